This is an optimization exercise on Yosys and OpenROAD, whose aim is small area, not a production implementation.
Only simulation tests tie the RTL to the original design; equivalence was not proved.
The runs stand in the order in which they began. Some may have run side by side, so a run need not build on the results above it, and the first need not be the original design.
Not every run is shown, and edits may drop behaviour that the tests do not exercise.

`flow/config.mk`:
```
export PLATFORM = sky130hd
export DESIGN_NAME = ee354_2048
export DESIGN_NICKNAME = ee354_2048
export VERILOG_FILES = /design/flow/design.v
export SDC_FILE = /design/flow/constraint.sdc
export NUM_CORES = 4
export LEC_CHECK = 0
export CAP_MARGIN = 20
export CORE_MARGIN = 2
export CORE_UTILIZATION = 40
export SLEW_MARGIN = 20
```
`flow/constraint.sdc`:
```
create_clock -name core_clock -period 15.0 [get_ports {Clk}]
set_input_delay 3.0000 -clock core_clock [delete_from_list [all_inputs] [get_ports {Clk}]]
set_output_delay 3.0000 -clock core_clock [all_outputs]
set_load 0.01 [all_outputs]
```
`flow/design.v`:
```
`timescale 1ns / 1ps
module ee354_2048(Clk, Reset, q_I, q_Wait, q_Up, q_Down, q_Right, q_Left, q_Win, q_Lose, up, down, left, right, hCount, vCount, rgb, background, bright);
input Clk, Reset;
input up, down, left, right;
input [9:0] hCount, vCount;
input bright;
output q_I, q_Wait, q_Up, q_Down, q_Right, q_Left, q_Win, q_Lose;
output reg [11:0] rgb;
output reg [11:0] background;
reg[7:0] state;
assign {q_Lose, q_Win, q_Left, q_Right, q_Down, q_Up, q_Wait, q_I} = state;
localparam
I = 8'b00000001, WAIT = 8'b00000010, UP = 8'b00000100, DOWN = 8'b00001000, 
RIGHT = 8'b00010000, LEFT = 8'b00100000, WIN = 8'b01000000, LOSE = 8'b10000000;
reg[10:0] board [3:0][3:0];
integer i, j;
integer m, n;
reg placeable, found_11;
reg place;
reg enter_loop;
task BLOCK_COLOR;
    input[1:0] k, l;
    begin
    rgb = 12'b0000_0000_0000;  
    if (board[k][l] == 11'b00000000000)  
        rgb = 12'b0110_0110_0110;
    if (board[k][l] == 11'b00000000001)  
        rgb = 12'b1110_1101_1100;
    if (board[k][l] == 11'b00000000010)  
        rgb = 12'b1100_1001_1000;
    if (board[k][l] == 11'b00000000100)  
        rgb = 12'b1101_1001_0101;
    if (board[k][l] == 11'b00000001000)  
        rgb = 12'b1111_1000_0100;
    if (board[k][l] == 11'b00000010000)  
        rgb = 12'b1111_0110_0101;
    if (board[k][l] == 11'b00000100000)  
        rgb = 12'b1111_0011_0011;
    if (board[k][l] == 11'b00001000000)  
        rgb = 12'b1110_1011_0100;
    if (board[k][l] == 11'b00010000000)  
        rgb = 12'b1111_1011_0000;
    if (board[k][l] == 11'b00100000000)  
        rgb = 12'b1000_1011_0101;
    if (board[k][l] == 11'b01000000000)  
        rgb = 12'b0100_1010_1101;
    if (board[k][l] == 11'b10000000000)  
        rgb = 12'b0001_0101_1101;
    end
endtask
always @ (*) begin
    if (~bright)
        rgb = 12'b0000_0000_0000;
    else if ( (vCount >= 40) && (vCount <= 80) && (hCount >= 180) && (hCount <= 220) )
        rgb = 12'b1110_1101_1100;    
    else if ( (vCount >= 40) && (vCount <= 80) && (hCount >= 230) && (hCount <= 270) )
        rgb = 12'b1100_1001_1000;    
    else if ( (vCount >= 40) && (vCount <= 80) && (hCount >= 280) && (hCount <= 320) )
        rgb = 12'b1101_1001_0101;    
    else if ( (vCount >= 40) && (vCount <= 80) && (hCount >= 330) && (hCount <= 370) )
        rgb = 12'b1111_1000_0100;    
    else if ( (vCount >= 40) && (vCount <= 80) && (hCount >= 380) && (hCount <= 420) )
        rgb = 12'b1111_0110_0101;    
    else if ( (vCount >= 40) && (vCount <= 80) && (hCount >= 430) && (hCount <= 470) )
        rgb = 12'b1111_0011_0011;    
    else if ( (vCount >= 40) && (vCount <= 80) && (hCount >= 480) && (hCount <= 520) )
        rgb = 12'b1110_1011_0100;    
    else if ( (vCount >= 40) && (vCount <= 80) && (hCount >= 530) && (hCount <= 570) )
        rgb = 12'b1111_1011_0000;    
    else if ( (vCount >= 40) && (vCount <= 80) && (hCount >= 580) && (hCount <= 620) )
        rgb = 12'b1000_1011_0101;    
    else if ( (vCount >= 40) && (vCount <= 80) && (hCount >= 630) && (hCount <= 670) )
        rgb = 12'b0100_1010_1101;    
    else if ( (vCount >= 40) && (vCount <= 80) && (hCount >= 680) && (hCount <= 720) )
        rgb = 12'b0001_0101_1101;    
    else if ( (vCount >= 180) && (vCount <= 220) && (hCount >= 380) && (hCount <= 420) )
        BLOCK_COLOR(0,0);
    else if ( (vCount >= 180) && (vCount <= 220) && (hCount >= 425) && (hCount <= 465) )
        BLOCK_COLOR(0,1);
    else if ( (vCount >= 180) && (vCount <= 220) && (hCount >= 470) && (hCount <= 510) )
        BLOCK_COLOR(0,2);
    else if ( (vCount >= 180) && (vCount <= 220) && (hCount >= 515) && (hCount <= 555) )
        BLOCK_COLOR(0,3);
    else if ( (vCount >= 225) && (vCount <= 265) && (hCount >= 380) && (hCount <= 420) )
        BLOCK_COLOR(1,0);
    else if ( (vCount >= 225) && (vCount <= 265) && (hCount >= 425) && (hCount <= 465) )
        BLOCK_COLOR(1,1);
    else if ( (vCount >= 225) && (vCount <= 265) && (hCount >= 470) && (hCount <= 510) )
        BLOCK_COLOR(1,2);
    else if ( (vCount >= 225) && (vCount <= 265) && (hCount >= 515) && (hCount <= 555) )
        BLOCK_COLOR(1,3);
    else if ( (vCount >= 270) && (vCount <= 310) && (hCount >= 380) && (hCount <= 420) )
        BLOCK_COLOR(2,0);
    else if ( (vCount >= 270) && (vCount <= 310) && (hCount >= 425) && (hCount <= 465) )
        BLOCK_COLOR(2,1);
    else if ( (vCount >= 270) && (vCount <= 310) && (hCount >= 470) && (hCount <= 510) )
        BLOCK_COLOR(2,2);
    else if ( (vCount >= 270) && (vCount <= 310) && (hCount >= 515) && (hCount <= 555) )
        BLOCK_COLOR(2,3);
    else if ( (vCount >= 315) && (vCount <= 355) && (hCount >= 380) && (hCount <= 420) )
        BLOCK_COLOR(3,0);
    else if ( (vCount >= 315) && (vCount <= 355) && (hCount >= 425) && (hCount <= 465) )
        BLOCK_COLOR(3,1);
    else if ( (vCount >= 315) && (vCount <= 355) && (hCount >= 470) && (hCount <= 510) )
        BLOCK_COLOR(3,2);
    else if ( (vCount >= 315) && (vCount <= 355) && (hCount >= 515) && (hCount <= 555) )
        BLOCK_COLOR(3,3);
    else
        rgb=background;
end
always @ (*) begin
    placeable = 0;
    found_11 = 0;
    for (m = 0; m < 4; m = m+1) begin
        for (n = 0; n < 4; n = n+1) begin
            if (board[m][n] == 0)
                placeable = 1;
            else if (board[m][n] == 11'b10000000000)
                found_11 = 1;
        end
    end
end
always @ (posedge Clk, posedge Reset)
begin
    if(Reset)
    begin
        state <= I;
        background <= 12'b1111_1111_1111;
    end
    else
        case(state)
            I:
                state <= WAIT;
            WAIT:
            begin
                if (up)
                    state <= UP;
                else if (down)
                    state <= DOWN;
                else if (left)
                    state <= LEFT;
                else if (right)
                    state <= RIGHT;
                if (found_11)
                    state <= WIN;
                else if (!placeable)
                    state <= LOSE;
            end
            UP, DOWN, RIGHT, LEFT:
                state <= WAIT;
            WIN:
            begin
                background <= 12'b0000_1000_0000;
            end
            LOSE:
            begin
                background <= 12'b1000_0000_0000;
            end
            default: ;
        endcase
end
always @ (posedge Clk)
begin
    if(!Reset)
        case(state)
            I:
            begin
            enter_loop <= 1;
                for (i = 0; i < 4; i = i+1) begin
                    for (j = 0; j < 4; j = j+1) begin
                        board[i][j] = 11'b00000000000;
                    end
                end
                board[0][0] = 11'b00000000001;
            end
            WAIT:
            begin
                place = enter_loop;
                for (i = 0; i < 4; i = i+1) begin
                    for (j = 0; j < 4; j = j+1) begin
                        if (board[i][j] == 0) begin
                            if (place) begin
                                board[i][j] = 11'b00000000001;
                                place = 0;
                            end
                        end
                        else if (board[i][j] == 11'b10000000000)
                            place = 0;
                    end
                end
                enter_loop <= place;
            end
            UP:
            begin
                enter_loop <= 1;
            for (j = 0; j<4; j=j+1) begin
                if(board[0][j] == 11'b00000000000) begin
                    board[0][j] = board[1][j];
                    board[1][j] = 11'b00000000000;
                end
                else if (board[0][j] == board[1][j]) begin
                    board[0][j] = board[0][j] << 1;
                    board[1][j] = 11'b00000000000;
                end
            end
            for (j = 0; j<4; j=j+1) begin
                if(board[1][j] == 11'b00000000000) begin
                    board[1][j] = board[2][j];
                    board[2][j] = 11'b00000000000;
                end
                else if (board[1][j] == board[2][j]) begin
                    board[1][j] = board[1][j] << 1;
                    board[2][j] = 11'b00000000000;
                end
                if(board[0][j] == 11'b00000000000) begin
                    board[0][j] = board[1][j];
                    board[1][j] = 11'b00000000000;
                end
                else if (board[0][j] == board[1][j]) begin
                    board[0][j] = board[0][j] << 1;
                    board[1][j] = 11'b00000000000;
                end
            end
            for (j = 0; j<4; j=j+1) begin
                if(board[2][j] == 11'b00000000000) begin
                    board[2][j] = board[3][j];
                    board[3][j] = 11'b00000000000;
                end
                else if (board[2][j] == board[3][j]) begin
                    board[2][j] = board[2][j] << 1;
                    board[3][j] = 11'b00000000000;
                end
                if(board[1][j] == 11'b00000000000) begin
                    board[1][j] = board[2][j];
                    board[2][j] = 11'b00000000000;
                end
                else if (board[1][j] == board[2][j]) begin
                    board[1][j] = board[1][j] << 1;
                    board[2][j] = 11'b00000000000;
                end
                if(board[0][j] == 11'b00000000000) begin
                    board[0][j] = board[1][j];
                    board[1][j] = 11'b00000000000;
                end
                else if (board[0][j] == board[1][j]) begin
                    board[0][j] = board[0][j] << 1;
                    board[1][j] = 11'b00000000000;
                end
            end
            end
            DOWN:
            begin
            enter_loop <= 1;
            for (j = 0; j<4; j=j+1) begin
                if(board[3][j] == 11'b00000000000) begin
                    board[3][j] = board[2][j];
                    board[2][j] = 11'b00000000000;
                end
                else if (board[3][j] == board[2][j]) begin
                    board[3][j] = board[3][j] << 1;
                    board[2][j] = 11'b00000000000;
                end
            end
            for (j = 0; j<4; j=j+1) begin
                if(board[2][j] == 11'b00000000000) begin
                    board[2][j] = board[1][j];
                    board[1][j] = 11'b00000000000;
                end
                else if (board[2][j] == board[1][j]) begin
                    board[2][j] = board[2][j] << 1;
                    board[1][j] = 11'b00000000000;
                end
                if(board[3][j] == 11'b00000000000) begin
                    board[3][j] = board[2][j];
                    board[2][j] = 11'b00000000000;
                end
                else if (board[3][j] == board[2][j]) begin
                    board[3][j] = board[3][j] << 1;
                    board[2][j] = 11'b00000000000;
                end
            end
            for (j = 0; j<4; j=j+1) begin
                if(board[1][j] == 11'b00000000000) begin
                    board[1][j] = board[0][j];
                    board[0][j] = 11'b00000000000;
                end
                else if (board[1][j] == board[0][j]) begin
                    board[1][j] = board[1][j] << 1;
                    board[0][j] = 11'b00000000000;
                end
                if(board[2][j] == 11'b00000000000) begin
                    board[2][j] = board[1][j];
                    board[1][j] = 11'b00000000000;
                end
                else if (board[2][j] == board[1][j]) begin
                    board[2][j] = board[2][j] << 1;
                    board[1][j] = 11'b00000000000;
                end
                if(board[3][j] == 11'b00000000000) begin
                    board[3][j] = board[2][j];
                    board[2][j] = 11'b00000000000;
                end
                else if (board[3][j] == board[2][j]) begin
                    board[3][j] = board[3][j] << 1;
                    board[2][j] = 11'b00000000000;
                end
            end
            end
            LEFT:
            begin
            enter_loop <= 1;
            for (i = 0; i<4; i=i+1) begin
                if(board[i][0] == 11'b00000000000) begin
                    board[i][0] = board[i][1];
                    board[i][1] = 11'b00000000000;
                end
                else if (board[i][0] == board[i][1]) begin
                    board[i][0] = board[i][0] << 1;
                    board[i][1] = 11'b00000000000;
                end
            end
            for (i = 0; i<4; i=i+1) begin
                if(board[i][1] == 11'b00000000000) begin
                    board[i][1] = board[i][2];
                    board[i][2] = 11'b00000000000;
                end
                else if (board[i][1] == board[i][2]) begin
                    board[i][1] = board[i][1] << 1;
                    board[i][2] = 11'b00000000000;
                end
                if(board[i][0] == 11'b00000000000) begin
                    board[i][0] = board[i][1];
                    board[i][1] = 11'b00000000000;
                end
                else if (board[i][0] == board[i][1]) begin
                    board[i][0] = board[i][0] << 1;
                    board[i][1] = 11'b00000000000;
                end
            end
            for (i = 0; i<4; i=i+1) begin
                if(board[i][2] == 11'b00000000000) begin
                    board[i][2] = board[i][3];
                    board[i][3] = 11'b00000000000;
                end
                else if (board[i][2] == board[i][3]) begin
                    board[i][2] = board[i][2] << 1;
                    board[i][3] = 11'b00000000000;
                end
                if(board[i][1] == 11'b00000000000) begin
                    board[i][1] = board[i][2];
                    board[i][2] = 11'b00000000000;
                end
                else if (board[i][1] == board[i][2]) begin
                    board[i][1] = board[i][1] << 1;
                    board[i][2] = 11'b00000000000;
                end
                if(board[i][0] == 11'b00000000000) begin
                    board[i][0] = board[i][1];
                    board[i][1] = 11'b00000000000;
                end
                else if (board[i][0] == board[i][1]) begin
                    board[i][0] = board[i][0] << 1;
                    board[i][1] = 11'b00000000000;
                end
            end
            end
            RIGHT:
            begin
            enter_loop <= 1;
            for (i = 0; i<4; i=i+1) begin
                if(board[i][3] == 11'b00000000000) begin
                    board[i][3] = board[i][2];
                    board[i][2] = 11'b00000000000;
                end
                else if (board[i][3] == board[i][2]) begin
                    board[i][3] = board[i][3] << 1;
                    board[i][2] = 11'b00000000000;
                end
            end
            for (i = 0; i<4; i=i+1) begin
                if(board[i][2] == 11'b00000000000) begin
                    board[i][2] = board[i][1];
                    board[i][1] = 11'b00000000000;
                end
                else if (board[i][2] == board[i][1]) begin
                    board[i][2] = board[i][2] << 1;
                    board[i][1] = 11'b00000000000;
                end
                if(board[i][3] == 11'b00000000000) begin
                    board[i][3] = board[i][2];
                    board[i][2] = 11'b00000000000;
                end
                else if (board[i][3] == board[i][2]) begin
                    board[i][3] = board[i][3] << 1;
                    board[i][2] = 11'b00000000000;
                end
            end
            for (i = 0; i<4; i=i+1) begin
                if(board[i][1] == 11'b00000000000) begin
                    board[i][1] = board[i][0];
                    board[i][0] = 11'b00000000000;
                end
                else if (board[i][1] == board[i][0]) begin
                    board[i][1] = board[i][1] << 1;
                    board[i][0] = 11'b00000000000;
                end
                if(board[i][2] == 11'b00000000000) begin
                    board[i][2] = board[i][1];
                    board[i][1] = 11'b00000000000;
                end
                else if (board[i][2] == board[i][1]) begin
                    board[i][2] = board[i][2] << 1;
                    board[i][1] = 11'b00000000000;
                end
                if(board[i][3] == 11'b00000000000) begin
                    board[i][3] = board[i][2];
                    board[i][2] = 11'b00000000000;
                end
                else if (board[i][3] == board[i][2]) begin
                    board[i][3] = board[i][3] << 1;
                    board[i][2] = 11'b00000000000;
                end
            end
            end
            default: ;
        endcase
end
endmodule
```
`flow/run.sh`:
```
#!/bin/bash
# synth_recipe.tcl (not shown) runs the flow's synth.tcl, then flattens the netlist and writes it again
# the make line also repeats each setting of config.mk as NAME=value (left out here)
make -C /OpenROAD-flow-scripts/flow DESIGN_CONFIG=/design/flow/config.mk WORK_HOME=/design/flow/orfs CLKGATE_MAP_FILE= SYNTH_SCRIPT=/design/flow/synth_recipe.tcl finish
```
==> results.toml, run 1 <==
[outcome]
outcome = "complete, no violations"

[logic_synthesis]
avgSynthCellArea_um2 = 6.532
synth_cells = 10434
synth-seq-cells = 188
async_reset_ff_share_pct = 5.851
ys_warn_count = 2
syn_area_um2 = 68160
syn_nets = 10461
yosysSeqAreaShare_pct = 8.209
synth_edf_count = 177
synth_cell_type_count = 127
ys.flop_type = "edfxtp_1"

[timing]
whs_ns = 0.5301
final-max-slew-violation-count = 0
rsz0062_at_grt = "false"
finClkSkew_ns = 0.02202
worst_slew_pin_slew_ns = 1.338
slew_headroom_pct = 10.83
tns_ns = 0
timing.fmax_ghz = 0.07635
setup_viol = 0
post-route-min-period_ns = 13.10
hold_violations = 0
finalCritPeriodShare_pct = 87.32

[routing]
vias = 94127
wirelength_um = 453600
drtIter0Drc = 16266
first_pass_iters = 13
routed_via_density = 7.684
post_drt_wl_per_cell_um = 37.03
ant_nets = 0
drc_errors = 0

[cts]
cts_setup_buffers = 0
htreeDepth = 4
clk_path_buf_depth = 2
cts_root_buf = "clkbuf_16"
clk_pin_slew_ns = 0.08
numCtsBuffers = 17
cts.repair.resized = 0
ctsHoldBuffers = 0
clock_latency_ns = 0.59
tritoncts = "built"
clock-sinks = 188

[placed_design]
dp_hpwl_um = 343000
gp_congestion = 1.129
portBuffers = 58

[job]
drv_cap = 0

[worst_hold_path]
holdCritPathClass = "flip-flop to flip-flop"
hold_path.startpoint = "state[0]"
hold_end = "state[0]"
hold_depth = 1

[critical_path]
critPathCaptureType = "primary output"
cpLargestDelayFamily = "compound AO/OA/AOI/OAI gates"
start_kind = "input port"
worst_path_max_delay_cell = "clkdlybuf4s50_1"
cpMostUsedCell = "o21ai_0"
r2r_start = "board[3][10]"
cp.buffers_inverters = 3
rrSetupSlack_ns = 4.12
critPathMaxStageDelay_ns = 0.86
arrival_ns = 10.10
crit_fanout = 14
timing.rr.end = "board[2][1]"
required_ns = 12.00
path_cells = "clkdlybuf4s50_1, or4b_2, a221oi_1, buf_4, o2111a_1, and2_1, o21ai_0, a21oi_1, o21ai_0, a21oi_1, a31oi_1, a211oi_1, a311o_1, nand3_1, o21ai_0, a21oi_1, o21ai_0, o21ai_0, o21ai_0, nand2_1, a311oi_1, a2111oi_0, nor3_1, clkdlybuf4s50_1"
reg2reg_depth = 21
critPathKind = "input port to primary output"

[floorplanning]
die_y_um = 416.8
num_rows = 151
core-area_um2 = 169300
die-area_um2 = 173700
start_util_pct = 40.26
io_pins = 59
die_w_um = 416.8

[layout]
fin_nets = 10027
regArea_um2 = 5595
fillers = 17973
multiInputGateArea_um2 = 58050
areaGrowthSynthToFinish_pct = 5.423
drive_above_1_share_pct = 9.338

[global_route]
antenna_found_initial = 25
first_global_vias = 82690
grt_max_degree = 40
grtUsageTotal_pct = 49.27
grt.overflow.total = 0
grt_pass1_wl_um = 629500
## Yosys cell counts, types with 74 or more instances
| cell type | number | area [µm²] |
|---|---|---|
| a211oi_1 | 106 | 795.8 |
| o22ai_1 | 219 | 1370 |
| xor2_1 | 228 | 1997 |
| or2_2 | 97 | 606.8 |
| nand2b_1 | 75 | 469.2 |
| nand3_1 | 385 | 1927 |
| nand2_1 | 1102 | 4136 |
| nor3_1 | 390 | 1952 |
| a221oi_1 | 74 | 648.1 |
| nor2_1 | 1045 | 3923 |
| a31oi_1 | 346 | 2165 |
| buf_1 | 135 | 506.7 |
| inv_1 | 194 | 728.2 |
| a21oi_1 | 531 | 2658 |
| or3_1 | 122 | 763.2 |
| a221o_1 | 90 | 900.9 |
| edfxtp_1 | 177 | 5315 |
| a31o_2 | 75 | 656.9 |
| mux2_2 | 79 | 889.6 |
| nand4_1 | 276 | 1727 |
| and3_1 | 141 | 882.1 |
| buf_2 | 186 | 930.9 |
| nor4_1 | 223 | 1395 |
| and4_1 | 75 | 656.9 |
| xnor2_1 | 475 | 4160 |
| clkbuf_1 | 606 | 2275 |
| o31ai_1 | 157 | 1179 |
| a22oi_1 | 107 | 803.3 |
| o21ai_0 | 594 | 2973 |
| o211ai_1 | 118 | 885.9 |
| mux2i_1 | 363 | 3633 |
| and2_1 | 95 | 594.3 |
| o221ai_1 | 91 | 797.0 |
## through the flow
stage          instances  utilization (%)  cell area [µm²]  setup slack, ns
2_1_floorplan      10434                -            68160            4.931
3_3_place_gp       12186            41.94            71000            1.777
3_5_place_dp       12187            41.95            71010            1.965
4_1_cts            12219            42.31            71620            1.942
5_1_grt            12233            42.42            71820            1.689
6_report           12249            42.45            71860            1.902
## per-layer routing
layer  track usage [%]  routed length, µm  vias up
li1                  -                  -    39393
met1             63.44             173900    44912
met2             67.02             173700     8055
met3             18.65              66760     1751
met4             33.90              38960       16
met5                 0                337        -
## cells by family (layout without fill, tap and decap cells)
group,after synthesis,after routing,share of synthesized area [%]
DFF,188,188,8.209
buffers and inverters,1175,754,7.084
xor gates and xnor gates,703,703,9.034
and+or+nand+nor,4418,4418,32.72
AOI/OAI and AO/OA,3503,3503,36.23
muxes,447,447,6.724
other,0,18,0
## cell usage in the layout (no fill, tap or decap), drive strengths merged, types with 90 or more instances in the layout
master     n
xor2     228
nor3     406
nand4    279
xnor2    475
a211oi   112
or2      101
inv      202
mux2i    363
or3      122
o211ai   119
nand2   1104
o21ai    655
and3     142
nor2    1049
nand3    388
o22ai    223
a22oi    115
nor4     238
o221ai    91
a221o     90
buf      453
o31ai    164
a21oi    533
a31oi    352
edfxtp   177
and2     105
## cell type report
type                    count  area share, %
diodes                     18        0.06269
clock buffers              17         0.5920
clock inverters            15         0.2473
inverters                 208          1.087
multi-input cells        9071          80.79
flip-flops and latches    188          7.787
well taps                2218          3.862
repair buffers            514          5.572
## flip-flops by register name (all words and copies together), names as in the netlist
name / count
board: 176
state: 8
background: 3
enter_loop: 1
## how the worst max path moves through the flow
| stage | cells after the start | endpoint | slack [ns] | start |
|---|---|---|---|---|
| 2_1_floorplan | 22 | rgb[8] | 4.93 | hCount[8] |
| 3_5_place_dp | 24 | rgb[1] | 1.97 | hCount[9] |
| 5_1_grt | 24 | rgb[1] | 1.69 | hCount[9] |
| 6_report | 24 | rgb[1] | 1.90 | hCount[9] |
| 3_3_place_gp | 24 | rgb[1] | 1.78 | hCount[9] |
| 4_1_cts | 24 | rgb[1] | 1.94 | hCount[9] |
Power of run 1 is not shown: the default activity estimate is doubtful for this run.
==> run 2, diff against run 1 <==
==> flow/design.v (replaced) <==
`timescale 1ns / 1ps
module step2048(input [3:0] a, input [3:0] b, output [3:0] ao, output [3:0] bo);
    wire z  = (a == 4'd0);
    wire eq = (a == b);
    wire [3:0] inc = (a == 4'd11) ? 4'd0 : a + 4'd1;
    assign ao = z ? b : (eq ? inc : a);
    assign bo = (z | eq) ? 4'd0 : b;
endmodule
module line2048(input [15:0] i, output [15:0] o);
    wire [3:0] a0 = i[3:0], a1 = i[7:4], a2 = i[11:8], a3 = i[15:12];
    wire [3:0] b0, b1, c1, c2, d1, e1, e2, e3, f1, f2, g0, g1;
    step2048 s1(a0, a1, b0, b1);    
    step2048 s2(b1, a2, c1, c2);    
    step2048 s3(b0, c1, d1, e1);    
    step2048 s4(c2, a3, e2, e3);    
    step2048 s5(e1, e2, f1, f2);    
    step2048 s6(d1, f1, g0, g1);    
    assign o = {e3, f2, g1, g0};
endmodule
module move_in(input [63:0] bd, input A, input B, input dU, input dD, input dL, input dR,
               output [31:0] uin);
    function [3:0] cellv(input [63:0] b, input integer r, input integer c);
        cellv = b[(4*r+c)*4 +: 4];
    endfunction
    genvar gu, gp;
    generate for (gu = 0; gu < 2; gu = gu + 1) begin : u
        for (gp = 0; gp < 4; gp = gp + 1) begin : ip
            assign uin[gu*16 + gp*4 +: 4] =
                ({4{A & dL}} & cellv(bd, gu, gp))     | ({4{B & dL}} & cellv(bd, gu+2, gp))   |
                ({4{A & dR}} & cellv(bd, gu, 3-gp))   | ({4{B & dR}} & cellv(bd, gu+2, 3-gp)) |
                ({4{A & dU}} & cellv(bd, gp, gu))     | ({4{B & dU}} & cellv(bd, gp, gu+2))   |
                ({4{A & dD}} & cellv(bd, 3-gp, gu))   | ({4{B & dD}} & cellv(bd, 3-gp, gu+2));
        end
    end endgenerate
endmodule
module move_out(input [63:0] bd, input [31:0] uout, input A, input B, input clr, input pl,
                input dU, input dD, input dL, input dR, input [15:0] place,
                output [63:0] cur, output [63:0] bd_next);
    genvar gi, gj;
    generate for (gi = 0; gi < 4; gi = gi + 1) begin : ni
        for (gj = 0; gj < 4; gj = gj + 1) begin : nj
            wire [3:0] cL = uout[(gi%2)*16 + gj*4 +: 4];
            wire [3:0] cR = uout[(gi%2)*16 + (3-gj)*4 +: 4];
            wire [3:0] cU = uout[(gj%2)*16 + gi*4 +: 4];
            wire [3:0] cD = uout[(gj%2)*16 + (3-gi)*4 +: 4];
            wire bL = ((gi >= 2) & B & dL) | clr;
            wire bR = (gi >= 2) & B & dR;
            wire bU = (gj >= 2) & B & dU;
            wire bD = (gj >= 2) & B & dD;
            wire bany = bL | bR | bU | bD;
            wire [3:0] cv = ({4{bL}} & cL) | ({4{bR}} & cR) | ({4{bU}} & cU) | ({4{bD}} & cD) |
                            ({4{~bany}} & bd[(4*gi+gj)*4 +: 4]);
            assign cur[(4*gi+gj)*4 +: 4] = cv;
            wire aL = (gi < 2) & A & dL;
            wire aR = (gi < 2) & A & dR;
            wire aU = (gj < 2) & A & dU;
            wire aD = (gj < 2) & A & dD;
            wire aany = aL | aR | aU | aD;
            wire [3:0] pv = (pl & place[4*gi+gj]) ? 4'd1 : cv;
            wire [3:0] nv = ({4{aL}} & cL) | ({4{aR}} & cR) | ({4{aU}} & cU) | ({4{aD}} & cD) |
                            ({4{~aany}} & pv);
            assign bd_next[(4*gi+gj)*4 +: 4] = (gi == 0 && gj == 0) ? (nv | {3'b000, clr}) : nv;
        end
    end endgenerate
endmodule
module placer(input [63:0] cur, output [15:0] place, output placeable, output found_11);
    wire [15:0] blank, is11;
    genvar gk;
    generate for (gk = 0; gk < 16; gk = gk + 1) begin : t
        assign blank[gk] = (cur[gk*4 +: 4] == 4'd0);
        assign is11[gk]  = (cur[gk*4 +: 4] == 4'd11);
    end endgenerate
    assign placeable = |blank;
    assign found_11  = |is11;
    wire [15:0] stop = blank | is11;
    generate for (gk = 0; gk < 16; gk = gk + 1) begin : p
        if (gk == 0) assign place[gk] = blank[gk];
        else assign place[gk] = blank[gk] & ~|stop[gk-1:0];
    end endgenerate
endmodule
module display(input [9:0] hCount, input [9:0] vCount, input bright, input [63:0] cur,
               input bgset, input win, output [11:0] rgb);
    wire [10:0] t, u;
    genvar i;
    generate for (i = 0; i < 11; i = i + 1) begin : k
        assign t[i] = hCount >= 180 + 50*i;
        assign u[i] = hCount >= 221 + 50*i;
    end endgenerate
    wire keyh = |(t & ~u);
    wire keyv = (vCount >= 40) && (vCount < 81);
    wire inkey = keyh & keyv;
    wire [3:0] kexp;
    assign kexp[0] = ~t[1] | (t[2] & ~t[3]) | (t[4] & ~t[5]) | (t[6] & ~t[7]) | (t[8] & ~t[9]) | t[10];
    assign kexp[1] = (t[1] & ~t[3]) | (t[5] & ~t[7]) | t[9];
    assign kexp[2] = t[3] & ~t[7];
    assign kexp[3] = t[7];
    wire [3:0] rt, ru, ct, cu;
    generate for (i = 0; i < 4; i = i + 1) begin : b
        assign rt[i] = vCount >= 180 + 45*i;
        assign ru[i] = vCount >= 221 + 45*i;
        assign ct[i] = hCount >= 380 + 45*i;
        assign cu[i] = hCount >= 421 + 45*i;
    end endgenerate
    wire inboard = |(rt & ~ru) & |(ct & ~cu);
    wire [1:0] br = {rt[2], (rt[1] & ~rt[2]) | rt[3]};
    wire [1:0] bc = {ct[2], (ct[1] & ~ct[2]) | ct[3]};
    wire [3:0] bexp = cur[{br, bc, 2'b00} +: 4];
    wire [3:0] e = inkey ? kexp : bexp;
    reg [11:0] color;
    always @(*)
        case (e)
            4'd0:  color = 12'h666;
            4'd1:  color = 12'hEDC;
            4'd2:  color = 12'hC98;
            4'd3:  color = 12'hD95;
            4'd4:  color = 12'hF84;
            4'd5:  color = 12'hF65;
            4'd6:  color = 12'hF33;
            4'd7:  color = 12'hEB4;
            4'd8:  color = 12'hFB0;
            4'd9:  color = 12'h8B5;
            4'd10: color = 12'h4AD;
            4'd11: color = 12'h15D;
            default: color = 12'h000;
        endcase
    wire [11:0] background = ~bgset ? 12'hFFF : (win ? 12'h080 : 12'h800);
    assign rgb = ~bright ? 12'h000 : (inkey | inboard) ? color : background;
endmodule
module ee354_2048(Clk, Reset, q_I, q_Wait, q_Up, q_Down, q_Right, q_Left, q_Win, q_Lose, up, down, left, right, hCount, vCount, rgb, background, bright);
input Clk, Reset;
input up, down, left, right;
input [9:0] hCount, vCount;
input bright;
output q_I, q_Wait, q_Up, q_Down, q_Right, q_Left, q_Win, q_Lose;
output [11:0] rgb;
output [11:0] background;
reg sI, sW, sM, sWin, sLose;
reg [1:0] dir;    
reg bgset;        
reg first;        
reg pend;         
wire dU = (dir == 2'd0), dD = (dir == 2'd1), dL = (dir == 2'd2), dR = (dir == 2'd3);
assign q_I = sI;
assign q_Wait = sW;
assign q_Up = sM & dU;
assign q_Down = sM & dD;
assign q_Left = sM & dL;
assign q_Right = sM & dR;
assign q_Win = sWin;
assign q_Lose = sLose;
assign background = ~bgset ? 12'hFFF : (sWin ? 12'h080 : 12'h800);
reg [63:0] bd;    
wire A = sM;            
wire B = sW & pend;     
wire [31:0] uin, uout;
wire [63:0] cur, bd_next;
wire [15:0] place;
wire placeable, found_11;
move_in mi(.bd(bd), .A(A), .B(B), .dU(dU), .dD(dD), .dL(dL), .dR(dR), .uin(uin));
line2048 ln0(uin[15:0], uout[15:0]);
line2048 ln1(uin[31:16], uout[31:16]);
move_out mo(.bd(bd), .uout(uout), .A(A), .B(B), .clr(sI), .pl(sW & first),
            .dU(dU), .dD(dD), .dL(dL), .dR(dR), .place(place), .cur(cur), .bd_next(bd_next));
placer pc(.cur(cur), .place(place), .placeable(placeable), .found_11(found_11));
display dp(.hCount(hCount), .vCount(vCount), .bright(bright), .cur(cur), .bgset(bgset),
           .win(sWin), .rgb(rgb));
always @(posedge Clk)
    bd <= bd_next;
wire go = ~found_11 & placeable & (up | down | left | right);
always @(posedge Clk) begin
    first <= ~sW;
    pend <= sM;
    if (sW)
        dir <= up ? 2'd0 : down ? 2'd1 : left ? 2'd2 : 2'd3;
end
always @(posedge Clk, posedge Reset)
begin
    if (Reset) begin
        sI <= 1'b1;
        sW <= 1'b0;
        sM <= 1'b0;
        sWin <= 1'b0;
        sLose <= 1'b0;
        bgset <= 1'b0;
    end else begin
        sI <= 1'b0;
        sW <= sI | sM | (sW & ~found_11 & placeable & ~go);
        sM <= sW & go;
        sWin <= sWin | (sW & found_11);
        sLose <= sLose | (sW & ~found_11 & ~placeable);
        bgset <= sWin | sLose;
    end
end
endmodule
--- a/flow/config.mk
+++ b/flow/config.mk
@@ -11 +11,2 @@
 export SLEW_MARGIN = 20
+export SYNTH_HIERARCHICAL = 1
==> run 2 against run 1 <==
  * Still clean on timing, DRC and antenna
  * Final cell count is 84% lower
  * Setup slack worse by 0.97 ns
  * Global-route usage is 20 points lower
  * Highest routed layer unchanged
==> results.toml, run 2 <==
[outcome]
outcome = "complete, no violations"

[floorplanning]
die-area_um2 = 32890
die_y_um = 181.4
core-area_um2 = 30750
num_rows = 64
start_util_pct = 40.92
io_pins = 59
die_w_um = 181.4

[logic_synthesis]
synth_cells = 1675
synthTopCellsByCount = "186 x nand2_1, 104 x a22o_1, 80 x inv_1"
synth_area_leaders = "dfxtp_1 11%, a22o_1 7.2%, nand2_1 5.5%"
syn_nets = 1733
synth_top_cell_by_area = "dfxtp_1"
synth_cell_type_count = 99
syn_area_um2 = 12580
avgSynthCellArea_um2 = 7.512
ys.flop_type = "dfxtp_1"
yosys.area.top_type_share_pct = 10.50
async_reset_ff_share_pct = 8.108
ys_warn_count = 9
synth-seq-cells = 74
yosysMostFrequentCell = "nand2_1"
yosysSeqAreaShare_pct = 12.18
synth_edf_count = 2

[routing]
wirelength_met1_um = 20020
wirelength_um = 50110
vias = 14333
wl_met2_um = 21260
ant_nets = 0
highest_layer = "met5"
post_drt_wl_per_cell_um = 24.99
drc_errors = 0
drtIter0Drc = 1990
first_pass_iters = 10
route.met3.wl_um = 5972
routed_via_density = 7.149

[layout]
drive_above_1_share_pct = 11.50
fillers = 3146
final_cell_mix = "186 x nand2_1, 104 x a22o_1, 80 x inv_1, 78 x a22oi_1, 76 x o21ai_0"
layout_commonest_cell = "nand2_1"
largest_reg_flops = 64
areaGrowthSynthToFinish_pct = 5.150
fin_nets = 1661

[worst_hold_path]
holdCritPathClass = "flip-flop to flip-flop"
hold_path.startpoint = "sLose"

[global_route]
grt.overflow.total = 0
grt_max_degree = 86
first_global_vias = 13100
antenna_found_initial = 2
grt_pass1_wl_um = 76960
grtUsageTotal_pct = 29.38

[critical_path]
cpMostUsedCell = "nand4_2"
crit_fanout = 33
r2r_start = "dir[0]"
critPathCaptureType = "primary output"
critPathKind = "flip-flop to primary output"
start_kind = "flip-flop"
arrival_ns = 11.07
critPathMaxStageDelay_ns = 0.70
required_ns = 12.00
cp-startpoint = "dir[0]"
worst_path_max_delay_cell = "and2_2"

[timing]
post-route-min-period_ns = 14.07
worst_slew_pin_slew_ns = 1.102
hold_violations = 0
finClkSkew_ns = 0.01033
timing.fmax_ghz = 0.07109
finalCritPeriodShare_pct = 93.77
rsz0062_at_grt = "false"
tns_ns = 0
slew_headroom_pct = 26.28
final-max-slew-violation-count = 0
setup_viol = 0

[cts]
clk_pin_slew_ns = 0.07
ctsHoldBuffers = 0
tritoncts = "built"
clock-sinks = 74
clk_path_buf_depth = 2
cts_setup_buffers = 0
numCtsBuffers = 9
clock_latency_ns = 0.35
cts_root_buf = "clkbuf_16"
htreeDepth = 3
cts.repair.resized = 0

[placed_design]
gp_congestion = 1.026
portBuffers = 58
dp_hpwl_um = 37110

[job]
drv_cap = 0
-- run 2: modules after synthesis, one instance, submodules excluded, excerpt --
module	cells	times used	flops+latches
move_out	507	1	0
display	330	1	0
ee354_2048	112	1	74
move_in	204	1	0
placer	78	1	0
step2048	37	12	0
-- run 2: layout make-up --
type | instances | area [µm²] | area share (%)
clock buffer | 9 | 225.2 | 1.702
tap | 396 | 495.5 | 3.745
clock inverter | 7 | 101.3 | 0.7660
inverter | 80 | 300.3 | 2.270
sequential | 74 | 1536 | 11.61
antenna | 1 | 2.502 | 0.01891
timing repair buffer | 78 | 747.0 | 5.645
multi-input combinational | 1360 | 9823 | 74.24
-- run 2: critical path: cells and delay by family (launching register included) --
kind	cells	cell delay [ns]
xor gates and xnor gates	5	0.93
DFF	1	0.58
and+or+nand+nor	13	4.17
buffers and inverters	1	0.57
AOI/OAI and AO/OA	13	3.93
adders and majority gates	1	0.28
muxes	1	0.18
-- run 2: stage by stage --
stage                     hold slack (ns)  utilization (%)  worst slack (ns)  area [µm²]  std cells
after floorplan                    0.4782                -             3.665       12580       1675
after global placement             0.4927            41.92             1.863       12890       1987
after detailed placement           0.4947            41.92             1.577       12890       1987
after CTS                          0.5205            42.99             1.148       13220       2003
after global routing               0.5340            43.02            0.2756       13230       2004
final                              0.5097            43.03            0.9340       13230       2005
-- run 2: final timing paths --
path	endpoint	slack (ns)	depth (start not counted)
min in group asynchronous	sLose	2.85	2
max in group asynchronous	sI	11.89	2
hold reg to reg	bgset	0.51	1
hold / removal	bgset	0.51	1
setup reg to reg	bd[37]	4.76	31
setup / recovery	rgb[7]	0.93	34
-- run 2: logic make-up after synthesis --
family | Yosys count | share of synthesized area, %
AO/OA/AOI/OAI | 633 | 39.22
AND/OR/NAND/NOR | 602 | 27.16
buffers and inverters | 241 | 9.983
flip-flops | 74 | 12.18
XOR/XNOR | 48 | 4.057
multiplexers | 45 | 4.295
adder cells (fa/ha/maj) | 31 | 3.082
other | 1 | 0.02980
-- run 2: routing by layer --
metal | vias to the layer above | track usage, %
li1 | 6439 | -
met1 | 6681 | 39.28
met2 | 1003 | 44.17
met3 | 208 | 6.511
met4 | 2 | 15.12
met5 | - | 0
Power of run 2 is left out: the tool's default activity adds up to more than one toggle a clock period on the data nets, which glitch-free logic cannot reach.
==> run 3, diff against run 2 <==
==> flow/design.v (replaced) <==
`timescale 1ns / 1ps
module step2048(input [3:0] a, input [3:0] b, output [3:0] ao, output [3:0] bo);
    wire z  = ~|a;
    wire eq = ~|(a ^ b);
    wire f = (~a[3] & ~(a[2] & a[1])) | (a[3] & a[1] & ~a[0]);
    wire m = z | eq;
    assign ao = m ? (z ? b : {a[2:0], f}) : a;
    assign bo = m ? 4'd0 : b;
endmodule
module line2048(input [15:0] i, output [15:0] o);
    wire [3:0] a0 = i[3:0], a1 = i[7:4], a2 = i[11:8], a3 = i[15:12];
    wire [3:0] b0, b1, c1, c2, d1, e1, e2, e3, f1, f2, g0, g1;
    step2048 s1(a0, a1, b0, b1);    
    step2048 s2(b1, a2, c1, c2);    
    step2048 s3(b0, c1, d1, e1);    
    step2048 s4(c2, a3, e2, e3);    
    step2048 s5(e1, e2, f1, f2);    
    step2048 s6(d1, f1, g0, g1);    
    assign o = {e3, f2, g1, g0};
endmodule
module move_in(input [63:0] bd, input A, input B, input ax, input fr, output [31:0] uin);
    function [3:0] cellv(input [63:0] b, input integer r, input integer c);
        cellv = b[(4*r+c)*4 +: 4];
    endfunction
    wire rn = ~ax & ~fr, rf = ~ax & fr, cn = ax & ~fr, cf = ax & fr;
    genvar gu, gp;
    generate for (gu = 0; gu < 2; gu = gu + 1) begin : u
        for (gp = 0; gp < 4; gp = gp + 1) begin : ip
            assign uin[gu*16 + gp*4 +: 4] =
                ({4{A & rn}} & cellv(bd, gu, gp))     | ({4{B & rn}} & cellv(bd, gu+2, gp))   |
                ({4{A & rf}} & cellv(bd, gu, 3-gp))   | ({4{B & rf}} & cellv(bd, gu+2, 3-gp)) |
                ({4{A & cn}} & cellv(bd, gp, gu))     | ({4{B & cn}} & cellv(bd, gp, gu+2))   |
                ({4{A & cf}} & cellv(bd, 3-gp, gu))   | ({4{B & cf}} & cellv(bd, 3-gp, gu+2));
        end
    end endgenerate
endmodule
module move_out(input [63:0] bd, input [31:0] uout, input A, input B, input clr, input pl,
                input ax, input [15:0] place, output [63:0] cur, output [63:0] bd_next);
    genvar gi, gj;
    generate for (gi = 0; gi < 4; gi = gi + 1) begin : ni
        for (gj = 0; gj < 4; gj = gj + 1) begin : nj
            wire [3:0] cR = uout[(gi%2)*16 + gj*4 +: 4];    
            wire [3:0] cC = uout[(gj%2)*16 + gi*4 +: 4];    
            wire bR = ((gi >= 2) & B & ~ax) | clr;
            wire bC = (gj >= 2) & B & ax;
            wire [3:0] cv = ({4{bR}} & cR) | ({4{bC}} & cC) | ({4{~(bR | bC)}} & bd[(4*gi+gj)*4 +: 4]);
            assign cur[(4*gi+gj)*4 +: 4] = cv;
            wire aR = (gi < 2) & A & ~ax;
            wire aC = (gj < 2) & A & ax;
            wire [3:0] pv = (pl & place[4*gi+gj]) ? 4'd1 : cv;
            wire [3:0] nv = ({4{aR}} & cR) | ({4{aC}} & cC) | ({4{~(aR | aC)}} & pv);
            assign bd_next[(4*gi+gj)*4 +: 4] = (gi == 0 && gj == 0) ? (nv | {3'b000, clr}) : nv;
        end
    end endgenerate
endmodule
module placer(input [63:0] cur, input hf, input vf, output [15:0] place, output placeable,
              output found_11);
    wire [15:0] blank, is11;
    genvar gi, gj;
    generate for (gi = 0; gi < 16; gi = gi + 1) begin : t
        assign blank[gi] = (cur[gi*4 +: 4] == 4'd0);
        assign is11[gi]  = (cur[gi*4 +: 4] == 4'b1000);
    end endgenerate
    assign placeable = |blank;
    assign found_11  = |is11;
    wire [15:0] stop = blank | is11;
    wire [3:0] rs = {|stop[15:12], |stop[11:8], |stop[7:4], |stop[3:0]};
    generate for (gi = 0; gi < 4; gi = gi + 1) begin : pr
        wire rb = vf ? |(rs >> (gi + 1)) : |(rs << (4 - gi));
        for (gj = 0; gj < 4; gj = gj + 1) begin : pc
            wire [3:0] rw = stop[4*gi +: 4];
            wire cb = hf ? |(rw >> (gj + 1)) : |(rw << (4 - gj));
            assign place[4*gi+gj] = blank[4*gi+gj] & ~rb & ~cb;
        end
    end endgenerate
endmodule
module display(input [9:0] hCount, input [9:0] vCount, input bright, input [63:0] cur,
               input hf, input vf, input bgset, input win, output [11:0] rgb);
    wire [10:0] t, u;
    genvar i;
    generate for (i = 0; i < 11; i = i + 1) begin : k
        assign t[i] = hCount >= 180 + 50*i;
        assign u[i] = hCount >= 221 + 50*i;
    end endgenerate
    wire keyh = |(t & ~u);
    wire keyv = (vCount >= 40) && (vCount < 81);
    wire inkey = keyh & keyv;
    wire [3:0] kexp;
    assign kexp[0] = ~t[3] | (t[4] & ~t[5]) | (t[6] & ~t[8]);
    assign kexp[1] = (t[1] & ~t[4]) | (t[5] & ~t[6]) | (t[7] & ~t[9]);
    assign kexp[2] = (t[2] & ~t[5]) | (t[6] & ~t[7]) | (t[8] & ~t[10]);
    assign kexp[3] = (t[3] & ~t[6]) | (t[7] & ~t[8]) | t[9];
    wire [3:0] rt, ru, ct, cu;
    generate for (i = 0; i < 4; i = i + 1) begin : b
        assign rt[i] = vCount >= 180 + 45*i;
        assign ru[i] = vCount >= 221 + 45*i;
        assign ct[i] = hCount >= 380 + 45*i;
        assign cu[i] = hCount >= 421 + 45*i;
    end endgenerate
    wire inboard = |(rt & ~ru) & |(ct & ~cu);
    wire [1:0] br = {rt[2], (rt[1] & ~rt[2]) | rt[3]};
    wire [1:0] bc = {ct[2], (ct[1] & ~ct[2]) | ct[3]};
    wire [3:0] bexp = cur[{br ^ {vf, vf}, bc ^ {hf, hf}, 2'b00} +: 4];
    wire [3:0] e = inkey ? kexp : bexp;
    reg [11:0] color;
    always @(*)
        case (e)
            4'b0000: color = 12'h666;    
            4'b0001: color = 12'hEDC;    
            4'b0010: color = 12'hC23;    
            4'b0011: color = 12'hC98;    
            4'b0100: color = 12'h2B4;    
            4'b0101: color = 12'hEB4;    
            4'b0110: color = 12'h8B5;    
            4'b0111: color = 12'hD95;    
            4'b1000: color = 12'h15D;    
            4'b1001: color = 12'hBD4;    
            4'b1010: color = 12'hF33;    
            4'b1011: color = 12'hFB0;    
            4'b1100: color = 12'h4AD;    
            4'b1101: color = 12'hF65;    
            4'b1110: color = 12'hF84;    
            4'b1111: color = 12'hF44;    
        endcase
    wire [11:0] background = ~bgset ? 12'hFFF : (win ? 12'h080 : 12'h800);
    assign rgb = ~bright ? 12'h000 : (inkey | inboard) ? color : background;
endmodule
module ee354_2048(Clk, Reset, q_I, q_Wait, q_Up, q_Down, q_Right, q_Left, q_Win, q_Lose, up, down, left, right, hCount, vCount, rgb, background, bright);
input Clk, Reset;
input up, down, left, right;
input [9:0] hCount, vCount;
input bright;
output q_I, q_Wait, q_Up, q_Down, q_Right, q_Left, q_Win, q_Lose;
output [11:0] rgb;
output [11:0] background;
reg sI, sW, sM, sWin, sLose;
reg ax;           
reg fr;           
reg hf, vf;       
reg bgset;        
reg first;        
reg pend;         
wire far = fr ^ (ax ? vf : hf);
assign q_I = sI;
assign q_Wait = sW;
assign q_Up = sM & ax & ~far;
assign q_Down = sM & ax & far;
assign q_Left = sM & ~ax & ~far;
assign q_Right = sM & ~ax & far;
assign q_Win = sWin;
assign q_Lose = sLose;
assign background = ~bgset ? 12'hFFF : (sWin ? 12'h080 : 12'h800);
reg [63:0] bd;    
wire A = sM;            
wire B = sW & pend;     
wire [31:0] uin, uout;
wire [63:0] cur, bd_next;
wire [15:0] place;
wire placeable, found_11;
move_in mi(.bd(bd), .A(A), .B(B), .ax(ax), .fr(fr), .uin(uin));
line2048 ln0(uin[15:0], uout[15:0]);
line2048 ln1(uin[31:16], uout[31:16]);
move_out mo(.bd(bd), .uout(uout), .A(A), .B(B), .clr(sI), .pl(sW & first), .ax(ax),
            .place(place), .cur(cur), .bd_next(bd_next));
placer pc(.cur(cur), .hf(hf), .vf(vf), .place(place), .placeable(placeable), .found_11(found_11));
display dp(.hCount(hCount), .vCount(vCount), .bright(bright), .cur(cur), .hf(hf), .vf(vf),
           .bgset(bgset), .win(sWin), .rgb(rgb));
always @(posedge Clk)
    bd <= bd_next;
wire go = ~found_11 & placeable & (up | down | left | right);
always @(posedge Clk) begin
    first <= ~sW;
    pend <= sM;
    if (sW) begin
        ax <= up | down;
        fr <= (up | down) ? (~up ^ vf) : (~left ^ hf);
    end
    if (sI) begin
        hf <= 1'b0;
        vf <= 1'b0;
    end else if (sM & fr) begin
        hf <= hf ^ ~ax;
        vf <= vf ^ ax;
    end
end
always @(posedge Clk, posedge Reset)
begin
    if (Reset) begin
        sI <= 1'b1;
        sW <= 1'b0;
        sM <= 1'b0;
        sWin <= 1'b0;
        sLose <= 1'b0;
        bgset <= 1'b0;
    end else begin
        sI <= 1'b0;
        sW <= sI | sM | (sW & ~found_11 & placeable & ~go);
        sM <= sW & go;
        sWin <= sWin | (sW & found_11);
        sLose <= sLose | (sW & ~found_11 & ~placeable);
        bgset <= sWin | sLose;
    end
end
endmodule
==> flow/flow/run.sh (new file) <==
#!/bin/bash
# Layout flow: the standard layout, with the synthesis step run by the standard flow's own
# synthesis script but an area-oriented ABC mapping script (area.abc) in place of
# ORFS's speed script. Everything before and after ABC (flip-flop mapping, flattening,
# renaming) is the standard flow's synthesis unchanged, so the registers keep their names and cells.
set -euo pipefail
W=$(pwd)
export AREA_ABC_SCRIPT="$W/flow/area.abc"
export FLOW_SYNTH_TCL="$W/synth_recipe.tcl"
make -C "$FLOW_HOME" DESIGN_CONFIG="$W/config.mk" WORK_HOME="$W/orfs" CLKGATE_MAP_FILE= \
    SYNTH_SCRIPT="$W/flow/synth_area.tcl" synth > "$W/synth.log" 2>&1
bash "$W/standard.sh" > "$W/layout.log" 2>&1
==> flow/flow/area.abc (new file) <==
strash
&get -n
&fraig -x
&put
scorr
dc2
dretime
strash
dc2
balance
rewrite
refactor
balance
rewrite
rewrite -z
balance
refactor -z
rewrite -z
balance
dc2
balance
rewrite
refactor
balance
rewrite
rewrite -z
balance
refactor -z
rewrite -z
balance
&get -n
&dch -f
&nf -R 1000
&put
==> flow/flow/synth_area.tcl (new file) <==
# synth_recipe.tcl with ORFS's ABC call redirected to the area script in AREA_ABC_SCRIPT
proc abc {args} {
  set i [lsearch -exact $args -script]
  if { $i >= 0 } {
    set args [lreplace $args [expr { $i + 1 }] [expr { $i + 1 }] $::env(AREA_ABC_SCRIPT)]
  }
  puts "area abc: $args"
  yosys abc {*}$args
}
source $::env(FLOW_SYNTH_TCL)
==> flow/standard.sh (new file) <==
#!/bin/bash
# synth_recipe.tcl (not shown) runs the flow's synth.tcl, then flattens the netlist and writes it again
# the make line also repeats each setting of config.mk as NAME=value (left out here)
make -C /OpenROAD-flow-scripts/flow DESIGN_CONFIG=/design/flow/config.mk WORK_HOME=/design/flow/orfs CLKGATE_MAP_FILE= SYNTH_SCRIPT=/design/flow/synth_recipe.tcl "${@:-finish}"
--- a/flow/config.mk
+++ b/flow/config.mk
@@ -11,2 +11 @@
 export SLEW_MARGIN = 20
-export SYNTH_HIERARCHICAL = 1
removed: flow/run.sh
==> run 3 against run 2 <==
  * Still clean
  * Critical path depth up 11
  * Clock skew is 0.0031 ns lower
  * Flip-flop and latch count grew 2
  * Final cell count down 18%
  * Utilization increased by 5.6 points
  * Count of clock-buffer cells in the layout up 5
  * Global-route usage rose by 3.1 points
  * Final area down 25%
  * Die area is 33% lower
  * Non-clock buffer count increased by 26
  * Largest cell class unchanged
==> results.toml, run 3 <==
[outcome]
outcome = "complete, no violations"

[routing]
wl_met2_um = 15730
route.met3.wl_um = 4230
drtIter0Drc = 1710
highest_layer = "met4"
vias = 11055
post_drt_wl_per_cell_um = 22.34
routed_via_density = 6.761
first_pass_iters = 13
ant_nets = 0
drc_errors = 0
wirelength_met1_um = 14940
wirelength_um = 36530

[logic_synthesis]
yosysMostFrequentCell = "nand2_1"
syn_nets = 1285
synth_area_leaders = "dfxtp_1 16%, nand2_1 9.6%, o21ai_0 7.7%"
synthTopCellsByCount = "214 x nand2_1, 138 x nor2_1, 128 x o21ai_0"
yosys.area.top_type_share_pct = 16.29
avgSynthCellArea_um2 = 6.663
synth_top_cell_by_area = "dfxtp_1"
ys_warn_count = 3
ys.flop_type = "dfxtp_1"
synth_edf_count = 2
syn_area_um2 = 8356
synth_cells = 1254
synth-seq-cells = 76
synth_cell_type_count = 72
yosysSeqAreaShare_pct = 18.82
async_reset_ff_share_pct = 7.895

[layout]
fillers = 2109
final_cell_mix = "214 x nand2_1, 136 x nor2_1, 127 x o21ai_0, 125 x a21oi_1, 68 x dfxtp_1"
layout_commonest_cell = "nand2_1"
final_design_area_no_fill_um2 = 9911
antenna_cells = 0
drive_above_1_share_pct = 5.495
areaGrowthSynthToFinish_pct = 18.61
fin_nets = 1391
largest_reg_flops = 64

[worst_hold_path]
holdCritPathClass = "flip-flop to flip-flop"
hold_end = "sLose"
hold_path.startpoint = "sLose"
hold_depth = 1

[floorplanning]
io_pins = 59
core-area_um2 = 20360
die-area_um2 = 22060
num_rows = 52
start_util_pct = 41.03
die_y_um = 148.5
die_w_um = 148.5

[critical_path]
rrSetupSlack_ns = 4.84
critPathCaptureType = "primary output"
critPathKind = "flip-flop to primary output"
timing.rr.end = "bd[24]"
arrival_ns = 11.08
worst_path_max_delay_cell = "clkdlybuf4s50_1"
start_kind = "flip-flop"
required_ns = 12.00
crit_fanout = 24
reg2reg_depth = 39
critPathMaxStageDelay_ns = 0.56
r2r_start = "ax"
cpMostUsedCell = "nor2_1"

[global_route]
grt_pass1_wl_um = 56410
first_global_vias = 9936
grt.overflow.total = 0
grt_max_degree = 45
antenna_found_initial = 0
grtUsageTotal_pct = 32.45

[timing]
final-max-slew-violation-count = 0
timing.fmax_ghz = 0.07103
post-route-min-period_ns = 14.08
setup_viol = 0
worst_slew_pin_slew_ns = 1.054
finClkSkew_ns = 0.007263
hold_violations = 0
slew_headroom_pct = 29.71
finalCritPeriodShare_pct = 93.86
rsz0062_at_grt = "false"
tns_ns = 0

[cts]
clock-sinks = 76
clk_pin_slew_ns = 0.06
htreeDepth = 3
numCtsBuffers = 9
ctsHoldBuffers = 0
cts_root_buf = "clkbuf_16"
clk_path_buf_depth = 2
clock_latency_ns = 0.35
tritoncts = "built"

[placed_design]
portBuffers = 58
gp_congestion = 1.036
dp_hpwl_um = 27690
place_area_um2 = 9573

[job]
drv_cap = 0
## run 3: worst max-delay path: cells and delay by family, from the launching register on
family,cells,cell delay [ns]
buffers and inverters,8,1.76
and+or+nand+nor,21,4.19
AOI/OAI and AO/OA,12,3.23
DFF,1,0.55
muxes,1,0.40
xor gates and xnor gates,3,0.55
## run 3: worst max path at each step
stage	from	end	depth (start not counted)
final	sW	rgb[1]	45
after CTS	sM	rgb[3]	38
after global placement	sM	rgb[3]	38
after global routing	sW	rgb[1]	40
after floorplan	sW	rgb[1]	39
after detailed placement	sM	rgb[3]	38
## run 3: logic make-up (layout without fill, tap and decap cells)
family / Yosys count / in the layout / share of synthesized area (%)
multiplexers: 20 / 20 / 2.576
adder cells (fa/ha/maj): 4 / 4 / 0.5990
buffers and inverters: 53 / 164 / 2.785
flip-flops: 76 / 76 / 18.82
AO/OA/AOI/OAI: 510 / 510 / 40.30
XOR/XNOR: 48 / 48 / 5.031
other: 1 / 1 / 0.04488
AND/OR/NAND/NOR: 542 / 542 / 29.84
## run 3: per-stage QoR
step	worst slack, ns	utilization [%]	hold WS, ns	cells
floorplan	0.7451	-	0.4864	1254
global placement	0.6139	47.01	0.4908	1616
detailed placement	0.6233	47.01	0.4954	1616
CTS	0.1994	48.35	0.5123	1632
global route	0.01178	48.67	0.5244	1635
finish	0.9207	48.67	0.5119	1635
## run 3: repair_timing
item,in CTS,in global routing
resized for setup,0,12
setup endpoints to repair,0,12
setup buffers,0,3
## run 3: metal layers
metal,track usage (%),vias to the layer above
met2,50.58,809
li1,-,5048
met1,44.12,5064
met3,6.902,134
met4,12.10,0
met5,0,-
## run 3: cell type report
cell class	instances	area, µm²	area share [%]
clock inverters	2	10.01	0.1010
well taps	270	337.8	3.409
multi-input cells	1125	6610	66.70
clock buffers	14	264.0	2.664
flip-flops and latches	76	1573	15.87
inverters	44	165.2	1.666
repair buffers	104	950.9	9.595
Power of run 3 is left out for the same reason.
==> run 4, diff against run 3 <==
--- a/flow/design.v
+++ b/flow/design.v
@@ -43,5 +43,5 @@
             wire [3:0] cC = uout[(gj%2)*16 + gi*4 +: 4];    
-            wire bR = ((gi >= 2) & B & ~ax) | clr;
+            wire bR = (gi >= 2) & B & ~ax;
             wire bC = (gj >= 2) & B & ax;
-            wire [3:0] cv = ({4{bR}} & cR) | ({4{bC}} & cC) | ({4{~(bR | bC)}} & bd[(4*gi+gj)*4 +: 4]);
+            wire [3:0] cv = ({4{bR}} & cR) | ({4{bC}} & cC) | ({4{~(bR | bC | clr)}} & bd[(4*gi+gj)*4 +: 4]);
             assign cur[(4*gi+gj)*4 +: 4] = cv;
@@ -99,6 +99,18 @@
     end endgenerate
-    wire inboard = |(rt & ~ru) & |(ct & ~cu);
-    wire [1:0] br = {rt[2], (rt[1] & ~rt[2]) | rt[3]};
-    wire [1:0] bc = {ct[2], (ct[1] & ~ct[2]) | ct[3]};
-    wire [3:0] bexp = cur[{br ^ {vf, vf}, bc ^ {hf, hf}, 2'b00} +: 4];
+    wire [3:0] ir = rt & ~ru, ic = ct & ~cu;    
+    wire inboard = |ir & |ic;
+    wire [3:0] pr = vf ? {ir[0], ir[1], ir[2], ir[3]} : ir;
+    wire [3:0] pc = hf ? {ic[0], ic[1], ic[2], ic[3]} : ic;
+    reg [3:0] bexp;
+    reg [3:0] colv;
+    integer r, c;
+    always @(*) begin
+        bexp = 4'd0;
+        for (c = 0; c < 4; c = c + 1) begin
+            colv = 4'd0;
+            for (r = 0; r < 4; r = r + 1)
+                colv = colv | ({4{pr[r]}} & cur[(4*r+c)*4 +: 4]);
+            bexp = bexp | ({4{pc[c]}} & colv);
+        end
+    end
     wire [3:0] e = inkey ? kexp : bexp;
@@ -140,4 +152,3 @@
 reg bgset;        
-reg first;        
-reg pend;         
+reg pend;
 wire far = fr ^ (ax ? vf : hf);
@@ -162,3 +173,3 @@
 line2048 ln1(uin[31:16], uout[31:16]);
-move_out mo(.bd(bd), .uout(uout), .A(A), .B(B), .clr(sI), .pl(sW & first), .ax(ax),
+move_out mo(.bd(bd), .uout(uout), .A(A), .B(B), .clr(sI), .pl(B), .ax(ax),
             .place(place), .cur(cur), .bd_next(bd_next));
@@ -171,4 +182,3 @@
 always @(posedge Clk) begin
-    first <= ~sW;
-    pend <= sM;
+    pend <= ~sW;
     if (sW) begin
--- a/flow/flow/run.sh
+++ b/flow/flow/run.sh
@@ -5,2 +5,4 @@
 # renaming) is the standard flow's synthesis unchanged, so the registers keep their names and cells.
+# The later steps are standard.sh with smaller port buffers, no timing-driven
+# global placement and smaller clock-tree buffers (clkbuf_8).
 set -euo pipefail
@@ -11,2 +13,7 @@
     SYNTH_SCRIPT="$W/flow/synth_area.tcl" synth > "$W/synth.log" 2>&1
-bash "$W/standard.sh" > "$W/layout.log" 2>&1
+bash "$W/standard.sh" \
+    "BUFFER_PORTS_ARGS=-buffer_cell sky130_fd_sc_hd__buf_1" \
+    GPL_TIMING_DRIVEN=0 \
+    "CTS_ARGS=-sink_clustering_enable -repair_clock_nets -dont_use_dummy_load -buf_list sky130_fd_sc_hd__clkbuf_8" \
+    CAP_MARGIN=10 SLEW_MARGIN=10 \
+    finish > "$W/layout.log" 2>&1
--- a/flow/flow/area.abc
+++ b/flow/flow/area.abc
@@ -31,4 +31,5 @@
 &get -n
-&dch -f
-&nf -R 1000
+&deepsyn -T 300
+&dch -f -C 32
+&nf -R 1000 -p -C 32
 &put
==> run 4 against run 3 <==
  * Clock skew increased by 0.023 ns
  * Final cell count down 15%
  * Critical path type unchanged
  * Setup slack gained 0.11 ns
  * Die area fell by 11%
  * Still clean
==> results.toml, run 4 <==
[outcome]
outcome = "complete, no violations"

[global_route]
grt_use_met2_pct = 44.29
antenna_found_initial = 0
grt_pass1_wl_um = 44350
grt_max_degree = 43
grtUsageTotal_pct = 27.69
grt.overflow.total = 0
first_global_vias = 8252
grtUsageMet3_pct = 4.889
gr-max-usage-layer = "met2"
use_met1_pct = 37.54

[layout]
areaGrowthSynthToFinish_pct = 11.62
antenna_cells = 0
utilization_pct = 45.80
largest_reg_flops = 64
final_design_area_no_fill_um2 = 8255
final_cell_mix = "159 x nor2_1, 151 x nand2_1, 96 x a21oi_1, 84 x o21ai_0, 67 x dfxtp_1"
layout_commonest_cell = "nor2_1"
fin_nets = 1202
drive_above_1_share_pct = 4.296

[floorplanning]
start_util_pct = 41.03
die-area_um2 = 19590
die_y_um = 140.0
io_pins = 59
core-area_um2 = 18020
num_rows = 49
die_w_um = 140.0

[worst_hold_path]
hold_end = "sLose"
holdCritPathClass = "flip-flop to flip-flop"
hold_depth = 1
hold_path.startpoint = "sLose"

[logic_synthesis]
synthMuxAreaShare_pct = 2.115
synth_area_leaders = "dfxtp_1 18%, nor2_1 8.3%, nand2_1 7.7%"
synth_edf_count = 2
ys.flop_type = "dfxtp_1"
synth_top_cell_by_area = "dfxtp_1"
yosys.area.top_type_share_pct = 18.14
yosysSeqAreaShare_pct = 20.99
async_reset_ff_share_pct = 8.000
synth_top_family_by_area = "compound AO/OA/AOI/OAI gates"
synth_xor_area_share_pct = 3.316
synthTopCellsByCount = "164 x nor2_1, 152 x nand2_1, 98 x a21oi_1"
synth_cells = 1086
syn_nets = 1122
synth_compound_area_share_pct = 38.83
yosysMostFrequentCell = "nor2_1"
avgSynthCellArea_um2 = 6.810
ys_warn_count = 3
synth-seq-cells = 75
synthSimpleGateAreaFrac_pct = 30.43
synth_cell_type_count = 61
syn_area_um2 = 7396
synth_fa_ha_area_share_pct = 1.523

[critical_path]
reg2reg_depth = 39
critPathMaxStageDelay_ns = 0.71
worst_path_max_delay_cell = "a222oi_1"
crit_fanout = 38
critPathKind = "flip-flop to primary output"
r2r_start = "sM"
required_ns = 12.00
start_kind = "flip-flop"
timing.rr.end = "bd[12]"
rrSetupSlack_ns = 4.04
cp-startpoint = "sM"
critPathCaptureType = "primary output"
arrival_ns = 10.97

[placed_design]
portBuffers = 58
preCtsSetupSlack_ns = -0.3175
place_area_um2 = 8028
gp_congestion = 0.9814
dp_hpwl_um = 21530

[routing]
post_drt_wl_per_cell_um = 20.04
ant_nets = 0
first_pass_iters = 10
routed_via_density = 6.467
drc_errors = 0
drtIter0Drc = 1266
vias = 9009
wirelength_um = 27910

[cts]
clock_latency_ns = 0.38
clk_path_buf_depth = 2
clk_pin_slew_ns = 0.09
tritoncts = "built"
clock-sinks = 75
ctsHoldBuffers = 0
htreeDepth = 3
cts_root_buf = "clkbuf_8"
numCtsBuffers = 9

[timing]
setup_viol = 0
timing.fmax_ghz = 0.07159
slew_headroom_pct = 24.89
finalCritPeriodShare_pct = 93.13
finClkSkew_ns = 0.03013
hold_violations = 0
post-route-min-period_ns = 13.97
worst_slew_pin_slew_ns = 1.115
setup_ws_ns = 1.031
final-max-slew-violation-count = 0
whs_ns = 0.5198

[job]
drv_cap = 0
[run 4: cell types whose count changed after synthesis, moves of 9 or more]
cell      delta
nand2_1     -62
o21ai_0     -43
a21oi_1     -28
nor2_1      +26
nor3_1      +23
a22o_1      +15
a31oi_1     -15
nand2b_1    +15
xnor2_1     -15
a22oi_1     -14
and3_1      -12
nor2b_1     -11
nand4_1      -9
[run 4: worst max path at each step]
| stage | depth (start not counted) | slack (ns) | end |
|---|---|---|---|
| global route | 44 | -0.07 | rgb[8] |
| detailed placement | 38 | -0.32 | rgb[10] |
| finish | 41 | 1.03 | rgb[8] |
| CTS | 38 | 0.14 | rgb[10] |
| floorplan | 37 | 1.05 | rgb[10] |
| global placement | 38 | -2.52 | rgb[10] |
[run 4: layout make-up]
type	instances	area (µm²)
Buffer	9	67.56
Clock buffer	9	123.9
Fill cell	1941	9769
Inverter	36	135.1
Multi-Input combinational cell	966	5733
Sequential cell	75	1554
Tap cell	229	286.5
Timing Repair Buffer	69	355.3
[run 4: logic make-up after synthesis]
logic type,count (synthesis)
mux,15
compound gates,419
xor+xnor,28
fa+ha+maj,9
flops,75
simple gates,494
other cells,1
buf+inv,45
[run 4: metal layers]
layer | share of wire (%) | wire length (µm)
met5 | 0 | 0
met4 | 3.3 | 923
met3 | 7.6 | 2132
met2 | 45 | 12660
met1 | 44 | 12190
[run 4: timing repair]
action                                  4_1_cts  5_1_grt
resized for setup                             4       16
pin swaps                                     1        2
setup buffers                                 1        4
endpoints found under the setup margin       11       12
[run 4: critical path: cells and delay by family (launching register included)]
| family | cells | cell delay (ns) |
|---|---|---|
| and+or+nand+nor | 20 | 4.48 |
| AOI/OAI and AO/OA | 17 | 4.83 |
| xor gates and xnor gates | 2 | 0.26 |
| DFF | 1 | 0.60 |
| buffers and inverters | 2 | 0.41 |
[run 4: metrics by stage]
| step | setup TNS (ns) | std cells |
|---|---|---|
| 2_1_floorplan | 0 | 1086 |
| 3_3_place_gp | -25.57 | 1373 |
| 3_5_place_dp | -0.9406 | 1379 |
| 4_1_cts | 0 | 1389 |
| 5_1_grt | -0.1263 | 1393 |
| 6_report | 0 | 1393 |
Power of run 4 is left out for the same reason.
==> run 5, diff against run 4 <==
--- a/flow/design.v
+++ b/flow/design.v
@@ -4,5 +4,5 @@
     wire eq = ~|(a ^ b);
-    wire f = (~a[3] & ~(a[2] & a[1])) | (a[3] & a[1] & ~a[0]);
+    wire f = (~b[3] & ~(b[2] & b[1])) | (b[3] & b[1] & ~b[0]);
     wire m = z | eq;
-    assign ao = m ? (z ? b : {a[2:0], f}) : a;
+    assign ao = m ? (z ? b : {b[2:0], f}) : a;
     assign bo = m ? 4'd0 : b;
@@ -147,3 +147,10 @@
 output [11:0] background;
-reg sI, sW, sM, sWin, sLose;
+reg [2:0] st;
+wire sI = (st == 3'b000);
+wire sW = ~st[2] & st[0];
+wire sM = ~st[2] & st[1] & ~st[0];
+wire sWin = st[2] & ~st[1];
+wire sLose = st[2] & st[1];
+wire bgset = st[2] & st[0];
+wire pend = ~st[2] & ~st[1] & st[0];
 reg ax;           
@@ -151,4 +158,2 @@
 reg hf, vf;       
-reg bgset;        
-reg pend;
 wire far = fr ^ (ax ? vf : hf);
@@ -165,3 +170,3 @@
 wire A = sM;            
-wire B = sW & pend;     
+wire B = pend;          
 wire [31:0] uin, uout;
@@ -180,5 +185,3 @@
     bd <= bd_next;
-wire go = ~found_11 & placeable & (up | down | left | right);
 always @(posedge Clk) begin
-    pend <= ~sW;
     if (sW) begin
@@ -197,16 +200,8 @@
 begin
-    if (Reset) begin
-        sI <= 1'b1;
-        sW <= 1'b0;
-        sM <= 1'b0;
-        sWin <= 1'b0;
-        sLose <= 1'b0;
-        bgset <= 1'b0;
-    end else begin
-        sI <= 1'b0;
-        sW <= sI | sM | (sW & ~found_11 & placeable & ~go);
-        sM <= sW & go;
-        sWin <= sWin | (sW & found_11);
-        sLose <= sLose | (sW & ~found_11 & ~placeable);
-        bgset <= sWin | sLose;
+    if (Reset)
+        st <= 3'b000;
+    else begin
+        st[2] <= st[2] | (sW & (found_11 | ~placeable));
+        st[1] <= st[2] ? st[1] : (sW & ~found_11);
+        st[0] <= st[2] | ~st[0] | (~found_11 & placeable & ~(up | down | left | right));
     end
--- a/flow/flow/synth_area.tcl
+++ b/flow/flow/synth_area.tcl
@@ -1,2 +1,3 @@
-# synth_recipe.tcl with ORFS's ABC call redirected to the area script in AREA_ABC_SCRIPT
+# synth_recipe.tcl with ORFS's ABC call redirected to the area script in AREA_ABC_SCRIPT,
+# and no extraction of half and full adders (ABC maps that logic with the rest)
 proc abc {args} {
@@ -9,2 +10,4 @@
 }
+# leave half and full adders to ABC
+proc extract_fa {args} { puts "extract_fa skipped" }
 source $::env(FLOW_SYNTH_TCL)
==> run 5 against run 4 <==
  * Global-route usage grew 1.6 points
  * Critical path type unchanged
  * Setup slack worse by 0.33 ns
  * Final area rose by 0.14%
  * Final cell count grew 2.3%
  * Utilization grew 0.54 points
  * Highest routed layer unchanged
  * Sequential share of layout area is 1.2 points lower
==> results.toml, run 5 <==
[outcome]
outcome = "complete, no violations"

[routing]
drc_errors = 0
ant_nets = 0
first_pass_iters = 13
vias = 9338
post_drt_wl_per_cell_um = 21.00
wirelength_um = 29930
routed_via_density = 6.553
drtIter0Drc = 1506

[logic_synthesis]
ys_warn_count = 3
yosysSeqAreaShare_pct = 20.10
async_reset_ff_share_pct = 4.225
synth-seq-cells = 71
synth_cells = 1108
synth_edf_count = 2
ys.flop_type = "dfxtp_1"
avgSynthCellArea_um2 = 6.539
yosys.area.top_type_share_pct = 18.24
yosysMostFrequentCell = "nand2_1"
syn_area_um2 = 7246
synth_area_leaders = "dfxtp_1 18%, nand2_1 10%, o21ai_0 7.9%"
syn_nets = 1135
synth_cell_type_count = 63
synth_top_cell_by_area = "dfxtp_1"
synthTopCellsByCount = "202 x nand2_1, 141 x nor2_1, 115 x o21ai_0"

[global_route]
grt_pass1_wl_um = 44930
grt_max_degree = 36
grtUsageTotal_pct = 29.27
grt_use_met2_pct = 46.53
first_global_vias = 8214
use_met1_pct = 38.72
grtUsageMet3_pct = 6.354
gr-max-usage-layer = "met2"
antenna_found_initial = 0
grt.overflow.total = 0

[critical_path]
critPathKind = "flip-flop to primary output"
cpMostUsedCell = "o21ai_0"
critPathCaptureType = "primary output"
worst_path_max_delay_cell = "or4_1"
cpLargestDelayFamily = "simple AND/OR/NAND/NOR gates"
arrival_ns = 11.29
crit_fanout = 11
critPathMaxStageDelay_ns = 0.70
start_kind = "flip-flop"
required_ns = 12.00
cp.buffers_inverters = 2

[timing]
timing.fmax_ghz = 0.06995
whs_ns = 0.5352
setup_viol = 0
setup_ws_ns = 0.7051
worst_slew_pin_slew_ns = 1.229
final-max-slew-violation-count = 0
finalCritPeriodShare_pct = 95.30
tns_ns = 0
hold_violations = 0
slew_headroom_pct = 17.90
post-route-min-period_ns = 14.29
finClkSkew_ns = 0.02089

[layout]
largest_reg_flops = 64
fin_nets = 1225
final_cell_mix = "202 x nand2_1, 134 x nor2_1, 109 x o21ai_0, 99 x a21oi_1, 66 x dfxtp_1"
utilization_pct = 46.34
drive_above_1_share_pct = 5.435
regArea_um2 = 1460
multiInputGateArea_um2 = 5796
antenna_cells = 0
layout_commonest_cell = "nand2_1"
areaGrowthSynthToFinish_pct = 14.09
fillers = 1872

[worst_hold_path]
holdCritPathClass = "flip-flop to flip-flop"

[cts]
clock-sinks = 71
htreeDepth = 3
clk_path_buf_depth = 2
cts_root_buf = "clkbuf_8"
numCtsBuffers = 9
clock_latency_ns = 0.38
tritoncts = "built"
clk_pin_slew_ns = 0.08

[floorplanning]
num_rows = 49
die-area_um2 = 19210
core-area_um2 = 17840
die_y_um = 138.6
start_util_pct = 40.61
io_pins = 59
die_w_um = 138.6

[placed_design]
portBuffers = 58
gp_congestion = 0.9980
preCtsSetupSlack_ns = -0.8511
dp_hpwl_um = 22270

[job]
drv_cap = 0
run 5: changes by cell type after synthesis, sizes merged, moves of 8 or more:
cell    delta
clkinv     -8
a22oi     -19
and3       +8
o21ai     +30
a222oi    -12
nor2      -23
nor2b      +8
nand2     +50
nand3     +11
a22o      -20
o221ai    +11
nor3       -9
ha         -9
run 5: kinds of logic after synthesis:
group,after synthesis,share of synthesized area (%)
simple gates,539,34.07
compound gates,415,37.61
flops,71,20.10
buf+inv,37,2.383
xor+xnor,30,3.626
mux,16,2.210
run 5: per-layer routing:
layer / routed length (µm) / share of wire (%)
met5: 0 / 0
met2: 13130 / 44
met4: 1257 / 4.2
met3: 3134 / 10
met1: 12410 / 41
run 5: layout make-up:
type | instances | area share (%)
multi-input cells | 1004 | 70.11
flip-flops and latches | 71 | 17.66
repair buffers | 75 | 5.176
well taps | 229 | 3.466
clock buffers | 9 | 1.498
inverters | 28 | 1.271
plain buffers | 9 | 0.8173
run 5: path summary, 6_finish.rpt:
kind	slack, ns	cells after the start	from	end
setup / recovery	0.71	45	ax	rgb[7]
min in group asynchronous	2.43	2	Reset	st[0]
hold reg to reg	0.54	2	bd[1]	bd[1]
max in group asynchronous	12.45	2	Reset	st[2]
hold / removal	0.54	2	bd[1]	bd[1]
setup reg to reg	3.65	45	ax	bd[12]
run 5: repair_timing:
action | CTS | global route
setup endpoints to repair | 12 | 12
gates resized for setup | 11 | 28
buffers inserted | 0 | 11
pin swaps | 0 | 4
hold buffers | 0 | 0
hold endpoints to repair | 0 | 0
cloned | 1 | 3
run 5: worst register-to-register path: cells and delay by family, from the launching register on:
| kind | cells | cell delay, ns |
|---|---|---|
| flops | 1 | 0.55 |
| buf+inv | 1 | 0.15 |
| xor+xnor | 2 | 0.39 |
| simple gates | 26 | 7.09 |
| compound gates | 16 | 3.08 |
run 5: metrics by stage:
step / instances / instance area [µm²]
3_5_place_dp: 1401 / 7883
4_1_cts: 1411 / 8039
6_report: 1425 / 8267
2_1_floorplan: 1108 / 7246
5_1_grt: 1425 / 8267
3_3_place_gp: 1395 / 7750
Power of run 5 is not shown: the default activity estimate is doubtful for this run.
==> run 6, diff against run 5 <==
--- a/flow/design.v
+++ b/flow/design.v
@@ -147,10 +147,3 @@
 output [11:0] background;
-reg [2:0] st;
-wire sI = (st == 3'b000);
-wire sW = ~st[2] & st[0];
-wire sM = ~st[2] & st[1] & ~st[0];
-wire sWin = st[2] & ~st[1];
-wire sLose = st[2] & st[1];
-wire bgset = st[2] & st[0];
-wire pend = ~st[2] & ~st[1] & st[0];
+reg sI, sW, sM, sWin, sLose;
 reg ax;           
@@ -158,2 +151,4 @@
 reg hf, vf;       
+reg bgset;        
+reg pend;
 wire far = fr ^ (ax ? vf : hf);
@@ -185,2 +180,3 @@
     bd <= bd_next;
+wire go = ~found_11 & placeable & (up | down | left | right);
 always @(posedge Clk) begin
@@ -200,8 +196,18 @@
 begin
-    if (Reset)
-        st <= 3'b000;
-    else begin
-        st[2] <= st[2] | (sW & (found_11 | ~placeable));
-        st[1] <= st[2] ? st[1] : (sW & ~found_11);
-        st[0] <= st[2] | ~st[0] | (~found_11 & placeable & ~(up | down | left | right));
+    if (Reset) begin
+        sI <= 1'b1;
+        sW <= 1'b0;
+        sM <= 1'b0;
+        sWin <= 1'b0;
+        sLose <= 1'b0;
+        bgset <= 1'b0;
+        pend <= 1'b0;
+    end else begin
+        pend <= sI | sM;
+        sI <= 1'b0;
+        sW <= sI | sM | (sW & ~found_11 & placeable & ~go);
+        sM <= sW & go;
+        sWin <= sWin | (sW & found_11);
+        sLose <= sLose | (sW & ~found_11 & ~placeable);
+        bgset <= sWin | sLose;
     end
--- a/flow/flow/synth_area.tcl
+++ b/flow/flow/synth_area.tcl
@@ -12,2 +12,4 @@
 proc extract_fa {args} { puts "extract_fa skipped" }
+# the smallest buffer for output ports that share a net (they get port buffers later)
+set ::env(MIN_BUF_CELL_AND_PORTS) "sky130_fd_sc_hd__buf_1 A X"
 source $::env(FLOW_SYNTH_TCL)
==> run 6 against run 5 <==
  * Still clean
  * Critical path depth is 4 lower
  * Global-route usage is 0.99 points lower
  * Clock skew is 0.0035 ns higher
  * Sequential share of layout area is 1.6 points higher
  * Largest cell class unchanged
==> results.toml, run 6 <==
[critical_path]
critPathMaxStageDelay_ns = 0.64
crit_fanout = 37
timing.rr.end = "bd[48]"
r2r_start = "pend"
critPathCaptureType = "primary output"
cp-startpoint = "pend"
rrSetupSlack_ns = 3.66
arrival_ns = 11.04
start_kind = "flip-flop"
critPathKind = "flip-flop to primary output"
reg2reg_depth = 41
required_ns = 12.00
worst_path_max_delay_cell = "dfrtp_2"

[timing]
finalCritPeriodShare_pct = 93.58
setup_ws_ns = 0.9633
slew_headroom_pct = 30.01
post-route-min-period_ns = 14.04
timing.fmax_ghz = 0.07124
worst_slew_pin_slew_ns = 1.050
finClkSkew_ns = 0.02436
hold_violations = 0
whs_ns = 0.5049
setup_viol = 0
final-max-slew-violation-count = 0
tns_ns = 0

[floorplanning]
num_rows = 49
die_w_um = 139.2
core-area_um2 = 17960
die_y_um = 139.2
die-area_um2 = 19370
io_pins = 59
start_util_pct = 40.68

[layout]
layout.cells.non_filler = 1394
areaGrowthSynthToFinish_pct = 11.25
fillers = 1926
final_cell_mix = "159 x nand2_1, 153 x nor2_1, 105 x o21ai_0, 95 x a21oi_1, 67 x buf_1"
fin_nets = 1194
layout_commonest_cell = "nand2_1"
largest_reg_flops = 64
antenna_cells = 0
drive_above_1_share_pct = 3.004

[logic_synthesis]
async_reset_ff_share_pct = 9.333
yosysSeqAreaShare_pct = 21.31
synth_cell_type_count = 61
synth_area_leaders = "dfxtp_1 18%, nor2_1 8.2%, nand2_1 8.2%"
yosys.area.top_type_share_pct = 18.08
synth_cells = 1092
synth_edf_count = 2
ys_warn_count = 3
yosysMostFrequentCell = "nor2_1"
syn_nets = 1119
avgSynthCellArea_um2 = 6.693
syn_area_um2 = 7308
synthTopCellsByCount = "160 x nor2_1, 159 x nand2_1, 106 x o21ai_0"
synth_top_cell_by_area = "dfxtp_1"
ys.flop_type = "dfxtp_1"
synth-seq-cells = 75

[cts]
clock-sinks = 75
clock_latency_ns = 0.38
clk_pin_slew_ns = 0.09
ctsHoldBuffers = 0
cts.repair.resized = 3
cts_root_buf = "clkbuf_8"
clk_path_buf_depth = 2
cts_setup_buffers = 0
htreeDepth = 3
numCtsBuffers = 9
tritoncts = "built"

[worst_hold_path]
hold_path.startpoint = "sLose"
holdCritPathClass = "flip-flop to flip-flop"
hold_end = "sLose"
hold_depth = 1

[routing]
ant_nets = 0
routed_via_density = 6.509
first_pass_iters = 9
post_drt_wl_per_cell_um = 20.21
drtIter0Drc = 1331
wirelength_um = 28170
drc_errors = 0
vias = 9074

[placed_design]
preCtsSetupSlack_ns = 0.08437
portBuffers = 58
gp_congestion = 1.016
dp_hpwl_um = 21630
dp.cells = 1385

[global_route]
grtUsageTotal_pct = 28.28
first_global_vias = 8087
grt_max_degree = 46
grt_pass1_wl_um = 44190
grt.overflow.total = 0
antenna_found_initial = 0

[outcome]
outcome = "complete, no violations"

[job]
drv_cap = 0
-- run 6: kinds of logic after synthesis --
logic type	share of synthesized area (%)
other	0.05131
AND/OR/NAND/NOR	31.64
multiplexers	2.414
XOR/XNOR	3.116
flip-flops	21.31
AO/OA/AOI/OAI	38.95
buffers and inverters	2.517
-- run 6: worst max-delay path by stage --
stage / endpoint / slack, ns / cells after the start
finish: rgb[8] / 0.96 / 41
detailed placement: rgb[8] / 0.08 / 40
CTS: rgb[8] / 0.22 / 40
floorplan: rgb[8] / 1.58 / 39
global route: rgb[8] / -0.05 / 44
global placement: rgb[8] / -1.93 / 39
-- run 6: final cells by class --
cell class / count / area (µm²) / share of cell area [%]
flip-flops and latches: 75 / 1563 / 19.22
repair buffers: 64 / 335.3 / 4.124
inverters: 40 / 150.1 / 1.847
plain buffers: 9 / 33.78 / 0.4155
multi-input cells: 968 / 5638 / 69.34
well taps: 229 / 286.5 / 3.524
clock buffers: 9 / 123.9 / 1.524
-- run 6: layer usage --
| metal | GRT usage, % | part of all wire [%] |
|---|---|---|
| met1 | 39.23 | 43 |
| met3 | 4.213 | 8.2 |
| met5 | 0 | 0 |
| met2 | 44.96 | 45 |
| met4 | 9.676 | 3.2 |
-- run 6: critical path, delay by kind of cell (launching register included) --
kind / cells / cell delay, ns
AOI/OAI and AO/OA: 14 / 3.80
xor gates and xnor gates: 1 / 0.16
buffers and inverters: 3 / 0.85
DFF: 1 / 0.64
muxes: 3 / 0.86
and+or+nand+nor: 20 / 4.30
-- run 6: per-stage QoR --
step	utilization (%)	instance area, µm²
3_3_place_gp	43.49	7812
3_5_place_dp	44.29	7955
4_1_cts	44.99	8082
2_1_floorplan	-	7308
6_report	45.26	8130
5_1_grt	45.26	8130
Power of run 6 is left out: the tool's default activity adds up to more than one toggle a clock period on the data nets, which glitch-free logic cannot reach.
==> run 7, diff against run 6 <==
--- a/flow/flow/run.sh
+++ b/flow/flow/run.sh
@@ -6,3 +6,3 @@
 # The later steps are standard.sh with smaller port buffers, no timing-driven
-# global placement and smaller clock-tree buffers (clkbuf_8).
+# global placement and smaller clock-tree buffers (clkbuf_8) and a denser floorplan.
 set -euo pipefail
@@ -17,3 +17,3 @@
     "CTS_ARGS=-sink_clustering_enable -repair_clock_nets -dont_use_dummy_load -buf_list sky130_fd_sc_hd__clkbuf_8" \
-    CAP_MARGIN=10 SLEW_MARGIN=10 \
+    CAP_MARGIN=10 SLEW_MARGIN=10 CORE_UTILIZATION=60 \
     finish > "$W/layout.log" 2>&1
==> run 7 against run 6 <==
  * Critical path type unchanged
  * Flip-flop and latch count did not move
  * Synthesized area did not move
  * Final cell count fell by 5.7%
  * Synthesized cell count did not move
==> results.toml, run 7 <==
[floorplanning]
die_w_um = 114.4
core-area_um2 = 11960
start_util_pct = 61.10
die_y_um = 114.4
io_pins = 59
num_rows = 40
die-area_um2 = 13080

[global_route]
first_global_vias = 7999
grt_pass1_wl_um = 41700
grtUsageTotal_pct = 40.06
grt_max_degree = 47
grt.overflow.total = 0
antenna_found_initial = 0

[routing]
post_drt_wl_per_cell_um = 20.55
wirelength_um = 27000
highest_layer = "met4"
wirelength_met1_um = 11200
vias = 9316
drtIter0Drc = 1897
drc_errors = 0
ant_nets = 0
wl_met2_um = 11580
route.met3.wl_um = 3209
first_pass_iters = 10
routed_via_density = 7.090

[placed_design]
portBuffers = 58
dp_hpwl_um = 19980
gp_congestion = 1.059

[timing]
hold_violations = 0
worst_slew_pin_slew_ns = 1.198
finalCritPeriodShare_pct = 95.49
slew_headroom_pct = 20.16
final-max-slew-violation-count = 0
setup_viol = 0
timing.fmax_ghz = 0.06981
finClkSkew_ns = 0.02941
post-route-min-period_ns = 14.32
rsz0062_at_grt = "false"

[logic_synthesis]
synth_cells = 1092
async_reset_ff_share_pct = 9.333
synth-seq-cells = 75
yosysSeqAreaShare_pct = 21.31
synth_cell_type_count = 61
yosysMostFrequentCell = "nor2_1"
ys_warn_count = 3
ys.flop_type = "dfxtp_1"
synth_top_cell_by_area = "dfxtp_1"
synth_edf_count = 2
syn_area_um2 = 7308
synth_area_leaders = "dfxtp_1 18%, nor2_1 8.2%, nand2_1 8.2%"
avgSynthCellArea_um2 = 6.693
yosys.area.top_type_share_pct = 18.08
synthTopCellsByCount = "160 x nor2_1, 159 x nand2_1, 106 x o21ai_0"
syn_nets = 1119

[layout]
fillers = 1129
largest_reg_flops = 64
areaGrowthSynthToFinish_pct = 9.827
fin_nets = 1196
antenna_cells = 0
utilization_pct = 67.10
drive_above_1_share_pct = 3.085
final_cell_mix = "159 x nand2_1, 154 x nor2_1, 104 x o21ai_0, 95 x a21oi_1, 67 x buf_1"
layout_commonest_cell = "nand2_1"

[critical_path]
critPathCaptureType = "primary output"
cpMostUsedCell = "nand2_1"
required_ns = 12.00
start_kind = "flip-flop"
critPathKind = "flip-flop to primary output"
worst_path_max_delay_cell = "dfrtp_2"
crit_fanout = 42
arrival_ns = 11.32
critPathMaxStageDelay_ns = 0.63

[cts]
cts_root_buf = "clkbuf_8"
tritoncts = "built"
clock_latency_ns = 0.37
htreeDepth = 3
clock-sinks = 75
numCtsBuffers = 9
clk_pin_slew_ns = 0.07
clk_path_buf_depth = 2

[outcome]
outcome = "complete, no violations"

[worst_hold_path]
holdCritPathClass = "flip-flop to flip-flop"

[job]
drv_cap = 0
==> run 7: per-stage QoR <==
step | worst slack, ns | instances | cell area, µm² | hold WS [ns] | TNS (ns)
floorplan | 1.585 | 1092 | 7308 | 0.4656 | 0
global placement | -1.576 | 1297 | 7710 | 0.4791 | -14.49
detailed placement | -0.2661 | 1301 | 7833 | 0.4811 | -0.2813
CTS | 0.01675 | 1311 | 7971 | 0.4972 | 0
global route | 0.05594 | 1314 | 8026 | 0.5194 | 0
finish | 0.6758 | 1314 | 8026 | 0.4899 | 0
==> run 7: cell families (layout without fill, tap and decap cells) <==
| logic type | Yosys count | in the layout | synth area share, % |
|---|---|---|---|
| AOI/OAI and AO/OA | 421 | 421 | 38.95 |
| xor gates and xnor gates | 26 | 26 | 3.116 |
| buffers and inverters | 49 | 122 | 2.517 |
| DFF | 75 | 75 | 21.31 |
| muxes | 17 | 17 | 2.414 |
| other | 1 | 1 | 0.05131 |
| and+or+nand+nor | 503 | 505 | 31.64 |
==> run 7: critical path: cells and delay by family, from the launching register on <==
kind	cells	cell delay, ns
AOI/OAI and AO/OA	17	4.83
buffers and inverters	3	0.76
and+or+nand+nor	17	3.92
DFF	1	0.63
xor gates and xnor gates	1	0.25
muxes	2	0.52
==> run 7: worst paths after layout <==
| check | startpoint | end | slack (ns) | cells past startpoint |
|---|---|---|---|---|
| worst max-delay path | sM | rgb[8] | 0.68 | 40 |
| worst min-delay path | sLose | sLose | 0.49 | 1 |
| worst max register to register | sM | bd[28] | 3.34 | 40 |
| worst min register to register | sLose | sLose | 0.49 | 1 |
| max in group asynchronous | Reset | sI | 12.26 | 2 |
| min in group asynchronous | Reset | sLose | 2.50 | 2 |
==> run 7: layout make-up <==
cell class	count	area, µm²	share of cell area, %
sequential	75	1560	19.44
buffer	9	33.78	0.4209
clock buffer	9	123.9	1.543
timing repair buffer	64	327.8	4.084
inverter	40	151.4	1.886
tap	147	183.9	2.291
multi-input combinational	970	5645	70.34
==> run 7: metal layers <==
layer  global-route usage [%]  vias to the layer above
li1                         -                     4339
met1                    56.02                     4261
met2                    60.16                      624
met3                    8.947                       92
met4                    15.28                        0
met5                        0                        -
==> run 7: repair_timing <==
item,CTS,global route
gates resized for setup,4,11
gates cloned,1,1
hold buffers,0,0
pin swaps,1,2
buffers inserted,0,2
setup endpoints to repair,12,12
Power of run 7 is left out for the same reason.
==> run 8, diff against run 7 <==
--- a/flow/flow/area.abc
+++ b/flow/flow/area.abc
@@ -33,3 +33,3 @@
 &dch -f -C 32
-&nf -R 1000 -p -C 32
+&nf -R 1000 -p -C 32 -F 8 -A 4 -E 10
 &put
==> run 8 against run 7 <==
  * Clock skew down 0.0019 ns
  * Routed wire length down 4.4%
  * Register-to-register slack better by 0.77 ns
  * Synthesized cell count down 3.8%
  * Final cell count down 3.4%
  * Setup slack better by 0.069 ns
  * Final area down 1.5%
  * Global-route usage down 0.93 points
  * Count of clock-buffer cells in the layout unchanged
  * Die area down 1.2%
  * Non-clock buffer count down 1
  * Critical path depth up 2
  * Largest cell class unchanged
==> results.toml, run 8 <==
[critical_path]
worst_path_max_delay_cell = "dfrtp_2"
critPathCaptureType = "primary output"
arrival_ns = 11.25
cpMostUsedCell = "o21ai_0"
critPathMaxStageDelay_ns = 0.66
required_ns = 12.00
critPathKind = "flip-flop to primary output"
start_kind = "flip-flop"
crit_fanout = 37

[floorplanning]
start_util_pct = 60.82
die_y_um = 113.7
die-area_um2 = 12920
core-area_um2 = 11860
num_rows = 40
die_w_um = 113.7
io_pins = 59

[logic_synthesis]
synthMuxAreaShare_pct = 2.601
avgSynthCellArea_um2 = 6.871
synthTopCellsByCount = "130 x nor2_1, 124 x nand2_1, 104 x a21oi_1"
syn_area_um2 = 7214
async_reset_ff_share_pct = 9.333
syn_nets = 1077
yosysMostFrequentCell = "nor2_1"
synth_fa_ha_area_share_pct = 0.1387
synth_top_family_by_area = "compound AO/OA/AOI/OAI gates"
synth_top_cell_by_area = "dfxtp_1"
yosysSeqAreaShare_pct = 21.59
synth_cell_type_count = 66
ys_warn_count = 3
synthSimpleGateAreaFrac_pct = 28.77
ys.flop_type = "dfxtp_1"
synth_cells = 1050
synth_compound_area_share_pct = 40.51
synth-seq-cells = 75
synth_edf_count = 2
synth_xor_area_share_pct = 3.156
synth_area_leaders = "dfxtp_1 18%, a21oi_1 7.2%, nor2_1 6.8%"
yosys.area.top_type_share_pct = 18.31

[cts]
numCtsBuffers = 9
cts_setup_buffers = 0
cts_root_buf = "clkbuf_8"
clk_pin_slew_ns = 0.07
tritoncts = "built"
clk_path_buf_depth = 2
clock_latency_ns = 0.38
clock-sinks = 75
htreeDepth = 3
ctsHoldBuffers = 0

[timing]
worst_slew_pin_slew_ns = 1.208
setup_viol = 0
rsz0062_at_grt = "false"
slew_headroom_pct = 19.47
finClkSkew_ns = 0.02750
hold_violations = 0
timing.fmax_ghz = 0.07015
finalCritPeriodShare_pct = 95.03
final-max-slew-violation-count = 0
post-route-min-period_ns = 14.25

[global_route]
grt_max_degree = 45
grtUsageTotal_pct = 39.13
antenna_found_initial = 0
grt_pass1_wl_um = 40610
first_global_vias = 7692
grt.overflow.total = 0

[layout]
final_design_area_no_fill_um2 = 7904
antenna_cells = 0
layout_commonest_cell = "nand2_1"
largest_reg_flops = 64
drive_above_1_share_pct = 2.941
final_cell_mix = "124 x nand2_1, 123 x nor2_1, 104 x a21oi_1, 83 x o21ai_0, 67 x buf_1"
fin_nets = 1151
areaGrowthSynthToFinish_pct = 9.556

[placed_design]
dp_hpwl_um = 19340
portBuffers = 58
gp_congestion = 1.042
place_area_um2 = 7705

[routing]
drc_errors = 0
routed_via_density = 7.172
vias = 9101
post_drt_wl_per_cell_um = 20.35
first_pass_iters = 8
ant_nets = 0
wirelength_um = 25830
drtIter0Drc = 1675

[outcome]
outcome = "complete, no violations"

[job]
drv_cap = 0

[worst_hold_path]
holdCritPathClass = "flip-flop to flip-flop"
-- run 8: cells by family (layout without fill, tap and decap cells) --
kind of cell | count (synthesis) | in the layout
AND/OR/NAND/NOR | 440 | 440
AO/OA/AOI/OAI | 428 | 428
flip-flops | 75 | 75
buffers and inverters | 61 | 133
XOR/XNOR | 26 | 26
multiplexers | 18 | 18
adder cells (fa/ha/maj) | 1 | 1
other | 1 | 1
-- run 8: repair_timing --
action	4_1_cts	5_1_grt
gates resized for setup	4	12
hold endpoints to repair	0	0
endpoints found under the setup margin	11	12
cloned	0	0
pin swaps	0	0
-- run 8: final cells by class --
| cell class | instances | area (µm²) |
|---|---|---|
| plain buffers | 9 | 33.78 |
| clock buffers | 9 | 123.9 |
| inverters | 52 | 195.2 |
| well taps | 147 | 183.9 |
| repair buffers | 63 | 287.8 |
| flip-flops and latches | 75 | 1563 |
| multi-input cells | 914 | 5517 |
| fillers | 1141 | 3958 |
-- run 8: per-layer routing --
layer	wire, µm	GRT usage, %	vias to the layer above
met5	0	0	-
met3	3012	8.980	103
met1	10610	54.73	4150
met4	1237	14.72	0
li1	-	-	4229
met2	10970	58.92	619
-- run 8: path summary, 6_finish.rpt --
check | from | end | slack, ns | cells after the start
max | sM | rgb[8] | 0.75 | 42
min | sLose | bgset | 0.51 | 1
max reg2reg | sM | sW | 4.11 | 38
min reg2reg | sLose | bgset | 0.51 | 1
max in group asynchronous | Reset | sI | 12.27 | 2
min in group asynchronous | Reset | sLose | 2.49 | 2
-- run 8: critical path, delay by kind of cell, from the launching register on --
kind	cells	cell delay [ns]
compound gates	21	5.36
simple gates	16	3.37
buf+inv	4	1.06
mux	1	0.39
flops	1	0.66
-- run 8: per-stage QoR --
step | utilization (%) | TNS (ns) | hold WS (ns) | cells | setup slack (ns)
finish | 66.64 | 0 | 0.5086 | 1269 | 0.7451
global route | 66.64 | 0 | 0.5387 | 1269 | 0.02154
CTS | 66.18 | 0 | 0.5110 | 1268 | 0.09625
detailed placement | 64.96 | -0.2483 | 0.4789 | 1259 | -0.1849
global placement | 64.21 | -20.67 | 0.4763 | 1255 | -2.157
floorplan | - | 0 | 0.4669 | 1050 | 1.220
Power of run 8 is left out for the same reason.
==> run 9, diff against run 8 <==
--- a/flow/design.v
+++ b/flow/design.v
@@ -147,3 +147,4 @@
 output [11:0] background;
-reg sI, sW, sM, sWin, sLose;
+reg sW, sM, sWin, sLose;
+wire sI = ~(sW | sM | sWin | sLose);
 reg ax;           
@@ -197,3 +198,2 @@
     if (Reset) begin
-        sI <= 1'b1;
         sW <= 1'b0;
@@ -206,3 +206,2 @@
         pend <= sI | sM;
-        sI <= 1'b0;
         sW <= sI | sM | (sW & ~found_11 & placeable & ~go);
==> run 9 against run 8 <==
  * Maximum frequency up 1.1%
  * Clock skew down 0.0020 ns
  * Final cell count up 5.3%
  * Flip-flop and latch count down 1
  * Count of clock-buffer cells in the layout unchanged
  * Synthesized area up 2.0%
  * Non-clock buffer count up 6
  * Final area up 3.2%
  * Critical endpoint unchanged
==> results.toml, run 9 <==
[global_route]
grt.overflow.total = 0
first_global_vias = 8128
grt_max_degree = 44
grtUsageTotal_pct = 39.92
antenna_found_initial = 0
grt_pass1_wl_um = 41660

[cts]
numCtsBuffers = 9
cts_root_buf = "clkbuf_8"
tritoncts = "built"
clk_path_buf_depth = 2
clock-sinks = 74
htreeDepth = 3
clk_pin_slew_ns = 0.07
clock_latency_ns = 0.38
ctsHoldBuffers = 0

[layout]
final_cell_mix = "149 x nand2_1, 146 x nor2_1, 123 x a21oi_1, 87 x o21ai_0, 67 x buf_1"
areaGrowthSynthToFinish_pct = 10.78
largest_reg_flops = 64
drive_above_1_share_pct = 3.448
layout.cells.non_filler = 1336
final_design_area_no_fill_um2 = 8153
antenna_cells = 0
layout_commonest_cell = "nand2_1"
fin_nets = 1218

[worst_hold_path]
hold_end = "sLose"
hold_path.startpoint = "sLose"
hold_depth = 1
holdCritPathClass = "flip-flop to flip-flop"

[logic_synthesis]
synth_cells = 1111
synth_cell_type_count = 57
yosysMostFrequentCell = "nor2_1"
syn_area_um2 = 7360
synth-seq-cells = 74
synthTopCellsByCount = "151 x nor2_1, 149 x nand2_1, 124 x a21oi_1"
synth_edf_count = 2
syn_nets = 1138
async_reset_ff_share_pct = 8.108
yosysSeqAreaShare_pct = 20.81
ys.flop_type = "dfxtp_1"
synth_area_leaders = "dfxtp_1 18%, a21oi_1 8.4%, nor2_1 7.7%"
yosys.area.top_type_share_pct = 17.95
synth_top_cell_by_area = "dfxtp_1"
ys_warn_count = 3
avgSynthCellArea_um2 = 6.624

[routing]
routed_via_density = 7.001
drtIter0Drc = 1622
post_drt_wl_per_cell_um = 19.95
first_pass_iters = 11
wl_met2_um = 11280
vias = 9353
wirelength_met1_um = 10810
drc_errors = 0
route.met3.wl_um = 3446
highest_layer = "met4"
ant_nets = 0
wirelength_um = 26650

[critical_path]
rrSetupSlack_ns = 3.93
arrival_ns = 11.10
start_kind = "flip-flop"
cp.buffers_inverters = 2
cpLargestDelayFamily = "compound AO/OA/AOI/OAI gates"
r2r_start = "sM"
timing.rr.end = "bd[44]"
critPathCaptureType = "primary output"
worst_path_max_delay_cell = "dfrtp_4"
critPathKind = "flip-flop to primary output"
reg2reg_depth = 40
required_ns = 12.00
critPathMaxStageDelay_ns = 0.61
crit_fanout = 43

[timing]
finClkSkew_ns = 0.02546
setup_viol = 0
worst_slew_pin_slew_ns = 1.199
rsz0062_at_grt = "false"
finalCritPeriodShare_pct = 94.03
timing.fmax_ghz = 0.07090
final-max-slew-violation-count = 0
hold_violations = 0
slew_headroom_pct = 20.09
post-route-min-period_ns = 14.10

[placed_design]
place_area_um2 = 7894
portBuffers = 58
gp_congestion = 1.028
dp_hpwl_um = 20400
dp.cells = 1323

[floorplanning]
num_rows = 40
io_pins = 59
die_w_um = 114.8
core-area_um2 = 12010
start_util_pct = 61.27
die-area_um2 = 13170
die_y_um = 114.8

[job]
drv_cap = 0

[outcome]
outcome = "complete, no violations"
## run 9: cell types whose count changed after synthesis, moves of 6 or more
| cell | delta |
|---|---|
| nand2_1 | +25 |
| nor2_1 | +21 |
| a21oi_1 | +20 |
| nand2b_1 | +11 |
| a221oi_1 | -8 |
| a22oi_1 | -8 |
| xnor2_1 | +8 |
| and2_0 | +7 |
| nor2b_1 | -7 |
| a221o_1 | +6 |
| nor4_1 | +6 |
| xor2_1 | -6 |
## run 9: cell families after synthesis
| kind of cell | after synthesis | share of synthesized area [%] |
|---|---|---|
| AOI/OAI and AO/OA | 426 | 38.54 |
| xor gates and xnor gates | 28 | 3.332 |
| adders and majority gates | 1 | 0.1360 |
| buffers and inverters | 66 | 3.366 |
| DFF | 74 | 20.81 |
| muxes | 18 | 2.465 |
| and+or+nand+nor | 498 | 31.35 |
## run 9: worst register-to-register path, delay by kind of cell (launching register included)
kind	cells	cell delay, ns
flops	1	0.61
mux	1	0.33
compound gates	18	5.12
buf+inv	1	0.12
simple gates	17	4.22
xor+xnor	3	0.55
## run 9: worst max-delay path by stage
| stage | startpoint | end | slack (ns) | cells after the start |
|---|---|---|---|---|
| 3_5_place_dp | sM | rgb[8] | 0.14 | 41 |
| 2_1_floorplan | sM | rgb[8] | 1.74 | 45 |
| 4_1_cts | sM | rgb[8] | 0.07 | 46 |
| 3_3_place_gp | sM | rgb[8] | -1.42 | 43 |
| 6_report | sM | rgb[8] | 0.90 | 42 |
| 5_1_grt | pend | rgb[8] | 0.03 | 47 |
## run 9: per-stage QoR
step                hold WS (ns)  utilization (%)  setup WS (ns)  TNS [ns]
finish                    0.5145            67.88         0.8954         0
global route              0.5342            67.88        0.02709         0
CTS                       0.5162            66.83        0.07203         0
detailed placement        0.4868            65.72         0.1372         0
global placement          0.4769            64.61         -1.418    -14.47
floorplan                 0.4642                -          1.738         0
## run 9: final cells by class
class,count,area [µm²]
tap,147,183.9
clock buffer,9,123.9
timing repair buffer,69,362.8
buffer,9,33.78
multi-input combinational,971,5698
inverter,57,214.0
fill,1134,3859
sequential,74,1536
## run 9: per-layer routing
metal	vias up	global-route usage, %
li1	4381	-
met1	4253	53.10
met2	622	61.14
met3	97	11.02
met4	0	16.71
met5	-	1.111
## run 9: repair_timing
item,CTS,global route
setup endpoints to repair,9,12
buffers inserted,0,4
pin swaps,0,2
gates resized for setup,3,18
Power of run 9 is not shown: the default activity estimate is doubtful for this run.
==> run 10, diff against run 9 <==
--- a/flow/design.v
+++ b/flow/design.v
@@ -147,4 +147,10 @@
 output [11:0] background;
-reg sW, sM, sWin, sLose;
-wire sI = ~(sW | sM | sWin | sLose);
+reg [2:0] st;
+wire sI = (st == 3'b000);
+wire sW = ~st[2] & st[0];
+wire sM = ~st[2] & st[1] & ~st[0];
+wire sWin = st[2] & ~st[1];
+wire sLose = st[2] & st[1];
+wire bgset = st[2] & st[0];
+wire pend = ~st[2] & ~st[1] & st[0];
 reg ax;           
@@ -152,4 +158,2 @@
 reg hf, vf;       
-reg bgset;        
-reg pend;
 wire far = fr ^ (ax ? vf : hf);
@@ -181,3 +185,2 @@
     bd <= bd_next;
-wire go = ~found_11 & placeable & (up | down | left | right);
 always @(posedge Clk) begin
@@ -197,16 +200,8 @@
 begin
-    if (Reset) begin
-        sW <= 1'b0;
-        sM <= 1'b0;
-        sWin <= 1'b0;
-        sLose <= 1'b0;
-        bgset <= 1'b0;
-        pend <= 1'b0;
-    end else begin
-        pend <= sI | sM;
-        sW <= sI | sM | (sW & ~found_11 & placeable & ~go);
-        sM <= sW & go;
-        sWin <= sWin | (sW & found_11);
-        sLose <= sLose | (sW & ~found_11 & ~placeable);
-        bgset <= sWin | sLose;
+    if (Reset)
+        st <= 3'b000;
+    else begin
+        st[2] <= st[2] | (sW & (found_11 | ~placeable));
+        st[1] <= st[2] ? st[1] : (sW & ~found_11);
+        st[0] <= st[2] | ~st[0] | (~found_11 & placeable & ~(up | down | left | right));
     end
==> run 10 against run 9 <==
  * Via count shrank 1.7%
  * Setup slack worse by 0.081 ns
  * Register-to-register slack got worse by 0.14 ns
  * Global-route usage decreased by 0.13 points
  * Synthesized cell count decreased by 2.8%
  * Worst hold slack improved by 0.029 ns
  * Maximum frequency is 0.57% lower
  * Routed wire length down 1.8%
  * Synthesized area shrank 2.5%
  * Utilization rose by 0.78 points
  * Critical endpoint unchanged
==> results.toml, run 10 <==
[layout]
utilization_pct = 68.66
largest_reg_flops = 64
antenna_cells = 0
fin_nets = 1192
drive_above_1_share_pct = 3.869
areaGrowthSynthToFinish_pct = 10.65
final_design_area_no_fill_um2 = 7940
layout_commonest_cell = "nand2_1"
final_cell_mix = "163 x nand2_1, 135 x nor2_1, 117 x a21oi_1, 96 x o21ai_0, 67 x buf_1"

[logic_synthesis]
synth-seq-cells = 71
synth_cells = 1080
avgSynthCellArea_um2 = 6.644
synth_area_leaders = "dfxtp_1 18%, nand2_1 8.5%, a21oi_1 8.2%"
ys.flop_type = "dfxtp_1"
synth_top_cell_by_area = "dfxtp_1"
syn_area_um2 = 7176
synth_cell_type_count = 63
yosysSeqAreaShare_pct = 20.30
async_reset_ff_share_pct = 4.225
synth_edf_count = 2
yosysMostFrequentCell = "nand2_1"
synthTopCellsByCount = "163 x nand2_1, 142 x nor2_1, 117 x a21oi_1"
ys_warn_count = 3
syn_nets = 1107
yosys.area.top_type_share_pct = 18.41

[worst_hold_path]
hold_depth = 2
holdCritPathClass = "flip-flop to flip-flop"
hold_path.startpoint = "bd[21]"
hold_end = "bd[21]"

[critical_path]
worst_path_max_delay_cell = "dfrtp_1"
cpMostUsedCell = "a21oi_1"
arrival_ns = 11.19
crit_fanout = 21
start_kind = "flip-flop"
critPathKind = "flip-flop to primary output"
r2r_start = "st[2]"
required_ns = 12.00
crit_cells = 46
critPathMaxStageDelay_ns = 0.61
cp.buffers_inverters = 4
reg2reg_depth = 48
cpLargestDelayFamily = "simple AND/OR/NAND/NOR gates"
rrSetupSlack_ns = 3.79
critPathCaptureType = "primary output"
timing.rr.end = "bd[56]"

[timing]
post-route-min-period_ns = 14.19
finalCritPeriodShare_pct = 94.57
finClkSkew_ns = 0.02478
hold_violations = 0
setup_viol = 0
tns_ns = 0
worst_slew_pin_slew_ns = 1.099
final-max-slew-violation-count = 0
slew_headroom_pct = 26.75
timing.fmax_ghz = 0.07049

[outcome]
outcome = "complete, no violations"

[global_route]
antenna_found_initial = 0
grt_pass1_wl_um = 41020
first_global_vias = 7814
grt.overflow.total = 0
grtUsageTotal_pct = 39.79
grt_max_degree = 35

[routing]
first_pass_iters = 14
drtIter0Drc = 1590
post_drt_wl_per_cell_um = 20.04
vias = 9190
ant_nets = 0
wirelength_um = 26170
routed_via_density = 7.037
drc_errors = 0

[placed_design]
gp_congestion = 1.067
portBuffers = 58
place_area_um2 = 7665
dp_hpwl_um = 19760

[floorplanning]
die_y_um = 113.4
die-area_um2 = 12850
start_util_pct = 62.05
num_rows = 39
die_w_um = 113.4
io_pins = 59
core-area_um2 = 11560

[cts]
clk_path_buf_depth = 2
cts_root_buf = "clkbuf_8"
tritoncts = "built"
ctsHoldBuffers = 0
clock_latency_ns = 0.37
numCtsBuffers = 9
clock-sinks = 71
clk_pin_slew_ns = 0.07
htreeDepth = 3

[job]
drv_cap = 0
run 10: logic make-up after synthesis:
group,after synthesis,share of synthesized area (%)
xor+xnor,33,4.028
buf+inv,54,2.825
mux,26,3.714
compound gates,421,38.80
simple gates,475,30.34
flops,71,20.30
run 10: per-layer routing:
metal,wire [µm],vias to the layer above,GRT usage [%]
li1,-,4294,-
met1,10650,4071,55.34
met2,10770,715,59.28
met3,3706,110,10.93
met4,1042,0,13.90
met5,0,-,0
run 10: layout make-up:
cell class	instances	area (µm²)
multi-input cells	956	5609
fillers	1082	3625
flip-flops and latches	71	1458
repair buffers	73	367.9
well taps	143	178.9
inverters	45	168.9
clock buffers	9	123.9
plain buffers	9	33.78
run 10: how the worst max path moves through the flow:
stage                   to  start  slack [ns]
detailed placement  rgb[3]  st[0]       -0.68
global route        rgb[0]  st[2]       -0.03
global placement    rgb[3]  st[1]       -1.90
finish              rgb[8]  st[2]        0.81
CTS                 rgb[7]  st[1]        0.01
floorplan           rgb[3]  st[1]        1.49
run 10: worst min-delay path, cell delays in order, from the launching register on:
cell and delay (ns):
dfxtp_1 0.35, nor2_1 0.11, a21oi_1 0.04
run 10: per-stage QoR:
step	hold slack (ns)	cells	setup WS [ns]
2_1_floorplan	0.4655	1080	1.490
3_3_place_gp	0.5138	1281	-1.901
3_5_place_dp	0.5251	1286	-0.6792
4_1_cts	0.5365	1296	0.01096
5_1_grt	0.5633	1306	-0.03378
6_report	0.5432	1306	0.8145
run 10: what timing repair did:
item	4_1_cts	5_1_grt
pin swaps	1	5
endpoints found under the hold margin	0	0
buffers inserted	0	10
setup endpoints to repair	12	12
gates resized for setup	7	20
gates cloned	1	0
Power of run 10 is not shown: the default activity estimate is doubtful for this run.

-- separate check: timing with driven ports --
The results above use ideal ports. As a check the final layouts listed here were re-extracted and re-timed, cells and wires unchanged.
Step 1 sets driving cells, clkbuf_16 on the clock port and buf_2 on the other inputs (assumed; they add their load-dependent delay and slew).
Step 2 adds t to the input delays and takes it off the output delays; t is the mean of the earliest and latest rising clock arrival at the registers after step 1. Input paths then give back, and output paths get back, about the clock's delay inside the block.
Slacks: no drivers / after step 1 / after step 2; pairs: no drivers / after step 1.
run | t (ns) | setup WS [ns] | hold slack, ns | worst register clock-pin slew, ns | worst data-port slew with drivers (ns)
run 1 | 0.660 | 1.902 / 1.871 / 1.871 | 0.530 / 0.530 / 0.530 | 0.10 / 0.10 | 0.05
run 2 | 0.391 | 0.934 / 0.890 / 1.281 | 0.510 / 0.510 / 0.510 | 0.07 / 0.07 | 0.03
run 3 | 0.392 | 0.921 / 0.873 / 1.265 | 0.512 / 0.512 / 0.512 | 0.06 / 0.06 | 0.04
run 4 | 0.397 | 1.031 / 1.003 / 1.400 | 0.520 / 0.520 / 0.520 | 0.09 / 0.09 | 0.04
run 5 | 0.409 | 0.705 / 0.663 / 1.072 | 0.535 / 0.535 / 0.535 | 0.08 / 0.08 | 0.03
run 6 | 0.408 | 0.963 / 0.925 / 1.333 | 0.505 / 0.505 / 0.505 | 0.09 / 0.09 | 0.03
run 7 | 0.396 | 0.676 / 0.638 / 1.034 | 0.490 / 0.490 / 0.490 | 0.09 / 0.09 | 0.03
run 8 | 0.401 | 0.745 / 0.709 / 1.111 | 0.509 / 0.509 / 0.509 | 0.09 / 0.09 | 0.03
run 9 | 0.401 | 0.895 / 0.859 / 1.260 | 0.514 / 0.514 / 0.514 | 0.09 / 0.09 | 0.03
run 10 | 0.394 | 0.814 / 0.783 / 1.177 | 0.543 / 0.543 / 0.543 | 0.08 / 0.08 | 0.03
After both steps setup and hold are still met in every run listed. For run 1, which loses most, drivers alone change the setup slack by -0.031 ns; drivers and shift together by -0.031 ns.
